What follows belongs to an exercise in optimizing a design on an open flow for small area; a production flow would make more cautious choices. Function was checked by simulation only, so behaviour that the tests miss may differ from the original. The runs stand in the order in which they began. Some may have run side by side, so a run need not build on the results above it, and the first need not be the original design. Some runs may be left out. An edit can pass the tests and still lose a function that they never use. The clock port is modelled as an ideal driver; clocking choices that lean on that would not hold on a real chip.

**flow/run.sh**
```bash
#!/bin/bash
# synth_recipe.tcl (not shown) runs the flow's synth.tcl, then flattens the netlist and writes it again
# the make line also repeats each setting of config.mk as NAME=value (left out here)
make -C /OpenROAD-flow-scripts/flow DESIGN_CONFIG=/design/flow/config.mk WORK_HOME=/design/flow/orfs CLKGATE_MAP_FILE= SYNTH_SCRIPT=/design/flow/synth_recipe.tcl finish
```
**flow/config.mk**
```make
export PLATFORM = sky130hd
export DESIGN_NAME = morse
export DESIGN_NICKNAME = morse
export VERILOG_FILES = /design/flow/design.v
export SDC_FILE = /design/flow/constraint.sdc
export NUM_CORES = 4
export LEC_CHECK = 0
export CAP_MARGIN = 20
export CORE_MARGIN = 2
export CORE_UTILIZATION = 40
export SLEW_MARGIN = 20
```
**flow/constraint.sdc**
```tcl
create_clock -name core_clock -period 10.0 [get_ports {clk}]
set_input_delay 2.0000 -clock core_clock [delete_from_list [all_inputs] [get_ports {clk}]]
set_output_delay 2.0000 -clock core_clock [all_outputs]
set_load 0.01 [all_outputs]
```
**flow/design.v**
```verilog
`default_nettype none
module clock #(
    parameter integer COUNTER_WIDTH = 13,
    parameter [COUNTER_WIDTH-1:0] MAX_COUNT = 624
) (
    input wire i_clk,
    input wire i_rst,
    output reg o_clk,
    output wire o_rise
);
    reg [COUNTER_WIDTH-1:0] counter;
    assign o_rise = (counter == MAX_COUNT) && !o_clk;
    always @ (posedge i_clk, posedge i_rst) begin
        if (i_rst) begin
            counter <= 0;
            o_clk <= 0;
        end else if (counter == MAX_COUNT) begin
            counter <= 0;
            o_clk <= ~o_clk;
        end else begin
            counter <= counter + 1;
        end
    end
endmodule
`default_nettype none
module receiver(
    i_clk,
    i_rx,
    i_rst,
    o_data,
    ready
);
    input wire i_clk;
    input wire i_rx;
    input wire i_rst;
    output reg ready;
    output reg[7:0] o_data;
    reg continue_rx;
    reg prev;
    reg rx_steady_val;
    reg [1:0] steady;
    reg[7:0] s_data;
    reg[3:0] bit_counter;
    wire baud_clk;
    wire baud_tick;
    wire internal_clk;
    wire internal_tick;
    clock #(
        .MAX_COUNT(78),
        .COUNTER_WIDTH(7)
    ) internal_clk_gen (
        .i_clk(i_clk),
        .i_rst(i_rst),
        .o_clk(internal_clk),
        .o_rise(internal_tick)
    );
    clock baud_gen(
        .i_clk(i_clk),
        .i_rst(i_rst),
        .o_clk(baud_clk),
        .o_rise(baud_tick)
    );
    always @ (posedge i_clk, posedge i_rst) begin
        if (i_rst) begin
            prev <= 1;
            steady <= 0;
            rx_steady_val <= 1;
        end else if (internal_tick) begin
            if (steady == 2'b11) begin
                rx_steady_val <= prev;
                steady <= 0;
            end else if (prev == i_rx) begin
                steady <= steady + 1;
            end else begin
                steady <= 0;
                prev <= i_rx;
            end
        end
    end
    always @ (posedge i_clk, posedge i_rst) begin
        if (i_rst) begin
            continue_rx <= 0;
            bit_counter <= 0;
            s_data <= 0;
            o_data <= 0;
            ready <= 0;
        end else if (baud_tick) begin
            if (continue_rx) begin
                if (bit_counter < 8) begin
                    s_data <= {rx_steady_val, s_data[7:1]};
                    bit_counter <= bit_counter + 1;
                    ready <= 0;
                end else begin
                    continue_rx <= 0;
                    o_data <= s_data;
                    ready <= 1;
                end
            end else if (~rx_steady_val) begin
                continue_rx <= 1;
                bit_counter <= 0;
                s_data <= 0;
                ready <= 0;
            end
        end
    end
endmodule
`default_nettype none
module translator (
    input wire[7:0] in_ascii,
    output reg[19:0] out
);
    localparam reg [3:0] DASH = 4'b1110;
    localparam reg [1:0] DOT = 2'b10;
    always @ (in_ascii) begin
        casez (in_ascii)
            8'b00110000: out = { 5{DASH}};                           
            8'b00110001: out = { {1{DOT}}, {4{DASH}}, {2'b0} };      
            8'b00110010: out = { {2{DOT}}, {3{DASH}}, {4'b0} };      
            8'b00110011: out = { {3{DOT}}, {2{DASH}}, {6'b0} };      
            8'b00110100: out = { {4{DOT}}, {1{DASH}}, {8'b0} };      
            8'b00110101: out = { {5{DOT}}, {0{DASH}}, {10'b0} };     
            8'b00110110: out = { {1{DASH}}, {4{DOT}}, {8'b0} };      
            8'b00110111: out = { {2{DASH}}, {3{DOT}}, {6'b0} };      
            8'b00111000: out = { {3{DASH}}, {2{DOT}}, {4'b0} };      
            8'b00111001: out = { {4{DASH}}, {1{DOT}}, {2'b0} };      
            8'b01?00001: out = { DOT, DASH, 14'b0 };
            8'b01?00010: out = { DASH, {3{DOT}}, 10'b0 };
            8'b01?00011: out = { {2{DASH, DOT}}, 8'b0 };
            8'b01?00100: out = { DASH, {2{DOT}}, 12'b0};
            8'b01?00101: out = { DOT, 18'b0 };
            8'b01?00110: out = { {2{DOT}}, DASH, DOT, 10'b0 };
            8'b01?00111: out = { {2{DASH}}, DOT, 10'b0 };
            8'b01?01000: out = { {4{DOT}}, 12'b0 };
            8'b01?01001: out = { {2{DOT}}, 16'b0 };
            8'b01?01010: out = { DOT, {3{DASH}}, 6'b0 };
            8'b01?01011: out = { DASH, DOT, DASH, 10'b0 };
            8'b01?01100: out = { DOT, DASH, {2{DOT}}, 10'b0};
            8'b01?01101: out = { {2{DASH}}, 12'b0 };
            8'b01?01110: out = { DASH, DOT, 14'b0 };
            8'b01?01111: out = { {3{DASH}}, 8'b0 };
            8'b01?10000: out = { DOT, DASH, DASH, DOT, 8'b0 };
            8'b01?10001: out = { {2{DASH}}, DOT, DASH, 6'b0};
            8'b01?10010: out = { DOT, DASH, DOT, 12'b0 };
            8'b01?10011: out = { DOT, DOT, DOT, 14'b0 };
            8'b01?10100: out = { DASH, 16'b0 };
            8'b01?10101: out = { DOT, DOT, DASH, 12'b0 };
            8'b01?10110: out = { {3{DOT}}, DASH, 10'b0 };
            8'b01?10111: out = { DOT, DASH, DASH, 10'b0 };
            8'b01?11000: out = { DASH, DOT, DOT, DASH, 8'b0 };
            8'b01?11001: out = { DASH, DOT, {2{DASH}}, 6'b0 };
            8'b01?11010: out = { {2{DASH}}, {2{DOT}}, 8'b0 };
            default : out = 0;
        endcase
    end
endmodule
`default_nettype none
module buffer(
    input wire i_clk,
    input wire i_rst,
    input wire [19:0] i_w_data,
    input wire i_r_next,
    output wire [19:0] o_r_data,
    output reg buff_warn
);
    integer i;
    reg [3:0] r_addr;
    reg [3:0] w_addr;
    reg r_next_q;
    reg [19:0] memory [0:9];
    assign o_r_data = memory[r_addr];
    always @ (posedge i_clk) begin
        buff_warn <= 0;
        if (i_rst) begin
            w_addr <= 0;
            for (i=0; i<10; i=i+1) memory[i] <= 0;
        end else if (i_w_data != memory[w_addr]) begin
            if (w_addr == 9) begin
                if (r_addr == 0) begin
                    buff_warn <= 1;
                end else begin
                    memory[0] <= i_w_data;
                    w_addr <= 0;
                end
            end else begin
                if (r_addr == w_addr + 1) begin
                    buff_warn <= 1;
                end else begin
                    memory[w_addr + 1] <= i_w_data;
                    w_addr <= w_addr + 1;
                end
            end
        end
    end
    always @ (posedge i_clk) begin
        r_next_q <= i_r_next;
        if (i_rst) begin
            r_addr <= 0;
        end else if (i_r_next && !r_next_q && r_addr != w_addr) begin
            if (r_addr == 9) begin
                r_addr <= 0;
            end else begin
                r_addr <= r_addr + 1;
            end
        end
    end
endmodule
`default_nettype none
module blinker(
    input wire[19:0] morse_code,
    input wire i_clk,
    input wire i_rst,
    input wire i_read,
    output wire LED_B,
    output reg ready
);
    wire blinker_clk;
    wire blinker_tick;
    reg[19:0] blink_data;
    assign LED_B = blink_data[19];
    clock #(
        .MAX_COUNT(2999),
        .COUNTER_WIDTH(12)
    ) blinker_clk_gen(
        .i_clk(i_clk),
        .i_rst(i_rst),
        .o_clk(blinker_clk),
        .o_rise(blinker_tick)
    );
    always @ (posedge i_clk, posedge i_rst) begin
        if (i_rst) begin
            blink_data <= 0;
            ready <= 1;
        end else if (blinker_tick) begin
            if (~ready) begin
                ready <= 0;
                blink_data <= blink_data << 1;
                if (~(blink_data[18] || blink_data[17])) begin
                    ready <= 1;
                end
            end else if (i_read) begin
                blink_data <= morse_code;
                ready <= 0;
            end
        end
    end
endmodule
`default_nettype none
module morse (
    input wire clk,
    input wire RX,
    input wire[3:0] SW,  
    output wire LED_R,
    output wire LED_G,
    output wire LED_B
);
    wire LED_B_inv;
    wire LED_R_inv;
    wire uart_ready;
    wire blinker_ready;
    wire [7:0] rx_ascii;
    wire [19:0] morse_data;
    wire [19:0] morse_data_buff;
    assign LED_B = ~LED_B_inv;
    assign LED_R = ~LED_R_inv;
    assign LED_G = ~blinker_ready;
    receiver uart_rx(
        .i_clk(clk),
        .i_rx(RX),
        .i_rst(~SW[0]),
        .o_data(rx_ascii),
        .ready(uart_ready)
    );
    translator morse_trsltr (
        .in_ascii(rx_ascii),
        .out(morse_data)
    );
    buffer morse_buffer (
        .i_clk(clk),
        .i_rst(~SW[0]),
        .i_w_data(morse_data),
        .i_r_next(blinker_ready),
        .o_r_data(morse_data_buff),
        .buff_warn(LED_R_inv)
    );
    blinker morse_blinker (
        .morse_code(morse_data_buff),
        .i_clk(clk),
        .i_rst(~SW[0]),
        .i_read(blinker_ready),
        .LED_B(LED_B_inv),
        .ready(blinker_ready)
    );
endmodule
```
==> flow_metrics.tcl, run 1 <==
set metrics [dict create \
    io_buffers 5 \
    placed_cells 2015 \
    final_common_cell "edfxtp_1" \
    syn2layout_area_growth_pct 10.73 \
    final_util 0.4463 \
    ys_seq_area_frac 0.5480 \
    yosysUniqueCellTypes 76 \
    finalMaxSlewViolations 0 \
    whs_path_depth 1 \
    crit_buf_inv 3 \
    initial_utilization 0.4031 \
    critPathMaxStageDelay_ns 0.79 \
    drtIter0Drc 1340 \
    syn_avg_cell_area_sq_um 14.14 \
    die_area_sq_mm 0.05205 \
    grt_antenna_before_repair 0 \
    clock_path_buffers 3 \
    critPathKind "reg -> reg" \
    cts_sinks 386 \
    cp.arrival_ns 5.96 \
    fp.dieH_um 228.2 \
    postCtsSetupBuffers 0 \
    core_sq_mm 0.04986 \
    crit_fanout 62 \
    crit_chain "buf_4 -> mux4_2 -> a22oi_1 -> nand3_1 -> o31ai_1 -> nand4_2 -> o21ai_4 -> buf_4 -> buf_4 -> nor3_1" \
    synth_edf_count 288 \
    min_period_over_period 0.5703 \
    dr_total_vias 12900 \
    post_drt_wl_per_cell_um 26.13 \
    grt_max_degree 78 \
    ctsRootBufferMaster "clkbuf_16" \
    overflow 0 \
    outcome "no timing/DRC/antenna violations" \
    fin_cells 2092 \
    ys_async_sr_fraction 0.2073 \
    htreeDepth 2 \
    relSlewSlack 0.2777 \
    syn_inst 1421 \
    r2r_cells 10 \
    drt-pass1-iter-count 6 \
    max_freq_mhz 175.3 \
    min_to "uart_rx.baud_gen.o_clk" \
    cts_tree "yes" \
    final_layout_size_suffix_gt1_frac 0.2401 \
    die-width_um 228.2 \
    ios 9 \
    grt_util_all_layers 0.2115 \
    hold_viol_final 0 \
    wl_um 54660 \
    synth_nets 1436 \
    finClkSkew_ns 0.01972 \
    hold_start "uart_rx.baud_gen.o_clk" \
    worstSetupEndpointType "register" \
    worstPathRequired_ns 10.26 \
    crit_slowest_cell "dfxtp_4" \
    num_rows 82 \
    layout_common_cells "edfxtp_1 (288), mux4_2 (162), nor2_1 (93)" \
    diodes 0 \
    min_period_ns 5.703 \
    ctsHoldBuffers 0 \
    hp-class "reg -> reg" \
    grt_pass1_wl_um 82880 \
    setup_viol 0 \
    ys.flop_type "edfxtp_1" \
    dp_hpwl_um 33130 \
    clk_latency_ns 0.57 \
    ys_warn_count 7 \
    drcViolationCount 0 \
    drtAntennaViolNets 0 \
    start_kind "register" \
    fin_tns_setup_ns 0 \
    ys_ff_latch 386 \
    crit_family "buffers and inverters" \
    cpMostUsedCell "buf_4" \
    cts_buffers 42 \
    tightest_slew_ns 1.081 \
    clk_pin_slew_ns 0.07 \
    timing.rr.end "morse_buffer.memory[10][8]" \
    fin_nets 1402 \
    rrSetupSlack_ns 4.30 \
    first_global_vias 12900 \
    avgViaCountPerCell 6.164 \
    grt_setup_unrepaired "false" \
    drv_cap 0 \
    place_congestion 0.8197 \
    synthesis.area_sq_mm 0.02010 \
    post_cts_resized 0 \
]
[final cells by class]
cell class | instances | area [sq um]
fillers | 4433 | 27610
clock inverters | 23 | 271.5
inverters | 17 | 63.81
well taps | 672 | 840.8
multi-input cells | 882 | 8453
clock buffers | 54 | 1147
flip-flops and latches | 386 | 11030
repair buffers | 58 | 449.2
[synth_stat cells, types with 13 or more instances]
master,count,area [sq um]
nor4_1,88,550.5
mux2_2,14,157.7
a22oi_1,13,97.59
nand3_1,38,190.2
buf_6,15,168.9
nor3b_1,14,105.1
mux4_2,162,3649
nor3_1,88,440.4
buf_2,33,165.2
dfxtp_1,18,360.4
o21ai_0,21,105.1
a21oi_1,35,175.2
inv_1,17,63.81
nor2b_1,19,118.9
nand2b_1,14,87.58
dfrtp_1,77,1927
mux2i_1,34,340.3
clkbuf_1,63,236.5
edfxtp_1,288,8648
xnor2_1,31,271.5
xor2_1,21,183.9
nor2_1,93,349.1
nand2_1,50,187.7
[flip-flops by register name, indices dropped and copies added (netlist names), named ones only]
name / count
uart_rx.s_data: 8
morse_blinker.blinker_clk_gen.counter: 12
morse_buffer.buff_warn: 1
uart_rx.steady: 2
morse_buffer.r_next_q: 1
morse_buffer.r_addr: 4
uart_rx.internal_clk_gen.o_clk: 1
morse_buffer.w_addr: 4
morse_blinker.ready: 1
uart_rx.o_data: 8
morse_buffer.memory: 288
uart_rx.baud_gen.o_clk: 1
morse_blinker.blink_data: 19
uart_rx.internal_clk_gen.counter: 7
uart_rx.continue_rx: 1
morse_blinker.blinker_clk_gen.o_clk: 1
uart_rx.prev: 1
uart_rx.rx_steady_val: 1
uart_rx.baud_gen.counter: 13
uart_rx.bit_counter: 4
[stage by stage]
step | hold WS [ns] | setup WS (ns) | area [sq um]
2_1_floorplan | 0.4019 | 4.422 | 20100
6_report | 0.4568 | 4.297 | 22260
3_3_place_gp | 0.4466 | 4.298 | 20830
5_1_grt | 0.4886 | 3.981 | 22260
3_5_place_dp | 0.4501 | 4.300 | 20830
4_1_cts | 0.4603 | 4.260 | 22250
[cell families after synthesis]
family,count (synthesis),share of synthesized area
XOR/XNOR,53,0.02378
adder cells (fa/ha/maj),9,0.005603
AO/OA/AOI/OAI,141,0.04881
multiplexers,210,0.2063
buffers and inverters,153,0.03947
AND/OR/NAND/NOR,469,0.1280
flip-flops,386,0.5480
[worst register-to-register path, delay by kind of cell (launching register included)]
kind            cells  cell delay [ns]
compound gates      3             1.17
buf+inv             3             1.94
flops               1             0.79
mux                 1             0.66
simple gates        3             0.83
[per-layer routing]
metal | track usage | vias up | wire length [um]
met2 | 0.3390 | 588 | 25890
met3 | 0.04788 | 122 | 4349
met5 | 0 | - | 0
li1 | - | 5581 | -
met1 | 0.2836 | 6605 | 22420
met4 | 0.07598 | 0 | 1996
[how the worst max path moves through the flow]
| stage | from | endpoint | slack [ns] | depth (start not counted) |
|---|---|---|---|---|
| 3_5_place_dp | register | morse_buffer.memory[13][8] | 4.30 | 10 |
| 3_3_place_gp | register | morse_buffer.memory[9][11] | 4.30 | 9 |
| 5_1_grt | register | morse_buffer.memory[12][8] | 3.98 | 11 |
| 6_report | register | morse_buffer.memory[10][8] | 4.30 | 10 |
| 4_1_cts | register | morse_buffer.memory[10][8] | 4.26 | 10 |
| 2_1_floorplan | SW[0] | morse_buffer.memory[12][10] | 4.42 | 2 |
Power of run 1 is not shown: the default activity estimate is doubtful for this run.
==> inputs of run 2 (changes only) <==
==> flow/design.v (replaced) <==
`default_nettype none
module morse (
    input wire clk,
    input wire RX,
    input wire[3:0] SW,  
    output wire LED_R,
    output wire LED_G,
    output wire LED_B
);
    wire rst = ~SW[0];
    reg [6:0] fc;
    reg       ft;
    wire fwrap = fc[6] & fc[3] & fc[2] & fc[1];       
    wire ftick = fwrap & ~ft;
    always @(posedge clk) begin
        if (rst) begin
            fc <= 0;
            ft <= 0;
        end else if (fwrap) begin
            fc <= 0;
            ft <= ~ft;
        end else begin
            fc <= fc + 1'b1;
        end
    end
    reg [6:0] pc;
    reg [2:0] q5;
    reg [5:0] q48;
    wire pwrap = &pc[6:2];                            
    wire q5wrap = q5[2];                              
    wire q48wrap = q48[5] & (&q48[3:0]);              
    wire btick = pwrap & q5wrap & ~q48[0];
    wire ltick = pwrap & q48wrap;
    always @(posedge clk) begin
        if (rst) begin
            pc <= 0;
            q5 <= 0;
            q48 <= 6'd24;
        end else if (pwrap) begin
            pc <= 0;
            q5 <= q5wrap ? 3'd0 : q5 + 1'b1;
            q48 <= q48wrap ? 6'd0 : q48 + 1'b1;
        end else begin
            pc <= pc + 1'b1;
        end
    end
    reg prev;
    reg rxv;
    reg [1:0] steady;
    always @(posedge clk) begin
        if (rst) begin
            prev <= 1;
            steady <= 0;
            rxv <= 1;
        end else if (ftick) begin
            if (steady == 2'b11) begin
                rxv <= prev;
                steady <= 0;
            end else if (prev == RX) begin
                steady <= steady + 1'b1;
            end else begin
                steady <= 0;
                prev <= RX;
            end
        end
    end
    reg [8:0] sr;
    reg [5:0] cur;
    wire idle = ~|sr;
    always @(posedge clk) begin
        if (rst) begin
            sr <= 0;
            cur <= 0;
        end else if (btick) begin
            if (sr[0]) begin
                sr <= 0;
                cur <= tr(sr[8:1]);
            end else begin
                sr <= {rxv ^ idle, sr[8:1]};
            end
        end
    end
    reg [4:0] w_addr;
    reg [4:0] r_addr;
    reg [5:0] last;
    reg warn;
    reg tick_d;
    reg rdy;
    reg [5:0] mem0, mem1, mem2, mem3, mem4, mem5, mem6, mem7, mem8, mem9;
    wire [4:0] w_next = {w_addr[3:0], ~w_addr[4]};
    wire [4:0] r_next = {r_addr[3:0], ~r_addr[4]};
    wire [9:0] ws = jdec(w_next);
    wire [9:0] rs = jdec(r_addr);
    wire full = (w_next == r_addr);
    wire pend = (cur != last);
    wire we = pend & ~full;
    always @(posedge clk) begin
        warn <= pend & full;
        tick_d <= ltick;
        if (rst) begin
            w_addr <= 0;
            last <= 0;
            mem0 <= 0;
        end else if (we) begin
            w_addr <= w_next;
            last <= cur;
            if (ws[0]) mem0 <= cur;
        end
        if (rst)
            r_addr <= 0;
        else if (tick_d & rdy & (r_addr != w_addr))
            r_addr <= r_next;
    end
    always @(posedge clk) begin
        if (we) begin
            if (ws[1]) mem1 <= cur;
            if (ws[2]) mem2 <= cur;
            if (ws[3]) mem3 <= cur;
            if (ws[4]) mem4 <= cur;
            if (ws[5]) mem5 <= cur;
            if (ws[6]) mem6 <= cur;
            if (ws[7]) mem7 <= cur;
            if (ws[8]) mem8 <= cur;
            if (ws[9]) mem9 <= cur;
        end
    end
    wire [5:0] code =
        ({6{rs[0]}} & mem0) | ({6{rs[1]}} & mem1) | ({6{rs[2]}} & mem2) |
        ({6{rs[3]}} & mem3) | ({6{rs[4]}} & mem4) | ({6{rs[5]}} & mem5) |
        ({6{rs[6]}} & mem6) | ({6{rs[7]}} & mem7) | ({6{rs[8]}} & mem8) |
        ({6{rs[9]}} & mem9);
    reg [2:0] j;
    reg [1:0] ph;
    wire elem = code[j];
    wire islast = ((code >> 2) >> j) == 0;               
    wire empty = ~|code[5:1];
    wire [1:0] ph_n = (ph == 2'd0 && !elem) ? 2'd3 : ph + 1'b1;
    always @(posedge clk) begin
        if (rst) begin
            rdy <= 1;
        end else if (ltick) begin
            if (rdy) begin
                rdy <= 0;
                j <= 0;
                ph <= 0;
            end else if (ph_n == 2'd3 && islast) begin
                rdy <= 1;
            end else begin
                ph <= ph_n;
                if (ph == 2'd3) j <= j + 1'b1;
            end
        end
    end
    assign LED_B = ~(~rdy & ~empty & (ph != 2'd3));
    assign LED_G = ~rdy;
    assign LED_R = ~warn;
    function [9:0] jdec(input [4:0] x);
        begin
            jdec[0] = ~x[4] & ~x[0];
            jdec[1] =  x[0] & ~x[1];
            jdec[2] =  x[1] & ~x[2];
            jdec[3] =  x[2] & ~x[3];
            jdec[4] =  x[3] & ~x[4];
            jdec[5] =  x[4] &  x[0];
            jdec[6] = ~x[0] &  x[1];
            jdec[7] = ~x[1] &  x[2];
            jdec[8] = ~x[2] &  x[3];
            jdec[9] = ~x[3] &  x[4];
        end
    endfunction
    function [5:0] tr(input [7:0] a);
        begin
            tr[0] = TR0[a];
            tr[1] = TR1[a];
            tr[2] = TR2[a];
            tr[3] = TR3[a];
            tr[4] = TR4[a];
            tr[5] = TR5[a];
        end
    endfunction
    localparam [255:0] TR0 = 256'h000000000000000000000000000000000712e89c0712e89c03c1000000000000;
    localparam [255:0] TR1 = 256'h000000000000000000000000000000000497b4a20497b4a20383000000000000;
    localparam [255:0] TR2 = 256'h0000000000000000000000000000000002a1ee4a02a1ee4a0307000000000000;
    localparam [255:0] TR3 = 256'h0000000000000000000000000000000003ee8c9003ee8c90020f000000000000;
    localparam [255:0] TR4 = 256'h000000000000000000000000000000000743154c0743154c001f000000000000;
    localparam [255:0] TR5 = 256'h00000000000000000000000000000000000000000000000003ff000000000000;
endmodule
--- a/flow/config.mk
+++ b/flow/config.mk
@@ -5,7 +5,8 @@
 export SDC_FILE = /design/flow/constraint.sdc
 export NUM_CORES = 4
 export LEC_CHECK = 0
+export ABC_AREA = 1
 export CAP_MARGIN = 20
 export CORE_MARGIN = 2
-export CORE_UTILIZATION = 40
+export CORE_UTILIZATION = 75
 export SLEW_MARGIN = 20
==> run 2 against run 1 <==
  * Still clean on timing, DRC and antenna
  * Register-to-register slack improved by 2.4 ns
  * Routed wire length fell by 74%
  * Synthesized cell count fell by 54%
  * Final cell count shrank 63%
  * Fmax grew 15%
  * Area after synthesis fell by 71%
  * Setup slack better by 0.75 ns
  * Global-route usage rose by 15 points
  * Critical path depth down 1
  * Design area down 71%
  * Largest cell class unchanged
==> flow_metrics.tcl, run 2 <==
set metrics [dict create \
    outcome "no timing/DRC/antenna violations" \
    clock_path_buffers 2 \
    drtIter0Drc 722 \
    fin_cells 773 \
    ctsHoldBuffers 0 \
    dr_total_vias 4903 \
    post_drt_wl_per_cell_um 18.68 \
    core_sq_mm 0.007607 \
    worstSetupEndpointType "primary output" \
    final_layout_size_suffix_gt1_frac 0.07601 \
    synth_top_area_frac 0.3066 \
    place_congestion 0.9142 \
    tightest_slew_ns 1.143 \
    r2r_cells 8 \
    ys_async_sr_fraction 0 \
    wl_um 14440 \
    post_dp_cell_area_sq_mm 0.005874 \
    cts_buffers 17 \
    drt-pass1-iter-count 19 \
    diodes 0 \
    grt_setup_unrepaired "false" \
    synth.most_common_cell "nand2_1" \
    cp.arrival_ns 2.95 \
    grt_max_degree 23 \
    hold_start "fc[0]" \
    setup_viol 0 \
    critPathKind "reg -> out" \
    hp-class "reg -> reg" \
    overflow 0 \
    synth_common_cells "nand2_1 (116), nor2_1 (74), dfxtp_1 (68), inv_1 (65), nand3_1 (63)" \
    final_common_cell "nand2_1" \
    drv_cap 0 \
    ys_warn_count 1 \
    ff_latch_area_sq_mm 0.003133 \
    post_cts_resized 0 \
    largest_reg_flops 9 \
    drcViolationCount 0 \
    num_rows 32 \
    layout_common_cells "nand2_1 (116), nor2_1 (74), dfxtp_1 (68)" \
    die-width_um 91.78 \
    cts_sinks 127 \
    yosysUniqueCellTypes 50 \
    cts_tree "yes" \
    max_freq_mhz 201.8 \
    avgViaCountPerCell 6.343 \
    syn2layout_area_growth_pct 12.21 \
    die_area_sq_mm 0.008424 \
    min_to "fc[0]" \
    relSlewSlack 0.2324 \
    hold_viol_final 0 \
    ctsRootBufferMaster "clkbuf_8" \
    fin_area_sq_mm 0.006485 \
    timing.rr.end "mem8[4]" \
    yosysTopAreaCell "edfxtp_1" \
    ys_ff_latch 127 \
    ys.flop_type "dfxtp_1" \
    ys_seq_area_frac 0.5421 \
    clk_pin_slew_ns 0.06 \
    first_global_vias 4760 \
    min_period_ns 4.955 \
    grt_util_all_layers 0.3619 \
    grt_antenna_before_repair 0 \
    syn_avg_cell_area_sq_um 8.878 \
    whs_path_depth 1 \
    crit_fanout 13 \
    critPathLaunch "r_addr[1]" \
    clk_latency_ns 0.52 \
    placed_cells 741 \
    ios 9 \
    worstPathRequired_ns 8.00 \
    postCtsSetupBuffers 0 \
    dp_hpwl_um 8529 \
    io_buffers 5 \
    min_period_over_period 0.4955 \
    start_kind "register" \
    fin_tns_setup_ns 0 \
    largest_register "sr" \
    drtAntennaViolNets 0 \
    multi_input_area_sq_mm 0.002298 \
    initial_utilization 0.7597 \
    ys_top_cells_by_area "edfxtp_1 (31%), dfxtp_1 (24%), nand2_1 (7.5%), nand3_1 (5.5%), nor2_1 (4.8%)" \
    fp.dieH_um 91.78 \
    reg2reg_from "r_addr[3]" \
    finalMaxSlewViolations 0 \
    rrSetupSlack_ns 6.73 \
    holdWs_ns 0.4448 \
    syn_inst 651 \
    fin_nets 679 \
    grt_pass1_wl_um 23390 \
    synth_nets 672 \
    finClkSkew_ns 0.008252 \
    synthesis.area_sq_mm 0.005779 \
    synth_edf_count 59 \
    n_fill_cell 412 \
    largestRegisters "sr (9), fc (7), pc (7)" \
    htreeDepth 4 \
]
==> run 2: cell count changes after synthesis, moves of 50 or more <==
cell      delta
dfrtp_1     -77
nor3_1      -80
edfxtp_1   -229
nor4_1      -86
dfxtp_1     +50
mux4_2     -162
nand2_1     +66
clkbuf_1    -54
==> run 2: worst max path at each step <==
| stage | endpoint | cells past startpoint |
|---|---|---|
| 2_1_floorplan | LED_B | 7 |
| 3_3_place_gp | cur[0] | 5 |
| 3_5_place_dp | j[2] | 5 |
| 4_1_cts | LED_B | 9 |
| 5_1_grt | LED_B | 9 |
| 6_report | LED_B | 9 |
==> run 2: kinds of logic after synthesis <==
| logic type | after synthesis | share of synthesized area |
|---|---|---|
| AND/OR/NAND/NOR | 292 | 0.2282 |
| flip-flops | 127 | 0.5421 |
| AO/OA/AOI/OAI | 118 | 0.1189 |
| buffers and inverters | 87 | 0.06019 |
| adder cells (fa/ha/maj) | 15 | 0.03247 |
| XOR/XNOR | 12 | 0.01819 |
==> run 2: metrics by stage <==
step / setup WS [ns] / util
4_1_cts: 5.178 / 0.8525
6_report: 5.045 / 0.8525
3_3_place_gp: 5.595 / 0.7722
3_5_place_dp: 5.554 / 0.7722
2_1_floorplan: 6.834 / -
5_1_grt: 4.975 / 0.8525
==> run 2: critical path, cell delays in order, from the launching register on <==
cell	delay [ns]
dfxtp_1	0.69
inv_1	0.30
nand3_1	0.17
nand2_1	0.11
nor2_1	0.13
nand3b_1	0.17
nor2_1	0.16
nand4_1	0.11
nand2_1	0.08
clkdlybuf4s50_1	0.53
==> run 2: layout make-up <==
class                   instances  share of cell area
flip-flops and latches        127              0.4831
multi-input cells             437              0.3544
clock buffers                  18             0.06444
inverters                      70             0.04090
clock inverters                14             0.02971
well taps                     102             0.01968
repair buffers                  5            0.007718
==> run 2: metal layers <==
layer	vias up	global-route usage	wire, um
li1	2236	-	-
met1	2215	0.4162	5220
met2	346	0.6232	6916
met3	106	0.08299	1399
met4	0	0.2027	902
met5	-	0	0
Power of run 2 is not shown: the default activity estimate is doubtful for this run.
==> inputs of run 3 (changes only) <==
--- a/flow/config.mk
+++ b/flow/config.mk
@@ -5,8 +5,7 @@
 export SDC_FILE = /design/flow/constraint.sdc
 export NUM_CORES = 4
 export LEC_CHECK = 0
-export ABC_AREA = 1
 export CAP_MARGIN = 20
 export CORE_MARGIN = 2
-export CORE_UTILIZATION = 75
+export CORE_UTILIZATION = 40
 export SLEW_MARGIN = 20
==> run 3 against run 2 <==
  * Global-route usage decreased by 20 points
  * Routed wire length decreased by 15%
  * Fmax decreased by 3.7%
  * Sequential share of layout area is 0.68 points lower
  * Critical path type unchanged
  * Largest cell class unchanged
==> flow_metrics.tcl, run 3 <==
set metrics [dict create \
    start_kind "register" \
    drcViolationCount 0 \
    synth_edf_count 59 \
    avgViaCountPerCell 5.297 \
    relSlewSlack 0.3100 \
    synthesis.area_sq_mm 0.005906 \
    grt_max_degree 37 \
    drt-pass1-iter-count 4 \
    crit_buf_inv 2 \
    worstSetupEndpointType "primary output" \
    wl_um 12230 \
    cts_sinks 127 \
    drv_cap 0 \
    grt_util_all_layers 0.1624 \
    synth_common_cells "nor2_1 (86), dfxtp_1 (68), edfxtp_1 (59), nand2_1 (38), a21oi_1 (31)" \
    initial_utilization 0.4079 \
    die-width_um 125.5 \
    syn_avg_cell_area_sq_um 10.51 \
    holdWs_ns 0.4512 \
    reg2reg_from "r_addr[1]" \
    final_util 0.4543 \
    fin_tns_setup_ns 0 \
    largestRegisters "sr (9), fc (7), pc (7)" \
    cts_tree "yes" \
    ys_ff_latch 127 \
    ys_top_cells_by_area "edfxtp_1 (30%), dfxtp_1 (23%), nor2_1 (5.5%), mux2i_1 (3.4%), ha_1 (3.2%)" \
    syn2layout_area_growth_pct 11.38 \
    ys_async_sr_fraction 0 \
    ios 9 \
    crit_fanout 17 \
    place_congestion 0.8261 \
    htreeDepth 4 \
    hp-class "reg -> reg" \
    largest_register "sr" \
    grt_antenna_before_repair 0 \
    syn_inst 562 \
    crit_slowest_cell "dfxtp_1" \
    setup_viol 0 \
    grt_pass1_wl_um 20140 \
    core_sq_mm 0.01448 \
    critPathKind "reg -> out" \
    min_period_over_period 0.5148 \
    finClkSkew_ns 0.01135 \
    diodes 0 \
    drtIter0Drc 362 \
    crit_family "buffers and inverters" \
    io_buffers 5 \
    ys_seq_area_frac 0.5305 \
    dr_total_vias 3999 \
    ctsRootBufferMaster "clkbuf_16" \
    final_common_cell "nor2_1" \
    postCtsSetupBuffers 0 \
    die_area_sq_mm 0.01575 \
    whs_path_depth 1 \
    grt_setup_unrepaired "false" \
    synth_nets 583 \
    critPathLaunch "r_addr[1]" \
    synth.most_common_cell "nor2_1" \
    outcome "no timing/DRC/antenna violations" \
    yosysTopAreaCell "edfxtp_1" \
    fin_nets 579 \
    final_layout_size_suffix_gt1_frac 0.08932 \
    ctsHoldBuffers 0 \
    dp_hpwl_um 8089 \
    first_global_vias 3946 \
    largest_reg_flops 9 \
    finalMaxSlewViolations 0 \
    clk_pin_slew_ns 0.06 \
    fp.dieH_um 125.5 \
    worst-path-stages 6 \
    hold_viol_final 0 \
    critPathMaxStageDelay_ns 0.84 \
    ys_warn_count 1 \
    r2r_cells 7 \
    min_period_ns 5.148 \
    max_freq_mhz 194.3 \
    tightest_slew_ns 1.027 \
    clock_path_buffers 2 \
    crit_chain "inv_1 -> a22oi_1 -> o221a_2 -> nand4_1 -> o31ai_1 -> clkdlybuf4s50_1" \
    cp.arrival_ns 3.15 \
    overflow 0 \
    layout_common_cells "nor2_1 (86), dfxtp_1 (68), edfxtp_1 (59)" \
    post_drt_wl_per_cell_um 16.19 \
    synth_top_area_frac 0.3000 \
    drtAntennaViolNets 0 \
    worstPathRequired_ns 8.00 \
    post_cts_resized 0 \
    hold_start "pc[0]" \
    yosysUniqueCellTypes 70 \
    cts_buffers 17 \
    num_rows 44 \
    clk_latency_ns 0.42 \
    ys.flop_type "dfxtp_1" \
]
-- run 3: per-stage QoR --
step / setup slack, ns / area (sq um) / instances
4_1_cts: 4.842 / 6578 / 755
3_3_place_gp: 5.283 / 6021 / 723
2_1_floorplan: 6.491 / 5906 / 562
5_1_grt: 4.664 / 6578 / 755
6_report: 4.852 / 6578 / 755
3_5_place_dp: 5.294 / 6021 / 723
-- run 3: logic make-up (layout without fill, tap and decap cells) --
kind of cell	after synthesis	after routing	share of synthesized area
XOR/XNOR	32	32	0.04873
buffers and inverters	49	58	0.04195
flip-flops	127	127	0.5305
AND/OR/NAND/NOR	213	213	0.1780
multiplexers	20	20	0.03390
adder cells (fa/ha/maj)	15	15	0.03178
AO/OA/AOI/OAI	106	106	0.1352
-- run 3: final timing paths --
| check | end | slack (ns) |
|---|---|---|
| min reg2reg | pc[0] | 0.45 |
| min | pc[0] | 0.45 |
| max reg2reg | ph[1] | 7.13 |
| max | LED_B | 4.85 |
-- run 3: area by class of cell --
class	instances	area [sq um]
inverter	20	75.07
timing repair buffer	6	57.56
clock inverter	12	120.1
multi-input combinational	386	2525
fill	1320	7901
tap	184	230.2
sequential	127	3133
clock buffer	20	436.7
-- run 3: metal layers --
| metal | wire length [um] | global-route usage | part of all wire |
|---|---|---|---|
| met1 | 5813 | 0.2104 | 0.48 |
| met2 | 5769 | 0.2607 | 0.47 |
| met3 | 471 | 0.04707 | 0.039 |
| met4 | 172 | 0.05556 | 0.014 |
| met5 | 0 | 0 | 0 |
Power of run 3 is not shown: the default activity estimate is doubtful for this run.
==> inputs of run 4 (changes only) <==
--- a/flow/config.mk
+++ b/flow/config.mk
@@ -8,4 +8,7 @@
 export CAP_MARGIN = 20
 export CORE_MARGIN = 2
 export CORE_UTILIZATION = 40
+export CTS_BUF_LIST = sky130_fd_sc_hd__clkbuf_4
+export CTS_CLUSTER_DIAMETER = 100
+export CTS_CLUSTER_SIZE = 40
 export SLEW_MARGIN = 20
==> run 4 against run 3 <==
  * Clock skew rose by 0.010 ns
  * Via count grew 0.80%
  * Area after synthesis is the same
  * Critical endpoint unchanged
  * Non-clock buffer count is the same
  * Sequential share of layout area rose by 2.2 points
  * Design area fell by 4.4%
  * Critical path type unchanged
  * Flip-flop and latch count is the same
  * Setup slack got worse by 0.14 ns
  * Fmax down 2.6%
==> flow_metrics.tcl, run 4 <==
set metrics [dict create \
    grt_pass1_wl_um 19950 \
    wl_um 12080 \
    start_kind "register" \
    largest_register "sr" \
    dp_hpwl_um 8089 \
    fp.dieH_um 125.5 \
    syn_avg_cell_area_sq_um 10.51 \
    critPathKind "reg -> out" \
    hp-class "reg -> reg" \
    worstSetupEndpoint "LED_B" \
    final_layout_size_suffix_gt1_frac 0.09457 \
    relSlewSlack 0.3058 \
    drt-pass1-iter-count 5 \
    htreeDepth 4 \
    ys_top_cells_by_area "edfxtp_1 (30%), dfxtp_1 (23%), nor2_1 (5.5%), mux2i_1 (3.4%), ha_1 (3.2%)" \
    postCtsSetupBuffers 0 \
    met3_usage 0.03937 \
    tightest_slew_ns 1.033 \
    diodes 0 \
    io_buffers 5 \
    critPathLaunch "r_addr[4]" \
    dr_total_vias 4031 \
    place_congestion 0.8261 \
    synth_nets 583 \
    setup_viol 0 \
    layout_common_cells "nor2_1 (86), dfxtp_1 (68), edfxtp_1 (59)" \
    ys_seq_area_frac 0.5305 \
    top_usage_layer "met2" \
    grt_setup_unrepaired "false" \
    use_met1 0.2085 \
    cts_sinks 127 \
    first_global_vias 3936 \
    ys_ff_latch 127 \
    clk_pin_slew_ns 0.11 \
    drcViolationCount 0 \
    hold_viol_final 0 \
    post_cts_resized 0 \
    drv_cap 0 \
    ctsRootBufferMaster "clkbuf_4" \
    synth_common_cells "nor2_1 (86), dfxtp_1 (68), edfxtp_1 (59), nand2_1 (38), a21oi_1 (31)" \
    core_sq_mm 0.01448 \
    min_period_ns 5.284 \
    finClkSkew_ns 0.02162 \
    finalMaxSlewViolations 0 \
    syn2layout_area_growth_pct 6.525 \
    holdWs_ns 0.4589 \
    r2r_cells 7 \
    die-width_um 125.5 \
    max_freq_mhz 189.2 \
    post_drt_wl_per_cell_um 15.99 \
    yosysTopAreaCell "edfxtp_1" \
    largest_reg_flops 9 \
    num_rows 44 \
    cp.arrival_ns 3.28 \
    largestRegisters "sr (9), fc (7), pc (7)" \
    ys_warn_count 1 \
    ios 9 \
    cts_tree "yes" \
    grt_antenna_before_repair 0 \
    cts_buffers 17 \
    die_area_sq_mm 0.01575 \
    min_period_over_period 0.5284 \
    drtIter0Drc 300 \
    final_common_cell "nor2_1" \
    met2_usage 0.2595 \
    worstPathRequired_ns 8.00 \
    ys_async_sr_fraction 0 \
    grt_util_all_layers 0.1606 \
    reg2reg_from "r_addr[3]" \
    overflow 0 \
    rrSetupSlack_ns 7.08 \
    final_util 0.4345 \
    yosysUniqueCellTypes 70 \
    grt_max_degree 37 \
    crit_fanout 13 \
    outcome "no timing/DRC/antenna violations" \
    syn_inst 562 \
    drtAntennaViolNets 0 \
    clk_latency_ns 0.55 \
    ys.flop_type "dfxtp_1" \
    synthesis.area_sq_mm 0.005906 \
    timing.rr.end "j[2]" \
    fin_tns_setup_ns 0 \
    clock_path_buffers 2 \
    avgViaCountPerCell 5.339 \
    initial_utilization 0.4079 \
    synth_top_area_frac 0.3000 \
    ctsHoldBuffers 0 \
    synth_edf_count 59 \
    fin_nets 579 \
    synth.most_common_cell "nor2_1" \
    worstSetupEndpointType "primary output" \
]
-- run 4: cell counts after synthesis --
No cell type changed its count.
-- run 4: final cells by class --
| type | instances | area (sq um) |
|---|---|---|
| fillers | 1348 | 8188 |
| flip-flops and latches | 127 | 3133 |
| multi-input cells | 386 | 2525 |
| well taps | 184 | 230.2 |
| clock buffers | 20 | 150.1 |
| clock inverters | 12 | 120.1 |
| inverters | 20 | 75.07 |
| repair buffers | 6 | 57.56 |
-- run 4: cells by family after synthesis --
logic type      after synthesis  share of synthesized area
flops                       127                     0.5305
mux                          20                    0.03390
xor+xnor                     32                    0.04873
fa+ha+maj                    15                    0.03178
buf+inv                      49                    0.04195
compound gates              106                     0.1352
simple gates                213                     0.1780
-- run 4: layer usage --
layer	part of all wire	up-vias
li1	-	2005
met1	0.46	1931
met2	0.48	78
met3	0.043	17
met4	0.017	0
met5	0	-
-- run 4: stage by stage --
stage,instances,setup slack [ns],area [sq um]
2_1_floorplan,562,6.491,5906
3_3_place_gp,723,5.283,6021
3_5_place_dp,723,5.294,6021
4_1_cts,755,4.667,6291
5_1_grt,755,4.505,6291
6_report,755,4.716,6291
-- run 4: critical path, stage by stage (launching register included) --
cell	delay [ns]
dfxtp_1	0.71
inv_2	0.24
a221oi_1	0.50
o2111a_1	0.36
nand2_1	0.08
o31ai_1	0.25
clkdlybuf4s50_1	0.59
-- run 4: worst min path at each step --
stage,startpoint,end,slack (ns),depth (start not counted)
final,pc[0],pc[0],0.46,1
after CTS,pc[0],pc[0],0.46,1
after floorplan,pc[0],pc[0],0.42,1
after detailed placement,pc[0],pc[0],0.44,1
after global routing,pc[0],pc[0],0.49,1
after global placement,pc[0],pc[0],0.44,1
Power of run 4 is not shown: the default activity estimate is doubtful for this run.
==> inputs of run 5 (changes only) <==
--- a/flow/design.v
+++ b/flow/design.v
@@ -82,58 +82,43 @@
     end
     reg [4:0] w_addr;
     reg [4:0] r_addr;
+    reg [4:0] phase;
     reg [5:0] last;
     reg warn;
     reg tick_d;
     reg rdy;
-    reg [5:0] mem0, mem1, mem2, mem3, mem4, mem5, mem6, mem7, mem8, mem9;
+    reg [59:0] ring;
+    reg [5:0] bcode;
     wire [4:0] w_next = {w_addr[3:0], ~w_addr[4]};
     wire [4:0] r_next = {r_addr[3:0], ~r_addr[4]};
-    wire [9:0] ws = jdec(w_next);
-    wire [9:0] rs = jdec(r_addr);
     wire full = (w_next == r_addr);
     wire pend = (cur != last);
     wire we = pend & ~full;
+    wire [5:0] port = ring[59:54];
     always @(posedge clk) begin
         warn <= pend & full;
         tick_d <= ltick;
         if (rst) begin
             w_addr <= 0;
             last <= 0;
-            mem0 <= 0;
         end else if (we) begin
             w_addr <= w_next;
             last <= cur;
-            if (ws[0]) mem0 <= cur;
         end
         if (rst)
             r_addr <= 0;
         else if (tick_d & rdy & (r_addr != w_addr))
             r_addr <= r_next;
+        if (rst)
+            phase <= 0;
+        else
+            phase <= {phase[3:0], ~phase[4]};
+        ring <= {ring[53:0], (phase == w_addr) ? last : port};
     end
-    always @(posedge clk) begin
-        if (we) begin
-            if (ws[1]) mem1 <= cur;
-            if (ws[2]) mem2 <= cur;
-            if (ws[3]) mem3 <= cur;
-            if (ws[4]) mem4 <= cur;
-            if (ws[5]) mem5 <= cur;
-            if (ws[6]) mem6 <= cur;
-            if (ws[7]) mem7 <= cur;
-            if (ws[8]) mem8 <= cur;
-            if (ws[9]) mem9 <= cur;
-        end
-    end
-    wire [5:0] code =
-        ({6{rs[0]}} & mem0) | ({6{rs[1]}} & mem1) | ({6{rs[2]}} & mem2) |
-        ({6{rs[3]}} & mem3) | ({6{rs[4]}} & mem4) | ({6{rs[5]}} & mem5) |
-        ({6{rs[6]}} & mem6) | ({6{rs[7]}} & mem7) | ({6{rs[8]}} & mem8) |
-        ({6{rs[9]}} & mem9);
-    reg [2:0] j;
     reg [1:0] ph;
-    wire elem = code[j];
-    wire islast = ((code >> 2) >> j) == 0;               
-    wire empty = ~|code[5:1];
+    wire elem = bcode[0];
+    wire islast = ~|bcode[5:2];
+    wire empty = ~|bcode[5:1];
     wire [1:0] ph_n = (ph == 2'd0 && !elem) ? 2'd3 : ph + 1'b1;
     always @(posedge clk) begin
         if (rst) begin
@@ -141,33 +126,20 @@
         end else if (ltick) begin
             if (rdy) begin
                 rdy <= 0;
-                j <= 0;
                 ph <= 0;
             end else if (ph_n == 2'd3 && islast) begin
                 rdy <= 1;
             end else begin
                 ph <= ph_n;
-                if (ph == 2'd3) j <= j + 1'b1;
+                if (ph == 2'd3) bcode <= bcode >> 1;
             end
         end
+        if (rdy && phase == r_addr)
+            bcode <= port;
     end
     assign LED_B = ~(~rdy & ~empty & (ph != 2'd3));
     assign LED_G = ~rdy;
     assign LED_R = ~warn;
-    function [9:0] jdec(input [4:0] x);
-        begin
-            jdec[0] = ~x[4] & ~x[0];
-            jdec[1] =  x[0] & ~x[1];
-            jdec[2] =  x[1] & ~x[2];
-            jdec[3] =  x[2] & ~x[3];
-            jdec[4] =  x[3] & ~x[4];
-            jdec[5] =  x[4] &  x[0];
-            jdec[6] = ~x[0] &  x[1];
-            jdec[7] = ~x[1] &  x[2];
-            jdec[8] = ~x[2] &  x[3];
-            jdec[9] = ~x[3] &  x[4];
-        end
-    endfunction
     function [5:0] tr(input [7:0] a);
         begin
             tr[0] = TR0[a];
==> run 5 against run 4 <==
  * Critical endpoint unchanged
  * Synthesized cell count down 14%
  * Via count down 21%
  * Non-clock buffer count unchanged
  * Still clean on timing, DRC and antenna
  * Die area down 14%
  * Design area down 13%
  * Fmax up 29%
  * Hold slack worse by 0.13 ns
  * Routed wire length down 33%
  * First-iteration DRC count down 38%
  * Setup slack better by 1.2 ns
  * Sequential share of layout area up 1.0 points
  * Area after synthesis down 14%
==> flow_metrics.tcl, run 5 <==
set metrics [dict create \
    synth_top_area_frac 0.5028 \
    syn_inst 486 \
    tightest_slew_ns 0.7996 \
    worstPathRequired_ns 8.00 \
    ys_async_sr_fraction 0 \
    start_kind "register" \
    fin_nets 507 \
    n_fill_cell 1227 \
    ys.flop_type "dfxtp_1" \
    outcome "no timing/DRC/antenna violations" \
    hold_start "ring[35]" \
    die_area_sq_mm 0.01356 \
    min_period_over_period 0.4107 \
    layout_common_cells "dfxtp_1 (127), nand2_1 (54), nor2_1 (39)" \
    setup_viol 0 \
    clock_path_buffers 2 \
    grt_setup_unrepaired "false" \
    htreeDepth 4 \
    final_common_cell "dfxtp_1" \
    yosysUniqueCellTypes 53 \
    critPathLaunch "bcode[5]" \
    fin_tns_setup_ns 0 \
    dp_worst_setup_slack_ns 6.121 \
    postCtsSetupBuffers 0 \
    crit_slowest_cell "clkdlybuf4s50_1" \
    hold_viol_final 0 \
    finalWorstSetupSlack_ns 5.893 \
    drt-pass1-iter-count 5 \
    ctsHoldBuffers 0 \
    clk_latency_ns 0.52 \
    cp.arrival_ns 2.11 \
    largestRegisters "ring (60), sr (9)" \
    initial_utilization 0.4056 \
    finalMaxSlewViolations 0 \
    drtIter0Drc 187 \
    yosysTopAreaCell "dfxtp_1" \
    core_sq_mm 0.01247 \
    grt_util_all_layers 0.1290 \
    synth_common_cells "dfxtp_1 (127), nand2_1 (54), nor2_1 (40), a21oi_1 (21), o21ai_0 (21)" \
    die-width_um 116.4 \
    overflow 0 \
    cts_buffers 17 \
    fp.dieH_um 116.4 \
    hp-class "reg -> reg" \
    finClkSkew_ns 0.01074 \
    multi_input_area_sq_mm 0.002052 \
    first_global_vias 3015 \
    post_drt_wl_per_cell_um 11.99 \
    synth_edf_count 8 \
    dr_total_vias 3193 \
    cts_sinks 135 \
    syn2layout_area_growth_pct 8.265 \
    grt_pass1_wl_um 13410 \
    syn_avg_cell_area_sq_um 10.40 \
    clk_pin_slew_ns 0.11 \
    ys_top_cells_by_area "dfxtp_1 (50%), edfxtp_1 (4.8%), nand2_1 (4.0%), ha_1 (3.5%), xnor2_1 (3.5%)" \
    synth.most_common_cell "dfxtp_1" \
    relSlewSlack 0.4662 \
    min_period_ns 4.107 \
    ys_seq_area_frac 0.5504 \
    io_buffers 5 \
    holdWs_ns 0.3337 \
    critPathKind "reg -> out" \
    place_congestion 0.8005 \
    largest_reg_flops 60 \
    post_cts_resized 0 \
    final_util 0.4391 \
    synth_nets 506 \
    grt_max_degree 44 \
    critPathMaxStageDelay_ns 0.53 \
    reg2reg_from "pc[2]" \
    dp_hpwl_um 5519 \
    max_freq_mhz 243.5 \
    wl_um 8054 \
    crit_chain "nor4_1 -> a211o_1 -> clkdlybuf4s50_1" \
    ios 9 \
    crit_fanout 2 \
    ys_warn_count 1 \
    ff_latch_area_sq_mm 0.002783 \
    ys_ff_latch 135 \
    drv_cap 0 \
    largest_register "ring" \
    final_layout_size_suffix_gt1_frac 0.1120 \
    worstSetupEndpointType "primary output" \
    avgViaCountPerCell 4.751 \
    synthesis.area_sq_mm 0.005056 \
    ctsRootBufferMaster "clkbuf_4" \
    drtAntennaViolNets 0 \
    drcViolationCount 0 \
    cts_tree "yes" \
    diodes 0 \
    grt_antenna_before_repair 0 \
    num_rows 41 \
]
run 5: cell types whose count changed in the layout (fill, tap and decap cells not counted), sizes merged, moves of 12 or more:
cell,change
dfxtp,+59
edfxtp,-51
nor2,-46
nand2,+17
nand2b,-14
mux2,+12
run 5: final cells by class:
class / count / area share
flip-flops and latches: 135 / 0.5083
multi-input cells: 311 / 0.3749
well taps: 172 / 0.03931
clock buffers: 21 / 0.02880
clock inverters: 11 / 0.02720
inverters: 16 / 0.01097
repair buffers: 6 / 0.01051
run 5: final timing paths:
check	endpoint	slack, ns	cells after the start
setup reg to reg	bcode[4]	7.73	5
hold / removal	ring[41]	0.33	0
setup / recovery	LED_B	5.89	3
hold reg to reg	ring[41]	0.33	0
run 5: kinds of logic (layout without fill, tap and decap cells):
kind of cell	Yosys count	count (layout)	synth area share
mux	27	27	0.05939
compound gates	71	71	0.08859
fa+ha+maj	14	14	0.03465
buf+inv	40	54	0.04430
flops	135	135	0.5504
xor+xnor	39	39	0.06756
simple gates	160	160	0.1552
run 5: per-stage QoR:
stage               instances  instance area (sq um)
finish                    672                   5474
floorplan                 486                   5056
CTS                       672                   5472
global placement          640                   5165
detailed placement        640                   5165
global route              672                   5474
run 5: routing by layer:
layer  vias to the layer above  wire (um)  track usage
li1                       1646          -            -
met1                      1502       4009       0.1540
met2                        35       3670       0.2035
met3                        10        253      0.05760
met4                         0        121      0.05238
met5                         -          0            0
run 5: critical path: cells and delay by family (launching register included):
family | cells | cell delay (ns)
AOI/OAI and AO/OA | 1 | 0.20
and+or+nand+nor | 1 | 0.45
buffers and inverters | 1 | 0.53
DFF | 1 | 0.41
Power of run 5 is not shown: the default activity estimate is doubtful for this run.
==> inputs of run 6 (changes only) <==
==> flow/flow/run.sh (new file) <==
#!/bin/bash
# The standard layout, with one change: synthesis maps the logic with an
# area-only ABC script (flow/abc_area.script, used through ABC_AREA 1) in
# place of ORFS's, which also buffers and sizes for speed. Everything else,
# register mapping included, is ORFS's own.
set -euo pipefail
here=$(pwd)
mkdir -p scripts
for f in "$FLOW_HOME"/scripts/*; do
  ln -sf "$f" scripts/
done
rm -f scripts/abc_area.script
cp flow/abc_area.script scripts/abc_area.script
export SCRIPTS_DIR="$here/scripts"
bash standard.sh > "$here/standard.log" 2>&1
==> flow/flow/abc_area.script (new file) <==
strash
&get -n
&st
&dch
&nf -R 1000
&put
==> flow/standard.sh (new file) <==
#!/bin/bash
# synth_recipe.tcl (not shown) runs the flow's synth.tcl, then flattens the netlist and writes it again
# the make line also repeats each setting of config.mk as NAME=value (left out here)
make -C /OpenROAD-flow-scripts/flow DESIGN_CONFIG=/design/flow/config.mk WORK_HOME=/design/flow/orfs CLKGATE_MAP_FILE= SYNTH_SCRIPT=/design/flow/synth_recipe.tcl "${@:-finish}"
--- a/flow/config.mk
+++ b/flow/config.mk
@@ -5,10 +5,11 @@
 export SDC_FILE = /design/flow/constraint.sdc
 export NUM_CORES = 4
 export LEC_CHECK = 0
+export ABC_AREA = 1
 export CAP_MARGIN = 20
 export CORE_MARGIN = 2
 export CORE_UTILIZATION = 40
-export CTS_BUF_LIST = sky130_fd_sc_hd__clkbuf_4
+export CTS_BUF_LIST = sky130_fd_sc_hd__clkbuf_8
 export CTS_CLUSTER_DIAMETER = 100
 export CTS_CLUSTER_SIZE = 40
 export SLEW_MARGIN = 20
removed: flow/run.sh
==> run 6 against run 5 <==
  * Critical path depth unchanged
  * Routed wire length fell by 3.9%
  * Die area is 6.4% lower
  * Setup slack improved by 0.047 ns
  * Synthesized cell count down 5.8%
  * Via count down 0.60%
  * Still clean on timing, DRC and antenna
==> flow_metrics.tcl, run 6 <==
set metrics [dict create \
    fin_area_sq_mm 0.005369 \
    postCtsSetupBuffers 0 \
    fp.dieH_um 112.6 \
    ctsHoldBuffers 0 \
    cts_tree "yes" \
    drt-pass1-iter-count 4 \
    largestRegisters "ring (60), sr (9)" \
    fin_nets 503 \
    drcViolationCount 0 \
    post_cts_resized 0 \
    synth_compound_area_frac 0.1217 \
    dp_hpwl_um 5264 \
    reg2reg_from "pc[3]" \
    grt_util_all_layers 0.1324 \
    rrSetupSlack_ns 7.72 \
    yosysUniqueCellTypes 39 \
    min_period_ns 4.060 \
    ys_top_cells_by_area "dfxtp_1 (54%), edfxtp_1 (5.1%), a21oi_1 (3.7%), ha_1 (3.7%), o21ai_0 (3.7%)" \
    synth-xor-area-share 0.06310 \
    muxShareOfSynthArea 0.02625 \
    critPathKind "reg -> out" \
    grt_max_degree 47 \
    ctsRootBufferMaster "clkbuf_8" \
    wl_um 7737 \
    diodes 0 \
    grt_setup_unrepaired "false" \
    clk_pin_slew_ns 0.08 \
    hold_viol_final 0 \
    synth.most_common_cell "dfxtp_1" \
    drv_cap 0 \
    synth_edf_count 8 \
    ys_ff_latch 135 \
    clock_path_buffers 2 \
    fin_tns_setup_ns 0 \
    core_sq_mm 0.01147 \
    dr_total_vias 3174 \
    worstSetupEndpointType "primary output" \
    r2r_cells 5 \
    hp-class "reg -> reg" \
    syn2layout_area_growth_pct 13.76 \
    yosys.area_share.adder 0.03712 \
    tightest_slew_ns 0.7607 \
    drtAntennaViolNets 0 \
    clk_latency_ns 0.42 \
    crit_fanout 2 \
    htreeDepth 4 \
    outcome "no timing/DRC/antenna violations" \
    post_drt_wl_per_cell_um 12.11 \
    grt_antenna_before_repair 0 \
    ys_warn_count 1 \
    cts_buffers 17 \
    setup_viol 0 \
    min_period_over_period 0.4060 \
    worstPathRequired_ns 8.00 \
    place_congestion 0.8140 \
    synth_top_family_by_area "simple AND/OR/NAND/NOR gates" \
    finalMaxSlewViolations 0 \
    synth-simple-area-share 0.1416 \
    timing.rr.end "bcode[5]" \
    finClkSkew_ns 0.01481 \
    io_buffers 5 \
    ios 9 \
    layout_common_cells "dfxtp_1 (127), nor2_1 (46), o21ai_0 (35), a21oi_1 (35), clkinv_1 (26)" \
    worstSetupEndpoint "LED_B" \
    num_rows 39 \
    die-width_um 112.6 \
    critPathLaunch "bcode[5]" \
    cts_sinks 135 \
    die_area_sq_mm 0.01268 \
    syn_avg_cell_area_sq_um 10.30 \
    largest_register "ring" \
    grt_pass1_wl_um 13530 \
    final_layout_size_suffix_gt1_frac 0.07056 \
    syn_inst 458 \
    drtIter0Drc 180 \
    largest_reg_flops 60 \
    yosysTopAreaCell "dfxtp_1" \
    synth_common_cells "dfxtp_1 (127), nor2_1 (46), a21oi_1 (35), o21ai_0 (35), clkinv_1 (26)" \
    synth_top_area_frac 0.5387 \
    overflow 0 \
    n_fill_cell 1059 \
    first_global_vias 2953 \
    ys_async_sr_fraction 0 \
    cp.arrival_ns 2.06 \
    ys_seq_area_frac 0.5896 \
    start_kind "register" \
    post_dp_cell_area_sq_mm 0.004964 \
    max_freq_mhz 246.3 \
    avgViaCountPerCell 4.967 \
    relSlewSlack 0.4873 \
    ys.flop_type "dfxtp_1" \
    initial_utilization 0.4116 \
    final_common_cell "dfxtp_1" \
    synthesis.area_sq_mm 0.004720 \
    synth_nets 478 \
]
run 6: area by class of cell:
type                    instances  area [sq um]  area share
repair buffers                  6         57.56     0.01072
multi-input cells             297          1849      0.3444
well taps                     143         178.9     0.03333
inverters                      26         97.59     0.01818
flip-flops and latches        135          2783      0.5183
clock buffers                  19         261.5     0.04871
clock inverters                13         141.4     0.02633
run 6: metrics by stage:
step / hold WS [ns] / util / cells / worst slack [ns]
floorplan: 0.3096 / - / 458 / 6.747
global placement: 0.3105 / 0.4322 / 607 / 5.537
detailed placement: 0.3121 / 0.4328 / 607 / 5.900
CTS: 0.3290 / 0.4680 / 639 / 5.894
global route: 0.3337 / 0.4682 / 639 / 5.810
finish: 0.3263 / 0.4682 / 639 / 5.940
run 6: metal layers:
layer  GRT usage  part of all wire  vias to the layer above
met5           0                 0                        -
met1      0.1771              0.50                     1468
li1            -                 -                     1657
met3     0.04698             0.033                        5
met4     0.04959            0.0079                        0
met2      0.1976              0.45                       44
run 6: worst min path at each step:
stage                        start       end  slack, ns  cells after the start
after floorplan            ring[4]  ring[10]       0.31                      0
after global placement    ring[40]  ring[46]       0.31                      0
after detailed placement  ring[46]  ring[52]       0.31                      0
after CTS                 ring[23]  ring[29]       0.33                      0
after global routing      ring[34]  ring[40]       0.33                      0
final                     ring[53]  ring[59]       0.33                      0
run 6: kinds of logic after synthesis:
logic type               count (synthesis)
multiplexers                            11
AND/OR/NAND/NOR                        139
AO/OA/AOI/OAI                           99
flip-flops                             135
XOR/XNOR                                34
adder cells (fa/ha/maj)                 14
buffers and inverters                   26
run 6: critical path, cell delays in order (launching register included):
cell             delay (ns)
edfxtp_1               0.38
or4_1                  0.55
o21ai_0                0.17
clkdlybuf4s50_1        0.56
Power of run 6 is not shown: the default activity estimate is doubtful for this run.
==> inputs of run 7 (changes only) <==
--- a/flow/flow/run.sh
+++ b/flow/flow/run.sh
@@ -12,4 +12,5 @@
 rm -f scripts/abc_area.script
 cp flow/abc_area.script scripts/abc_area.script
 export SCRIPTS_DIR="$here/scripts"
+export CTS_ARGS="-sink_clustering_enable -repair_clock_nets -buf_list sky130_fd_sc_hd__clkbuf_4 -sink_clustering_size 12 -sink_clustering_max_diameter 50 -dont_use_dummy_load"
 bash standard.sh > "$here/standard.log" 2>&1
--- a/flow/config.mk
+++ b/flow/config.mk
@@ -9,7 +9,7 @@
 export CAP_MARGIN = 20
 export CORE_MARGIN = 2
 export CORE_UTILIZATION = 40
-export CTS_BUF_LIST = sky130_fd_sc_hd__clkbuf_8
-export CTS_CLUSTER_DIAMETER = 100
-export CTS_CLUSTER_SIZE = 40
+export CTS_BUF_LIST = sky130_fd_sc_hd__clkbuf_4
+export CTS_CLUSTER_DIAMETER = 60
+export CTS_CLUSTER_SIZE = 20
 export SLEW_MARGIN = 20
==> run 7 against run 6 <==
  * Sequential share of layout area is 2.8 points higher
  * Global-route usage is 0.078 points lower
  * Utilization is 2.4 points lower
  * Still clean
  * Critical path type unchanged
  * Synthesized cell count stayed put
  * Critical endpoint unchanged
==> flow_metrics.tcl, run 7 <==
set metrics [dict create \
    drv_cap 0 \
    finClkSkew_ns 0.03911 \
    num_rows 39 \
    overflow 0 \
    ys_warn_count 1 \
    cp.arrival_ns 2.12 \
    crit_slowest_cell "clkdlybuf4s50_1" \
    synth_top_area_frac 0.5387 \
    cts_sinks 135 \
    initial_utilization 0.4116 \
    min_period_over_period 0.4115 \
    n_fill_cell 1085 \
    io_buffers 5 \
    grt_setup_unrepaired "false" \
    max_freq_mhz 243.0 \
    wl_um 7678 \
    ys.flop_type "dfxtp_1" \
    ctsRootBufferMaster "clkbuf_4" \
    grt_antenna_before_repair 0 \
    whs_path_depth 0 \
    synth_compound_area_frac 0.1217 \
    muxShareOfSynthArea 0.02625 \
    synth_top_family_by_area "simple AND/OR/NAND/NOR gates" \
    ys_ff_latch 135 \
    timing.rr.end "bcode[5]" \
    grt_pass1_wl_um 13410 \
    worst-path-stages 3 \
    fin_tns_setup_ns 0 \
    rrSetupSlack_ns 7.71 \
    drtIter0Drc 169 \
    worstSetupEndpointType "primary output" \
    ys_seq_area_frac 0.5896 \
    multi_input_area_sq_mm 0.001849 \
    die-width_um 112.6 \
    syn2layout_area_growth_pct 7.927 \
    reg2reg_from "pc[3]" \
    crit_buf_inv 1 \
    postCtsSetupBuffers 0 \
    synth_common_cells "dfxtp_1 (127), nor2_1 (46), a21oi_1 (35), o21ai_0 (35), clkinv_1 (26)" \
    synth.most_common_cell "dfxtp_1" \
    ios 9 \
    post_cts_resized 0 \
    clk_latency_ns 0.48 \
    diodes 0 \
    yosysUniqueCellTypes 39 \
    finalMaxSlewViolations 0 \
    fp.dieH_um 112.6 \
    synth-simple-area-share 0.1416 \
    dp_hpwl_um 5264 \
    min_period_ns 4.115 \
    synth-xor-area-share 0.06310 \
    relSlewSlack 0.4850 \
    yosys.area_share.adder 0.03712 \
    ctsHoldBuffers 0 \
    final_common_cell "dfxtp_1" \
    ys_async_sr_fraction 0 \
    yosysTopAreaCell "dfxtp_1" \
    synth_edf_count 8 \
    crit_chain "or4_1 -> o21ai_0 -> clkdlybuf4s50_1" \
    synth_nets 478 \
    synthesis.area_sq_mm 0.004720 \
    hp-class "reg -> reg" \
    ff_latch_area_sq_mm 0.002783 \
    core_sq_mm 0.01147 \
    r2r_cells 5 \
    avgViaCountPerCell 5.022 \
    syn_avg_cell_area_sq_um 10.30 \
    worstPathRequired_ns 8.00 \
    largest_reg_flops 60 \
    critPathMaxStageDelay_ns 0.56 \
    post_drt_wl_per_cell_um 12.30 \
    largest_register "ring" \
    drt-pass1-iter-count 4 \
    cts_buffers 17 \
    htreeDepth 4 \
    setup_viol 0 \
    critPathLaunch "bcode[5]" \
    drtAntennaViolNets 0 \
    crit_fanout 2 \
    place_congestion 0.8140 \
    grt_util_all_layers 0.1316 \
    fin_nets 503 \
    first_global_vias 2943 \
    die_area_sq_mm 0.01268 \
    clk_pin_slew_ns 0.08 \
    start_kind "register" \
    tightest_slew_ns 0.7641 \
    ys_top_cells_by_area "dfxtp_1 (54%), edfxtp_1 (5.1%), a21oi_1 (3.7%), ha_1 (3.7%), o21ai_0 (3.7%)" \
    final_layout_size_suffix_gt1_frac 0.04158 \
    drcViolationCount 0 \
    clock_path_buffers 2 \
    critPathKind "reg -> out" \
    syn_inst 458 \
    worstSetupEndpoint "LED_B" \
    grt_max_degree 47 \
    crit_family "buffers and inverters" \
    post_dp_cell_area_sq_mm 0.004964 \
    cts_tree "yes" \
    layout_common_cells "dfxtp_1 (127), nor2_1 (46), o21ai_0 (35), a21oi_1 (35), clkinv_1 (26)" \
    dr_total_vias 3134 \
    outcome "no timing/DRC/antenna violations" \
    fin_area_sq_mm 0.005094 \
    largestRegisters "ring (60), sr (9)" \
    hold_viol_final 0 \
]
## run 7: cell count changes in the layout (fill, tap and decap cells not counted), sizes merged
cell and change:
bufinv -2, clkbuf -2, clkinv -4, clkinvlp -2, inv -5
## run 7: kinds of logic after synthesis
| family | Yosys count |
|---|---|
| and+or+nand+nor | 139 |
| xor gates and xnor gates | 34 |
| buffers and inverters | 26 |
| AOI/OAI and AO/OA | 99 |
| DFF | 135 |
| adders and majority gates | 14 |
| muxes | 11 |
## run 7: worst min-delay path by stage
stage / from / end
detailed placement: ring[46] / ring[52]
floorplan: ring[4] / ring[10]
CTS: ring[23] / ring[29]
global route: ring[23] / ring[29]
global placement: ring[40] / ring[46]
finish: ring[23] / ring[29]
## run 7: per-stage QoR
step | util | cells | setup slack [ns] | hold WS [ns]
global route | 0.4442 | 624 | 5.720 | 0.3266
finish | 0.4442 | 624 | 5.885 | 0.3150
detailed placement | 0.4328 | 607 | 5.900 | 0.3121
global placement | 0.4322 | 607 | 5.537 | 0.3105
CTS | 0.4440 | 624 | 5.810 | 0.3155
floorplan | - | 458 | 6.747 | 0.3096
## run 7: layout make-up
cell class,count,share of cell area
Timing Repair Buffer,6,0.01130
Tap cell,143,0.03513
Multi-Input combinational cell,297,0.3631
Clock buffer,17,0.02506
Inverter,26,0.01916
Sequential cell,135,0.5463
## run 7: routing by layer
metal | share of wire | global-route usage | wire (um)
met3 | 0.030 | 0.04698 | 234
met4 | 0.0057 | 0.05203 | 44
met5 | 0 | 0 | 0
met1 | 0.51 | 0.1761 | 3935
met2 | 0.45 | 0.1948 | 3463
Power of run 7 is not shown: the default activity estimate is doubtful for this run.
==> inputs of run 8 (changes only) <==
--- a/flow/flow/run.sh
+++ b/flow/flow/run.sh
@@ -12,5 +12,5 @@
 rm -f scripts/abc_area.script
 cp flow/abc_area.script scripts/abc_area.script
 export SCRIPTS_DIR="$here/scripts"
-export CTS_ARGS="-sink_clustering_enable -repair_clock_nets -buf_list sky130_fd_sc_hd__clkbuf_4 -sink_clustering_size 12 -sink_clustering_max_diameter 50 -dont_use_dummy_load"
+export CTS_ARGS="-sink_clustering_enable -repair_clock_nets -buf_list {sky130_fd_sc_hd__clkbuf_4 sky130_fd_sc_hd__clkbuf_8} -root_buf sky130_fd_sc_hd__clkbuf_8 -sink_clustering_size 20 -sink_clustering_max_diameter 60 -dont_use_dummy_load"
 bash standard.sh > "$here/standard.log" 2>&1
==> run 8 against run 7 <==
  * Global-route usage hardly changed
  * Sequential share of layout area is 1.1 points lower
  * Synthesized cell count stayed put
  * Final cell count stayed put
  * Fmax is 1.6% higher
  * Setup slack better by 0.065 ns
  * Utilization is 0.93 points higher
  * Count of clock-buffer cells in the layout stayed put
  * Routed wire length is 0.61% higher
  * Die area stayed put
  * Clock skew is 0.013 ns lower
  * Highest routed layer unchanged
==> flow_metrics.tcl, run 8 <==
set metrics [dict create \
    avgViaCountPerCell 5.040 \
    setup_viol 0 \
    rrSetupSlack_ns 7.69 \
    cts_buffers 17 \
    fin_nets 503 \
    syn_avg_cell_area_sq_um 10.30 \
    start_kind "register" \
    post_drt_wl_per_cell_um 12.38 \
    ctsRootBufferMaster "clkbuf_8" \
    drv_cap 0 \
    htreeDepth 4 \
    die_area_sq_mm 0.01268 \
    worstSetupEndpointType "primary output" \
    worstPathRequired_ns 8.00 \
    clk_pin_slew_ns 0.06 \
    grt_util_all_layers 0.1318 \
    syn_inst 458 \
    fin_tns_setup_ns 0 \
    initial_utilization 0.4116 \
    dp_worst_setup_slack_ns 5.900 \
    min_to "ring[29]" \
    ctsHoldBuffers 0 \
    ios 9 \
    min_period_ns 4.050 \
    final_layout_size_suffix_gt1_frac 0.04158 \
    crit_fanout 2 \
    place_congestion 0.8140 \
    grt_antenna_before_repair 0 \
    synth_nets 478 \
    layout_common_cells "dfxtp_1 (127), nor2_1 (46), o21ai_0 (35), a21oi_1 (35), clkinv_1 (26)" \
    clock_path_buffers 2 \
    ys_async_sr_fraction 0 \
    crit_family "buffers and inverters" \
    ys.flop_type "dfxtp_1" \
    crit_chain "or4_1 -> o21ai_0 -> clkdlybuf4s50_1" \
    hold_viol_final 0 \
    cp.arrival_ns 2.05 \
    drtAntennaViolNets 0 \
    largest_reg_flops 60 \
    yosysUniqueCellTypes 39 \
    final_common_cell "dfxtp_1" \
    yosysTopAreaCell "dfxtp_1" \
    io_buffers 5 \
    post_cts_resized 0 \
    num_rows 39 \
    postCtsSetupBuffers 0 \
    crit_slowest_cell "clkdlybuf4s50_1" \
    ys_warn_count 1 \
    cts_sinks 135 \
    whs_path_depth 0 \
    outcome "no timing/DRC/antenna violations" \
    min_period_over_period 0.4050 \
    dr_total_vias 3145 \
    grt_pass1_wl_um 13460 \
    final_util 0.4535 \
    critPathMaxStageDelay_ns 0.56 \
    ys_top_cells_by_area "dfxtp_1 (54%), edfxtp_1 (5.1%), a21oi_1 (3.7%), ha_1 (3.7%), o21ai_0 (3.7%)" \
    timing.rr.end "bcode[5]" \
    synth.most_common_cell "dfxtp_1" \
    synthesis.area_sq_mm 0.004720 \
    dp_hpwl_um 5264 \
    diodes 0 \
    largestRegisters "ring (60), sr (9)" \
    hold_start "ring[23]" \
    synth_top_area_frac 0.5387 \
    grt_setup_unrepaired "false" \
    max_freq_mhz 246.9 \
    drcViolationCount 0 \
    overflow 0 \
    fp.dieH_um 112.6 \
    cts_tree "yes" \
    tightest_slew_ns 0.7576 \
    reg2reg_from "pc[3]" \
    die-width_um 112.6 \
    ys_seq_area_frac 0.5896 \
    hp-class "reg -> reg" \
    finClkSkew_ns 0.02562 \
    finalWorstSetupSlack_ns 5.950 \
    grt_max_degree 47 \
    finalMaxSlewViolations 0 \
    largest_register "ring" \
    fin_cells 624 \
    placed_cells 607 \
    clk_latency_ns 0.41 \
    ys_ff_latch 135 \
    drt-pass1-iter-count 5 \
    drtIter0Drc 142 \
    first_global_vias 2952 \
    relSlewSlack 0.4894 \
    wl_um 7725 \
    critPathKind "reg -> out" \
    synth_edf_count 8 \
    synth_common_cells "dfxtp_1 (127), nor2_1 (46), a21oi_1 (35), o21ai_0 (35), clkinv_1 (26)" \
    syn2layout_area_growth_pct 10.18 \
    crit_buf_inv 1 \
    core_sq_mm 0.01147 \
    r2r_cells 5 \
]
run 8: cell count changes in the layout (fill, tap and decap cells not counted):
cell	previous run	this run
clkbuf_8	0	17
clkbuf_4	17	0
run 8: worst max path at each step:
stage / end / cells past startpoint / slack, ns / from
2_1_floorplan: bcode[0] / 2 / 6.75 / SW[0]
3_3_place_gp: bcode[1] / 4 / 5.54 / SW[0]
3_5_place_dp: bcode[0] / 4 / 5.90 / SW[0]
4_1_cts: LED_B / 3 / 5.91 / bcode[5]
5_1_grt: LED_B / 3 / 5.83 / bcode[5]
6_report: LED_B / 3 / 5.95 / bcode[5]
run 8: per-stage QoR:
| stage | hold WS (ns) | cell area (sq um) |
|---|---|---|
| 6_report | 0.3150 | 5200 |
| 5_1_grt | 0.3236 | 5200 |
| 4_1_cts | 0.3153 | 5197 |
| 3_5_place_dp | 0.3121 | 4964 |
| 3_3_place_gp | 0.3105 | 4956 |
| 2_1_floorplan | 0.3096 | 4720 |
run 8: kinds of logic after synthesis:
| family | Yosys count | synth area share |
|---|---|---|
| AO/OA/AOI/OAI | 99 | 0.1217 |
| XOR/XNOR | 34 | 0.06310 |
| adder cells (fa/ha/maj) | 14 | 0.03712 |
| buffers and inverters | 26 | 0.02068 |
| flip-flops | 135 | 0.5896 |
| multiplexers | 11 | 0.02625 |
| AND/OR/NAND/NOR | 139 | 0.1416 |
run 8: metal layers:
metal	vias to the layer above	track usage	routed length, um
met5	-	0	0
met4	0	0.04959	105
met3	13	0.04698	310
met2	40	0.1968	3405
met1	1460	0.1758	3903
li1	1632	-	-
run 8: layout make-up:
cell class / count / area, sq um
clock buffer: 17 / 234.0
timing repair buffer: 6 / 57.56
inverter: 26 / 97.59
sequential: 135 / 2783
multi-input combinational: 297 / 1849
fill: 1072 / 6267
tap: 143 / 178.9
run 8: worst register-to-register path, stage by stage, from the launching register on:
cell and delay [ns]:
dfxtp_1 0.37, nand2_1 0.08, nor2_1 0.17, and2_0 0.36, nand4_1 0.27, o41ai_2 0.67
Power of run 8 is not shown: the default activity estimate is doubtful for this run.
==> inputs of run 9 (changes only) <==
--- a/flow/flow/run.sh
+++ b/flow/flow/run.sh
@@ -12,5 +12,5 @@
 rm -f scripts/abc_area.script
 cp flow/abc_area.script scripts/abc_area.script
 export SCRIPTS_DIR="$here/scripts"
-export CTS_ARGS="-sink_clustering_enable -repair_clock_nets -buf_list {sky130_fd_sc_hd__clkbuf_4 sky130_fd_sc_hd__clkbuf_8} -root_buf sky130_fd_sc_hd__clkbuf_8 -sink_clustering_size 20 -sink_clustering_max_diameter 60 -dont_use_dummy_load"
+export CTS_ARGS="-repair_clock_nets -buf_list sky130_fd_sc_hd__clkbuf_4 -dont_use_dummy_load"
 bash standard.sh > "$here/standard.log" 2>&1
==> run 9 against run 8 <==
  * Still clean on timing, DRC and antenna
  * First-iteration DRC count is 19% higher
  * Die area stayed put
  * Routed wire length shrank 0.61%
  * Non-clock buffer count stayed put
  * Fmax fell by 1.6%
  * Final cell count did not move
==> flow_metrics.tcl, run 9 <==
set metrics [dict create \
    fin_area_sq_mm 0.005094 \
    grt_setup_unrepaired "false" \
    place_congestion 0.8140 \
    setup_viol 0 \
    crit_slowest_cell "clkdlybuf4s50_1" \
    core_sq_mm 0.01147 \
    ys.flop_type "dfxtp_1" \
    post_dp_cell_area_sq_mm 0.004964 \
    met2_length_um 3463 \
    drt-pass1-iter-count 4 \
    yosysTopAreaCell "dfxtp_1" \
    dr_total_vias 3134 \
    cts_buffers 17 \
    outcome "no timing/DRC/antenna violations" \
    post_drt_wl_per_cell_um 12.30 \
    drtAntennaViolNets 0 \
    ctsRootBufferMaster "clkbuf_4" \
    synth.most_common_cell "dfxtp_1" \
    initial_utilization 0.4116 \
    worstSetupEndpointType "primary output" \
    dp_hpwl_um 5264 \
    grt_util_all_layers 0.1316 \
    wl_um 7678 \
    synth_top_area_frac 0.5387 \
    grt_max_degree 47 \
    grt_pass1_wl_um 13410 \
    diodes 0 \
    yosysUniqueCellTypes 39 \
    min_period_over_period 0.4115 \
    finClkSkew_ns 0.03911 \
    largest_register "ring" \
    overflow 0 \
    finalWorstSetupSlack_ns 5.885 \
    dp_worst_setup_slack_ns 5.900 \
    drcViolationCount 0 \
    ys_warn_count 1 \
    num_rows 39 \
    crit_buf_inv 1 \
    synthesis.area_sq_mm 0.004720 \
    ios 9 \
    syn_avg_cell_area_sq_um 10.30 \
    highest_layer "met4" \
    relSlewSlack 0.4850 \
    grt_antenna_before_repair 0 \
    die-width_um 112.6 \
    critPathKind "reg -> out" \
    final_layout_size_suffix_gt1_frac 0.04158 \
    final_common_cell "dfxtp_1" \
    syn_inst 458 \
    fin_tns_setup_ns 0 \
    cts_tree "yes" \
    rrSetupSlack_ns 7.71 \
    syn2layout_area_growth_pct 7.927 \
    met3_wirelength_um 234 \
    ys_top_cells_by_area "dfxtp_1 (54%), edfxtp_1 (5.1%), a21oi_1 (3.7%), ha_1 (3.7%), o21ai_0 (3.7%)" \
    synth_edf_count 8 \
    ys_ff_latch 135 \
    die_area_sq_mm 0.01268 \
    wl_met1_um 3935 \
    ys_seq_area_frac 0.5896 \
    worstPathRequired_ns 8.00 \
    io_buffers 5 \
    postCtsSetupBuffers 0 \
    cp.arrival_ns 2.12 \
    tightest_slew_ns 0.7641 \
    cts_sinks 135 \
    crit_chain "or4_1 -> o21ai_0 -> clkdlybuf4s50_1" \
    min_period_ns 4.115 \
    critPathMaxStageDelay_ns 0.56 \
    first_global_vias 2943 \
    crit_family "buffers and inverters" \
    crit_fanout 2 \
    clk_pin_slew_ns 0.08 \
    ctsHoldBuffers 0 \
    drv_cap 0 \
    synth_nets 478 \
    fp.dieH_um 112.6 \
    layout_common_cells "dfxtp_1 (127), nor2_1 (46), o21ai_0 (35), a21oi_1 (35), clkinv_1 (26)" \
    largestRegisters "ring (60), sr (9)" \
    synth_common_cells "dfxtp_1 (127), nor2_1 (46), a21oi_1 (35), o21ai_0 (35), clkinv_1 (26)" \
    clock_path_buffers 2 \
    avgViaCountPerCell 5.022 \
    drtIter0Drc 169 \
    ys_async_sr_fraction 0 \
    start_kind "register" \
    hold_viol_final 0 \
    htreeDepth 4 \
    clk_latency_ns 0.48 \
    max_freq_mhz 243.0 \
    largest_reg_flops 60 \
    hp-class "reg -> reg" \
    fin_nets 503 \
    finalMaxSlewViolations 0 \
    post_cts_resized 0 \
]
run 9: final cells by class:
type / instances / area (sq um)
Multi-Input combinational cell: 297 / 1849
Sequential cell: 135 / 2783
Clock buffer: 17 / 127.6
Fill cell: 1085 / 6374
Inverter: 26 / 97.59
Timing Repair Buffer: 6 / 57.56
Tap cell: 143 / 178.9
run 9: cell families after synthesis:
group | share of synthesized area
DFF | 0.5896
buffers and inverters | 0.02068
muxes | 0.02625
and+or+nand+nor | 0.1416
xor gates and xnor gates | 0.06310
adders and majority gates | 0.03712
AOI/OAI and AO/OA | 0.1217
run 9: final timing paths:
check | startpoint | end | cells after the start
min | ring[23] | ring[29] | 0
min reg2reg | ring[23] | ring[29] | 0
max | bcode[5] | LED_B | 3
max reg2reg | pc[3] | bcode[5] | 5
run 9: metrics by stage:
step	cells	hold slack (ns)	util
final	624	0.3150	0.4442
after global routing	624	0.3266	0.4442
after CTS	624	0.3155	0.4440
after detailed placement	607	0.3121	0.4328
after global placement	607	0.3105	0.4322
after floorplan	458	0.3096	-
run 9: per-layer routing:
metal	GRT usage	vias up
li1	-	1644
met1	0.1761	1450
met2	0.1948	38
met3	0.04698	2
met4	0.05203	0
met5	0	-
Power of run 9 is not shown: the default activity estimate is doubtful for this run.
==> inputs of run 10 (changes only) <==
--- a/flow/flow/run.sh
+++ b/flow/flow/run.sh
@@ -12,5 +12,5 @@
 rm -f scripts/abc_area.script
 cp flow/abc_area.script scripts/abc_area.script
 export SCRIPTS_DIR="$here/scripts"
-export CTS_ARGS="-repair_clock_nets -buf_list sky130_fd_sc_hd__clkbuf_4 -dont_use_dummy_load"
+export CTS_ARGS="-sink_clustering_enable -repair_clock_nets -buf_list {sky130_fd_sc_hd__clkbuf_4 sky130_fd_sc_hd__clkbuf_8} -sink_clustering_size 30 -sink_clustering_max_diameter 120 -sink_clustering_levels 1 -dont_use_dummy_load"
 bash standard.sh > "$here/standard.log" 2>&1
==> run 10 against run 9 <==
  * Via count grew 0.35%
  * Clock skew shrank 0.013 ns
  * Non-clock buffer count is the same
  * Flip-flop and latch count is the same
  * Die area is the same
  * Sequential share of layout area shrank 1.1 points
  * Routed wire length grew 0.61%
  * Setup slack gained 0.065 ns
  * Critical endpoint unchanged
==> flow_metrics.tcl, run 10 <==
set metrics [dict create \
    overflow 0 \
    cp.arrival_ns 2.05 \
    yosysTopAreaCell "dfxtp_1" \
    clk_latency_ns 0.41 \
    finClkSkew_ns 0.02562 \
    synth_top_area_frac 0.5387 \
    critPathKind "reg -> out" \
    cts_tree "yes" \
    tightest_slew_ns 0.7576 \
    holdWs_ns 0.3150 \
    num_rows 39 \
    drt-pass1-iter-count 5 \
    io_buffers 5 \
    syn_inst 458 \
    grt_util_all_layers 0.1318 \
    ys_warn_count 1 \
    ys.flop_type "dfxtp_1" \
    grt_setup_unrepaired "false" \
    ctsRootBufferMaster "clkbuf_8" \
    cts_sinks 135 \
    dr_total_vias 3145 \
    finalWorstSetupSlack_ns 5.950 \
    ys_seq_area_frac 0.5896 \
    synth_nets 478 \
    largestRegisters "ring (60), sr (9)" \
    placed_cells 607 \
    grt_antenna_before_repair 0 \
    largest_register "ring" \
    min_period_ns 4.050 \
    core_sq_mm 0.01147 \
    clock_path_buffers 2 \
    synthesis.area_sq_mm 0.004720 \
    post_drt_wl_per_cell_um 12.38 \
    drcViolationCount 0 \
    max_freq_mhz 246.9 \
    drtIter0Drc 142 \
    fp.dieH_um 112.6 \
    first_global_vias 2952 \
    outcome "no timing/DRC/antenna violations" \
    dp_hpwl_um 5264 \
    min_period_over_period 0.4050 \
    initial_utilization 0.4116 \
    wl_um 7725 \
    diodes 0 \
    clk_pin_slew_ns 0.06 \
    final_layout_size_suffix_gt1_frac 0.04158 \
    crit_fanout 2 \
    synth_common_cells "dfxtp_1 (127), nor2_1 (46), a21oi_1 (35), o21ai_0 (35), clkinv_1 (26)" \
    die-width_um 112.6 \
    n_fill_cell 1072 \
    yosysUniqueCellTypes 39 \
    fin_cells 624 \
    final_common_cell "dfxtp_1" \
    hp-class "reg -> reg" \
    synth.most_common_cell "dfxtp_1" \
    avgViaCountPerCell 5.040 \
    htreeDepth 4 \
    ys_async_sr_fraction 0 \
    hold_viol_final 0 \
    layout_common_cells "dfxtp_1 (127), nor2_1 (46), o21ai_0 (35), a21oi_1 (35), clkinv_1 (26)" \
    drtAntennaViolNets 0 \
    relSlewSlack 0.4894 \
    fin_tns_setup_ns 0 \
    postCtsSetupBuffers 0 \
    start_kind "register" \
    fin_nets 503 \
    post_cts_resized 0 \
    worstPathRequired_ns 8.00 \
    ys_ff_latch 135 \
    drv_cap 0 \
    ctsHoldBuffers 0 \
    worstSetupEndpointType "primary output" \
    syn_avg_cell_area_sq_um 10.30 \
    ys_top_cells_by_area "dfxtp_1 (54%), edfxtp_1 (5.1%), a21oi_1 (3.7%), ha_1 (3.7%), o21ai_0 (3.7%)" \
    synth_edf_count 8 \
    syn2layout_area_growth_pct 10.18 \
    largest_reg_flops 60 \
    finalMaxSlewViolations 0 \
    grt_pass1_wl_um 13460 \
    setup_viol 0 \
    cts_buffers 17 \
    dp_worst_setup_slack_ns 5.900 \
    ios 9 \
    grt_max_degree 47 \
    die_area_sq_mm 0.01268 \
    place_congestion 0.8140 \
]
[run 10: cell counts after synthesis]
Identical to the previous run, type by type.
[run 10: layer usage]
metal,wire [um],track usage
met1,3903,0.1758
met2,3405,0.1968
met3,310,0.04698
met4,105,0.04959
met5,0,0
[run 10: area by class of cell]
type / instances / area, sq um / area share
flip-flops and latches: 135 / 2783 / 0.5351
repair buffers: 6 / 57.56 / 0.01107
clock buffers: 17 / 234.0 / 0.04500
well taps: 143 / 178.9 / 0.03441
inverters: 26 / 97.59 / 0.01877
multi-input cells: 297 / 1849 / 0.3556
[run 10: logic make-up after synthesis]
kind of cell / synth area share
multiplexers: 0.02625
AO/OA/AOI/OAI: 0.1217
buffers and inverters: 0.02068
adder cells (fa/ha/maj): 0.03712
XOR/XNOR: 0.06310
flip-flops: 0.5896
AND/OR/NAND/NOR: 0.1416
[run 10: path summary, 6_finish.rpt]
path	startpoint	endpoint	slack [ns]	depth (start not counted)
max	bcode[5]	LED_B	5.95	3
min	ring[23]	ring[29]	0.31	0
min reg2reg	ring[23]	ring[29]	0.31	0
max reg2reg	pc[3]	bcode[5]	7.69	5
[run 10: stage by stage]
stage | instance area, sq um | utilization
floorplan | 4720 | -
global placement | 4956 | 0.4322
detailed placement | 4964 | 0.4328
CTS | 5197 | 0.4532
global route | 5200 | 0.4535
finish | 5200 | 0.4535
[run 10: critical path, stage by stage, from the launching register on]
cell and delay (ns):
edfxtp_1 0.37, or4_1 0.55, o21ai_0 0.17, clkdlybuf4s50_1 0.56
Power of run 10 is not shown: the default activity estimate is doubtful for this run.
==> inputs of run 11 (changes only) <==
--- a/flow/design.v
+++ b/flow/design.v
@@ -23,25 +23,33 @@
             fc <= fc + 1'b1;
         end
     end
-    reg [6:0] pc;
-    reg [2:0] q5;
-    reg [5:0] q48;
-    wire pwrap = &pc[6:2];                            
-    wire q5wrap = q5[2];                              
-    wire q48wrap = q48[5] & (&q48[3:0]);              
-    wire btick = pwrap & q5wrap & ~q48[0];
-    wire ltick = pwrap & q48wrap;
+    reg [4:0] phase;
+    reg [4:0] A;
+    reg [2:0] B5;
+    reg [4:0] B24;
+    wire ph9 = phase[4] & ~phase[3];                  
+    wire ph4 = ~phase[4] & phase[3];                  
+    wire Awrap = A[4] & A[3];                         
+    wire A12 = ~A[4] & A[3] & A[2] & ~A[1] & ~A[0];   
+    wire B5wrap = B5[2];                              
+    wire B24wrap = B24[4] & B24[2] & B24[1] & B24[0];  
+    wire btick = ph4 & A12 & B5wrap;
+    wire ltick = ph9 & Awrap & B24wrap;
     always @(posedge clk) begin
         if (rst) begin
-            pc <= 0;
-            q5 <= 0;
-            q48 <= 6'd24;
-        end else if (pwrap) begin
-            pc <= 0;
-            q5 <= q5wrap ? 3'd0 : q5 + 1'b1;
-            q48 <= q48wrap ? 6'd0 : q48 + 1'b1;
+            phase <= 0;
+            A <= 0;
+            B5 <= 3'd2;
+            B24 <= 5'd12;
         end else begin
-            pc <= pc + 1'b1;
+            phase <= {phase[3:0], ~phase[4]};
+            if (ph9) begin
+                A <= Awrap ? 5'd0 : A + 1'b1;
+                if (Awrap) begin
+                    B5 <= B5wrap ? 3'd0 : B5 + 1'b1;
+                    B24 <= B24wrap ? 5'd0 : B24 + 1'b1;
+                end
+            end
         end
     end
     reg prev;
@@ -74,7 +82,7 @@
         end else if (btick) begin
             if (sr[0]) begin
                 sr <= 0;
-                cur <= tr(sr[8:1]);
+                cur <= qc(sr[8:1]);
             end else begin
                 sr <= {rxv ^ idle, sr[8:1]};
             end
@@ -82,7 +90,6 @@
     end
     reg [4:0] w_addr;
     reg [4:0] r_addr;
-    reg [4:0] phase;
     reg [5:0] last;
     reg warn;
     reg tick_d;
@@ -109,10 +116,6 @@
             r_addr <= 0;
         else if (tick_d & rdy & (r_addr != w_addr))
             r_addr <= r_next;
-        if (rst)
-            phase <= 0;
-        else
-            phase <= {phase[3:0], ~phase[4]};
         ring <= {ring[53:0], (phase == w_addr) ? last : port};
     end
     reg [1:0] ph;
@@ -135,25 +138,33 @@
             end
         end
         if (rdy && phase == r_addr)
-            bcode <= port;
+            bcode <= tr2(port);
     end
     assign LED_B = ~(~rdy & ~empty & (ph != 2'd3));
     assign LED_G = ~rdy;
     assign LED_R = ~warn;
-    function [5:0] tr(input [7:0] a);
+    function [5:0] qc(input [7:0] a);
+        reg letter, digit;
         begin
-            tr[0] = TR0[a];
-            tr[1] = TR1[a];
-            tr[2] = TR2[a];
-            tr[3] = TR3[a];
-            tr[4] = TR4[a];
-            tr[5] = TR5[a];
+            letter = (a[7:6] == 2'b01) && (a[4:0] != 5'd0) && (a[4:0] <= 5'd26);
+            digit = (a[7:4] == 4'b0011) && (a[3:0] <= 4'd9);
+            qc = {digit, (letter | digit) ? a[4:0] : 5'd0};
         end
     endfunction
-    localparam [255:0] TR0 = 256'h000000000000000000000000000000000712e89c0712e89c03c1000000000000;
-    localparam [255:0] TR1 = 256'h000000000000000000000000000000000497b4a20497b4a20383000000000000;
-    localparam [255:0] TR2 = 256'h0000000000000000000000000000000002a1ee4a02a1ee4a0307000000000000;
-    localparam [255:0] TR3 = 256'h0000000000000000000000000000000003ee8c9003ee8c90020f000000000000;
-    localparam [255:0] TR4 = 256'h000000000000000000000000000000000743154c0743154c001f000000000000;
-    localparam [255:0] TR5 = 256'h00000000000000000000000000000000000000000000000003ff000000000000;
+    function [5:0] tr2(input [5:0] q);
+        begin
+            tr2[0] = TB0[q];
+            tr2[1] = TB1[q];
+            tr2[2] = TB2[q];
+            tr2[3] = TB3[q];
+            tr2[4] = TB4[q];
+            tr2[5] = TB5[q];
+        end
+    endfunction
+    localparam [63:0] TB0 = 64'h03c100000712e89c;
+    localparam [63:0] TB1 = 64'h038300000497b4a2;
+    localparam [63:0] TB2 = 64'h0307000002a1ee4a;
+    localparam [63:0] TB3 = 64'h020f000003ee8c90;
+    localparam [63:0] TB4 = 64'h001f00000743154c;
+    localparam [63:0] TB5 = 64'h03ff000000000000;
 endmodule
==> flow/flow/run.sh (replaced) <==
#!/bin/bash
# The standard layout (standard.sh, ORFS's own scripts), with two changes:
# - synthesis maps the logic with an area-only ABC script
#   (flow/abc_area.script, picked up through ABC_AREA 1) in place of ORFS's,
#   which also buffers and sizes for speed; register mapping is unchanged;
# - clock tree synthesis inserts no dummy loads (CTS_ARGS).
# ORFS's logs stay under orfs/logs; standard.sh's output goes to standard.log.
set -euo pipefail
here=$(pwd)
mkdir -p scripts
for f in "$FLOW_HOME"/scripts/*; do
  ln -sf "$f" scripts/
done
rm -f scripts/abc_area.script
cp flow/abc_area.script scripts/abc_area.script
export SCRIPTS_DIR="$here/scripts"
export CTS_ARGS="-sink_clustering_enable -repair_clock_nets -buf_list sky130_fd_sc_hd__clkbuf_4 -sink_clustering_size 12 -sink_clustering_max_diameter 50 -dont_use_dummy_load"
bash standard.sh > "$here/standard.log" 2>&1
==> run 11 against run 10 <==
  * Final cell count fell by 0.32%
  * Hold slack got worse by 0.0041 ns
  * Flip-flop and latch count fell by 3
  * Fmax fell by 3.0%
  * Register-to-register slack got worse by 0.66 ns
  * Area after synthesis fell by 1.9%
  * Utilization fell by 1.4 points
  * Critical path type unchanged
==> flow_metrics.tcl, run 11 <==
set metrics [dict create \
    outcome "no timing/DRC/antenna violations" \
    layout_common_cells "dfxtp_1 (124), nand2_1 (41), a21oi_1 (40)" \
    min_period_ns 4.176 \
    ys.flop_type "dfxtp_1" \
    min_period_over_period 0.4176 \
    synth_top_area_frac 0.5359 \
    syn_avg_cell_area_sq_um 10.16 \
    whs_path_depth 0 \
    critPathKind "reg -> out" \
    drv_cap 0 \
    ys_seq_area_frac 0.5878 \
    syn2layout_area_growth_pct 7.915 \
    overflow 0 \
    finalMaxSlewViolations 0 \
    max_freq_mhz 239.5 \
    clock_path_buffers 2 \
    ctsHoldBuffers 0 \
    postCtsSetupBuffers 0 \
    avgViaCountPerCell 5.166 \
    grt_antenna_before_repair 0 \
    grt_pass1_wl_um 13370 \
    grt_util_all_layers 0.1330 \
    post_drt_wl_per_cell_um 12.21 \
    post_cts_resized 0 \
    wl_um 7595 \
    initial_utilization 0.4074 \
    diodes 0 \
    critPathLaunch "bcode[4]" \
    cts_tree "yes" \
    cts_buffers 17 \
    drcViolationCount 0 \
    fin_nets 499 \
    place_congestion 0.8237 \
    drt-pass1-iter-count 4 \
    cp.arrival_ns 2.18 \
    drtAntennaViolNets 0 \
    largest_reg_flops 60 \
    synth_edf_count 8 \
    crit_fanout 2 \
    largest_register "ring" \
    ys_async_sr_fraction 0 \
    first_global_vias 3062 \
    hold_viol_final 0 \
    dr_total_vias 3213 \
    drtIter0Drc 212 \
    num_rows 39 \
    start_kind "register" \
    cts_sinks 132 \
    clk_pin_slew_ns 0.11 \
    final_common_cell "dfxtp_1" \
    synth_common_cells "dfxtp_1 (124), nand2_1 (41), a21oi_1 (40), nor2_1 (36), o21ai_0 (31)" \
    die-width_um 111.6 \
    hold_start "ring[23]" \
    htreeDepth 4 \
    synth.most_common_cell "dfxtp_1" \
    finClkSkew_ns 0.03157 \
    ios 9 \
    final_layout_size_suffix_gt1_frac 0.03967 \
    ys_warn_count 1 \
    relSlewSlack 0.3891 \
    grt_setup_unrepaired "false" \
    dp_hpwl_um 5135 \
    ys_ff_latch 132 \
    worstSetupEndpointType "primary output" \
    setup_viol 0 \
    r2r_cells 6 \
    synth_nets 474 \
    fin_tns_setup_ns 0 \
    io_buffers 5 \
    tightest_slew_ns 0.9085 \
    fp.dieH_um 111.6 \
    ctsRootBufferMaster "clkbuf_4" \
    worstPathRequired_ns 8.00 \
    yosysTopAreaCell "dfxtp_1" \
    core_sq_mm 0.01137 \
    synthesis.area_sq_mm 0.004632 \
    grt_max_degree 58 \
    yosysUniqueCellTypes 44 \
    reg2reg_from "phase[4]" \
    hp-class "reg -> reg" \
    syn_inst 456 \
    clk_latency_ns 0.51 \
    ys_top_cells_by_area "dfxtp_1 (54%), edfxtp_1 (5.2%), a21oi_1 (4.3%), xor2_1 (3.4%), o21ai_0 (3.3%)" \
    largestRegisters "ring (60), sr (9), fc (7)" \
    die_area_sq_mm 0.01246 \
]
-- run 11: cell types whose count changed after synthesis, moves of 5 or more --
cell	previous run	this run
mux2_1	11	4
nor3_1	13	7
nor2_1	46	36
nand2_1	24	41
a21oi_1	35	40
-- run 11: worst max-delay path, stage by stage, from the launching register on --
cell and delay [ns]:
edfxtp_1 0.41, or4_1 0.55, o21ai_0 0.16, clkdlybuf4s50_1 0.55
-- run 11: stage by stage --
step	setup slack [ns]	instances	hold WS [ns]	util	area [sq um]
after floorplan	6.824	456	0.3096	-	4632
after global placement	5.862	605	0.3098	0.4282	4868
after detailed placement	5.827	605	0.3121	0.4282	4868
after CTS	5.753	622	0.3146	0.4394	4996
after global routing	5.683	622	0.3188	0.4396	4999
final	5.824	622	0.3109	0.4396	4999
-- run 11: worst paths after layout --
check | end | slack [ns]
setup / recovery | LED_B | 5.82
hold / removal | ring[29] | 0.31
setup reg to reg | bcode[1] | 7.03
hold reg to reg | ring[29] | 0.31
-- run 11: logic make-up after synthesis --
family | count (synthesis) | share of synthesized area
mux | 5 | 0.01188
flops | 132 | 0.5878
simple gates | 140 | 0.1467
compound gates | 109 | 0.1407
xor+xnor | 31 | 0.05862
fa+ha+maj | 12 | 0.03241
buf+inv | 27 | 0.02188
-- run 11: layout make-up --
cell class              count  area [sq um]
fillers                  1106          6371
repair buffers              6         57.56
multi-input cells         297          1810
inverters                  27         101.3
well taps                 143         178.9
clock buffers              17         127.6
flip-flops and latches    132          2723
-- run 11: layer usage --
| layer | part of all wire | GRT usage | vias to the layer above |
|---|---|---|---|
| li1 | - | - | 1648 |
| met1 | 0.49 | 0.1617 | 1503 |
| met2 | 0.45 | 0.2041 | 44 |
| met3 | 0.035 | 0.04845 | 18 |
| met4 | 0.023 | 0.07654 | 0 |
| met5 | 0 | 0 | - |
Power of run 11 is not shown: the default activity estimate is doubtful for this run.
==> inputs of run 12 (changes only) <==
--- a/flow/design.v
+++ b/flow/design.v
@@ -10,18 +10,17 @@
     wire rst = ~SW[0];
     reg [6:0] fc;
     reg       ft;
-    wire fwrap = fc[6] & fc[3] & fc[2] & fc[1];       
+    wire fwrap = (fc == 7'b1001001);
     wire ftick = fwrap & ~ft;
     always @(posedge clk) begin
-        if (rst) begin
+        if (rst | fwrap)
             fc <= 0;
+        else
+            fc <= {fc[5:0], ~(fc[6] ^ fc[5])};
+        if (rst)
             ft <= 0;
-        end else if (fwrap) begin
-            fc <= 0;
+        else if (fwrap)
             ft <= ~ft;
-        end else begin
-            fc <= fc + 1'b1;
-        end
     end
     reg [4:0] phase;
     reg [4:0] A;
--- a/flow/flow/run.sh
+++ b/flow/flow/run.sh
@@ -3,7 +3,8 @@
 # - synthesis maps the logic with an area-only ABC script
 #   (flow/abc_area.script, picked up through ABC_AREA 1) in place of ORFS's,
 #   which also buffers and sizes for speed; register mapping is unchanged;
-# - clock tree synthesis inserts no dummy loads (CTS_ARGS).
+# - clock tree synthesis inserts no dummy loads (CTS_ARGS);
+# - the port buffers are buf_1 (BUFFER_PORTS_ARGS).
 # ORFS's logs stay under orfs/logs; standard.sh's output goes to standard.log.
 set -euo pipefail
 here=$(pwd)
@@ -15,4 +16,5 @@
 cp flow/abc_area.script scripts/abc_area.script
 export SCRIPTS_DIR="$here/scripts"
 export CTS_ARGS="-sink_clustering_enable -repair_clock_nets -buf_list sky130_fd_sc_hd__clkbuf_4 -sink_clustering_size 12 -sink_clustering_max_diameter 50 -dont_use_dummy_load"
+export BUFFER_PORTS_ARGS="-buffer_cell sky130_fd_sc_hd__buf_1"
 bash standard.sh > "$here/standard.log" 2>&1
==> run 12 against run 11 <==
  * Via count shrank 3.8%
  * Utilization up 0.56 points
  * Largest cell class unchanged
  * Highest routed layer unchanged
  * Critical path depth stayed put
  * Design area fell by 2.2%
  * Fmax up 11%
==> flow_metrics.tcl, run 12 <==
set metrics [dict create \
    outcome "no timing/DRC/antenna violations" \
    max_freq_mhz 264.7 \
    synth_top_family_by_area "simple AND/OR/NAND/NOR gates" \
    muxShareOfSynthArea 0.01209 \
    critPathKind "reg -> out" \
    fp.dieH_um 110.7 \
    final_layout_size_suffix_gt1_frac 0.04228 \
    min_period_over_period 0.3778 \
    synth-xor-area-share 0.05577 \
    fin_tns_setup_ns 0 \
    ios 9 \
    ys_async_sr_fraction 0 \
    yosys.area_share.adder 0.03022 \
    start_kind "register" \
    cp.arrival_ns 1.78 \
    grt_antenna_before_repair 1 \
    ys_ff_latch 132 \
    clk_pin_slew_ns 0.12 \
    crit_family "simple AND/OR/NAND/NOR gates" \
    relSlewSlack 0.4533 \
    ys_seq_area_frac 0.5978 \
    ctsRootBufferMaster "clkbuf_4" \
    synth.most_common_cell "dfxtp_1" \
    finClkSkew_ns 0.03849 \
    crit_chain "or4_1 -> o21ai_0 -> buf_1" \
    htreeDepth 4 \
    critPathMaxStageDelay_ns 0.55 \
    fin_area_sq_mm 0.004890 \
    drtIter0Drc 164 \
    dp_hpwl_um 4899 \
    cts_buffers 17 \
    ff_latch_area_sq_mm 0.002723 \
    multi_input_area_sq_mm 0.001718 \
    synth_edf_count 8 \
    die-width_um 110.7 \
    ys_warn_count 1 \
    timing.rr.end "bcode[5]" \
    synth_top_area_frac 0.5451 \
    synthesis.area_sq_mm 0.004554 \
    io_buffers 5 \
    setup_viol 0 \
    min_period_ns 3.778 \
    drv_cap 0 \
    n_fill_cell 1026 \
    worstPathRequired_ns 8.00 \
    ys.flop_type "dfxtp_1" \
    ctsHoldBuffers 0 \
    yosysTopAreaCell "dfxtp_1" \
    final_common_cell "dfxtp_1" \
    num_rows 38 \
    cts_sinks 132 \
    initial_utilization 0.4147 \
    fin_cells 614 \
    post_dp_cell_area_sq_mm 0.004757 \
    met3_usage 0.04429 \
    first_global_vias 2961 \
    syn_inst 450 \
    synth-simple-area-share 0.1404 \
    largest_reg_flops 60 \
    drt-pass1-iter-count 4 \
    met2_usage 0.1988 \
    synth_common_cells "dfxtp_1 (124), nand2_1 (42), a21oi_1 (39), o21ai_0 (35)" \
    postCtsSetupBuffers 0 \
    finalMaxSlewViolations 0 \
    post_drt_wl_per_cell_um 12.15 \
    worst-path-stages 3 \
    largest_register "ring" \
    place_congestion 0.8212 \
    grt_setup_unrepaired "false" \
    hold_viol_final 0 \
    wl_um 7462 \
    grt_max_degree 57 \
    worstSetupEndpoint "LED_B" \
    ys_top_cells_by_area "dfxtp_1 (55%), edfxtp_1 (5.3%), a21oi_1 (4.3%), o21ai_0 (3.8%), xor2_1 (3.8%)" \
    tightest_slew_ns 0.8115 \
    crit_buf_inv 1 \
    synth_compound_area_frac 0.1382 \
    reg2reg_from "phase[4]" \
    critPathLaunch "bcode[5]" \
    avgViaCountPerCell 5.033 \
    r2r_cells 6 \
    overflow 0 \
    fin_nets 492 \
    holdWs_ns 0.2994 \
    cts_tree "yes" \
    rrSetupSlack_ns 7.17 \
    whs_path_depth 0 \
    synth_nets 467 \
    drtAntennaViolNets 0 \
    die_area_sq_mm 0.01226 \
    dr_total_vias 3090 \
    drcViolationCount 0 \
    worstSetupEndpointType "primary output" \
    yosysUniqueCellTypes 42 \
    clk_latency_ns 0.53 \
    layout_common_cells "dfxtp_1 (124), nand2_1 (42), a21oi_1 (39)" \
    core_sq_mm 0.01098 \
    crit_slowest_cell "or4_1" \
    largestRegisters "ring (60), sr (9), fc (7)" \
    top_usage_layer "met2" \
    placed_cells 596 \
    grt_pass1_wl_um 13140 \
    grt_util_all_layers 0.1317 \
    hp-class "reg -> reg" \
    clock_path_buffers 2 \
    syn_avg_cell_area_sq_um 10.12 \
    use_met1 0.1666 \
    crit_fanout 2 \
    syn2layout_area_growth_pct 7.363 \
    post_cts_resized 0 \
]
## run 12: cell types whose count changed after synthesis, sizes merged, moves of 3 or more
| cell | delta |
|---|---|
| xnor2 | -4 |
| and2 | +4 |
| nor2 | -5 |
| nor2b | -3 |
| clkinv | +4 |
| a32o | -5 |
| o22ai | +6 |
| o21ai | +4 |
## run 12: cell type report
cell class,count,area share
inverter,31,0.02380
sequential,132,0.5568
timing repair buffer,6,0.005629
multi-input combinational,287,0.3513
clock buffer,17,0.02610
tap,140,0.03582
antenna,1,0.0005118
## run 12: worst min-delay path by stage
stage	start	end	slack (ns)
3_3_place_gp	ring[36]	ring[42]	0.31
4_1_cts	ring[35]	ring[41]	0.30
3_5_place_dp	ring[6]	ring[12]	0.31
5_1_grt	ring[47]	ring[53]	0.30
6_report	ring[35]	ring[41]	0.30
2_1_floorplan	ring[4]	ring[10]	0.31
## run 12: stage by stage
| stage | util | setup WS (ns) |
|---|---|---|
| floorplan | - | 6.825 |
| global placement | 0.4331 | 6.305 |
| detailed placement | 0.4331 | 6.264 |
| CTS | 0.4447 | 6.174 |
| global route | 0.4452 | 6.024 |
| finish | 0.4452 | 6.222 |
## run 12: logic make-up (layout without fill, tap and decap cells)
logic type	Yosys count	in the layout
AO/OA/AOI/OAI	109	109
flip-flops	132	132
AND/OR/NAND/NOR	133	133
buffers and inverters	31	54
XOR/XNOR	29	29
adder cells (fa/ha/maj)	11	11
multiplexers	5	5
other	0	1
## run 12: metal layers
layer,vias to the layer above,part of all wire
met4,0,0.020
met3,14,0.036
met5,-,0
li1,1608,-
met2,42,0.45
met1,1426,0.50
Power of run 12 is not shown: the default activity estimate is doubtful for this run.
==> inputs of run 13 (changes only) <==
--- a/flow/flow/run.sh
+++ b/flow/flow/run.sh
@@ -1,5 +1,5 @@
 #!/bin/bash
-# The standard layout (standard.sh, ORFS's own scripts), with two changes:
+# The standard layout (standard.sh, ORFS's own scripts), with these changes:
 # - synthesis maps the logic with an area-only ABC script
 #   (flow/abc_area.script, picked up through ABC_AREA 1) in place of ORFS's,
 #   which also buffers and sizes for speed; register mapping is unchanged;
==> run 13 against run 12 <==
  * Largest cell class unchanged
  * Critical path depth unchanged
  * Via count stayed put
  * Hold slack stayed put
==> flow_metrics.tcl, run 13 <==
set metrics [dict create \
    grt_max_degree 57 \
    whs_path_depth 0 \
    largestRegisters "ring (60), sr (9), fc (7)" \
    crit_chain "or4_1 -> o21ai_0 -> buf_1" \
    cts_sinks 132 \
    core_sq_mm 0.01098 \
    relSlewSlack 0.4533 \
    grt_util_all_layers 0.1317 \
    drv_cap 0 \
    clk_pin_slew_ns 0.12 \
    ys_warn_count 1 \
    drt-pass1-iter-count 4 \
    drtAntennaViolNets 0 \
    fin_area_sq_mm 0.004890 \
    synth_common_cells "dfxtp_1 (124), nand2_1 (42), a21oi_1 (39), o21ai_0 (35)" \
    syn_avg_cell_area_sq_um 10.12 \
    drcViolationCount 0 \
    ys_seq_area_frac 0.5978 \
    setup_viol 0 \
    cts_buffers 17 \
    die-width_um 110.7 \
    synth.most_common_cell "dfxtp_1" \
    critPathMaxStageDelay_ns 0.55 \
    avgViaCountPerCell 5.033 \
    io_buffers 5 \
    htreeDepth 4 \
    initial_utilization 0.4147 \
    largest_register "ring" \
    finalMaxSlewViolations 0 \
    synthesis.area_sq_mm 0.004554 \
    crit_family "simple AND/OR/NAND/NOR gates" \
    dp_hpwl_um 4899 \
    largest_reg_flops 60 \
    ctsHoldBuffers 0 \
    postCtsSetupBuffers 0 \
    grt_antenna_before_repair 1 \
    worstSetupEndpointType "primary output" \
    place_congestion 0.8212 \
    wl_um 7462 \
    grt_pass1_wl_um 13140 \
    synth_edf_count 8 \
    cts_tree "yes" \
    overflow 0 \
    critPathKind "reg -> out" \
    min_period_over_period 0.3778 \
    crit_buf_inv 1 \
    crit_slowest_cell "or4_1" \
    ys_ff_latch 132 \
    outcome "no timing/DRC/antenna violations" \
    hp-class "reg -> reg" \
    start_kind "register" \
    drtIter0Drc 164 \
    post_drt_wl_per_cell_um 12.15 \
    fin_tns_setup_ns 0 \
    ios 9 \
    rrSetupSlack_ns 7.17 \
    fin_nets 492 \
    synth_top_area_frac 0.5451 \
    timing.rr.end "bcode[5]" \
    clock_path_buffers 2 \
    grt_setup_unrepaired "false" \
    max_freq_mhz 264.7 \
    layout_common_cells "dfxtp_1 (124), nand2_1 (42), a21oi_1 (39)" \
    syn2layout_area_growth_pct 7.363 \
    final_common_cell "dfxtp_1" \
    tightest_slew_ns 0.8115 \
    min_period_ns 3.778 \
    r2r_cells 6 \
    num_rows 38 \
    worst-path-stages 3 \
    synth_nets 467 \
    syn_inst 450 \
    clk_latency_ns 0.53 \
    final_layout_size_suffix_gt1_frac 0.04228 \
    hold_viol_final 0 \
    hold_start "ring[35]" \
    ctsRootBufferMaster "clkbuf_4" \
    finClkSkew_ns 0.03849 \
    post_dp_cell_area_sq_mm 0.004757 \
    post_cts_resized 0 \
    crit_fanout 2 \
    min_to "ring[41]" \
    yosysTopAreaCell "dfxtp_1" \
    die_area_sq_mm 0.01226 \
    n_fill_cell 1026 \
    dr_total_vias 3090 \
    fp.dieH_um 110.7 \
    ys_async_sr_fraction 0 \
    ys.flop_type "dfxtp_1" \
    first_global_vias 2961 \
    ys_top_cells_by_area "dfxtp_1 (55%), edfxtp_1 (5.3%), a21oi_1 (4.3%), o21ai_0 (3.8%), xor2_1 (3.8%)" \
    yosysUniqueCellTypes 42 \
    worstPathRequired_ns 8.00 \
    cp.arrival_ns 1.78 \
    reg2reg_from "phase[4]" \
]
==> run 13: worst reg2reg max path, delay by kind of cell, from the launching register on <==
kind	cells	cell delay [ns]
and+or+nand+nor	4	1.27
DFF	1	0.46
buffers and inverters	1	0.07
AOI/OAI and AO/OA	1	0.69
==> run 13: cell families after synthesis <==
group / Yosys count / synth area share
xor+xnor: 29 / 0.05577
buf+inv: 31 / 0.02555
simple gates: 133 / 0.1404
flops: 132 / 0.5978
fa+ha+maj: 11 / 0.03022
compound gates: 109 / 0.1382
mux: 5 / 0.01209
==> run 13: per-layer routing <==
metal / share of wire / GRT usage / wire length (um) / up-vias
met5: 0 / 0 / 0 / -
met1: 0.50 / 0.1666 / 3701 / 1426
met3: 0.036 / 0.04429 / 268 / 14
li1: - / - / - / 1608
met2: 0.45 / 0.1988 / 3343 / 42
met4: 0.020 / 0.07083 / 149 / 0
==> run 13: cell type report <==
cell class / count / area, sq um / area share
multi-input combinational: 287 / 1718 / 0.3513
antenna: 1 / 2.502 / 0.0005118
clock buffer: 17 / 127.6 / 0.02610
timing repair buffer: 6 / 27.53 / 0.005629
sequential: 132 / 2723 / 0.5568
tap: 140 / 175.2 / 0.03582
inverter: 31 / 116.4 / 0.02380
==> run 13: how the worst max path moves through the flow <==
stage,startpoint,endpoint
after floorplan,bcode[5],LED_B
final,bcode[5],LED_B
after CTS,bcode[5],LED_B
after global placement,SW[0],bcode[3]
after global routing,bcode[5],LED_B
after detailed placement,SW[0],bcode[5]
==> run 13: through the flow <==
step / hold WS, ns / util / std cells / setup slack, ns
floorplan: 0.3096 / - / 450 / 6.825
global placement: 0.3103 / 0.4331 / 596 / 6.305
detailed placement: 0.3121 / 0.4331 / 596 / 6.264
CTS: 0.2997 / 0.4447 / 613 / 6.174
global route: 0.2985 / 0.4452 / 614 / 6.024
finish: 0.2994 / 0.4452 / 614 / 6.222
Power of run 13 is not shown: the default activity estimate is doubtful for this run.
==> inputs of run 14 (changes only) <==
--- a/flow/flow/run.sh
+++ b/flow/flow/run.sh
@@ -15,6 +15,7 @@
 rm -f scripts/abc_area.script
 cp flow/abc_area.script scripts/abc_area.script
 export SCRIPTS_DIR="$here/scripts"
-export CTS_ARGS="-sink_clustering_enable -repair_clock_nets -buf_list sky130_fd_sc_hd__clkbuf_4 -sink_clustering_size 12 -sink_clustering_max_diameter 50 -dont_use_dummy_load"
+export CTS_ARGS="-sink_clustering_enable -repair_clock_nets -buf_list sky130_fd_sc_hd__clkbuf_4 -sink_clustering_size 30 -sink_clustering_max_diameter 100 -dont_use_dummy_load"
 export BUFFER_PORTS_ARGS="-buffer_cell sky130_fd_sc_hd__buf_1"
+export PRE_CTS_TCL="$here/flow/pre_cts.tcl"
 bash standard.sh > "$here/standard.log" 2>&1
==> flow/flow/pre_cts.tcl (new file) <==
set_max_fanout 40 [current_design]
==> run 14 against run 13 <==
  * Non-clock buffer count up 2
  * Final cell count up 0.33%
  * Register-to-register slack better by 0.02 ns
  * Largest cell class unchanged
==> flow_metrics.tcl, run 14 <==
set metrics [dict create \
    grt_antenna_before_repair 1 \
    cts_tree "yes" \
    synthesis.area_sq_mm 0.004554 \
    largestRegisters "ring (60), sr (9), fc (7)" \
    first_global_vias 2961 \
    finalWorstSetupSlack_ns 5.969 \
    synth_nets 467 \
    n_fill_cell 1024 \
    worstPathRequired_ns 10.14 \
    hp-class "reg -> reg" \
    crit_fanout 24 \
    tightest_slew_ns 0.8069 \
    finClkSkew_ns 0.03651 \
    post_cts_resized 0 \
    rrSetupSlack_ns 7.19 \
    grt_setup_unrepaired "false" \
    dp_hpwl_um 4899 \
    fp.dieH_um 110.7 \
    die_area_sq_mm 0.01226 \
    cts_sinks 132 \
    fin_nets 494 \
    ys_top_cells_by_area "dfxtp_1 (55%), edfxtp_1 (5.3%), a21oi_1 (4.3%), o21ai_0 (3.8%), xor2_1 (3.8%)" \
    cts_buffers 17 \
    syn_avg_cell_area_sq_um 10.12 \
    overflow 0 \
    largest_reg_flops 60 \
    ys.flop_type "dfxtp_1" \
    largest_register "ring" \
    ys_ff_latch 132 \
    finalMaxSlewViolations 0 \
    yosysTopAreaCell "dfxtp_1" \
    cp.arrival_ns 4.17 \
    relSlewSlack 0.4564 \
    synth_common_cells "dfxtp_1 (124), nand2_1 (42), a21oi_1 (39), o21ai_0 (35)" \
    synth_edf_count 8 \
    min_period_over_period 0.4031 \
    syn_inst 450 \
    reg2reg_from "phase[4]" \
    initial_utilization 0.4147 \
    critPathKind "in -> reg" \
    core_sq_mm 0.01098 \
    outcome "no timing/DRC/antenna violations" \
    drt-pass1-iter-count 5 \
    worstSetupEndpointType "register" \
    dp_worst_setup_slack_ns 6.264 \
    grt_util_all_layers 0.1317 \
    fin_tns_setup_ns 0 \
    min_to "ring[41]" \
    dr_total_vias 3098 \
    drv_cap 0 \
    grt_max_degree 57 \
    final_common_cell "dfxtp_1" \
    whs_path_depth 0 \
    num_rows 38 \
    hold_viol_final 0 \
    die-width_um 110.7 \
    fin_area_sq_mm 0.004911 \
    avgViaCountPerCell 5.029 \
    hold_start "ring[35]" \
    ctsHoldBuffers 0 \
    synth.most_common_cell "dfxtp_1" \
    setup_viol 0 \
    final_layout_size_suffix_gt1_frac 0.04421 \
    grt_pass1_wl_um 13140 \
    ys_seq_area_frac 0.5978 \
    place_congestion 0.8212 \
    max_freq_mhz 248.1 \
    syn2layout_area_growth_pct 7.830 \
    post_drt_wl_per_cell_um 12.23 \
    layout_common_cells "dfxtp_1 (124), nand2_1 (42), a21oi_1 (39)" \
    drtIter0Drc 169 \
    io_buffers 5 \
    yosysUniqueCellTypes 42 \
    clk_latency_ns 0.52 \
    post_dp_cell_area_sq_mm 0.004757 \
    timing.rr.end "bcode[5]" \
    drtAntennaViolNets 0 \
    postCtsSetupBuffers 0 \
    holdWs_ns 0.2997 \
    min_period_ns 4.031 \
    ys_warn_count 1 \
    clk_pin_slew_ns 0.12 \
    ys_async_sr_fraction 0 \
    wl_um 7535 \
    start_kind "input pin" \
    ios 9 \
    drcViolationCount 0 \
    r2r_cells 6 \
    synth_top_area_frac 0.5451 \
]
-- run 14: cell counts after synthesis --
Identical to the previous run, type by type.
-- run 14: critical path: stages --
cell and delay [ns]:
clkbuf_2 0.07, buf_4 0.20, clkdlybuf4s50_1 0.85, buf_6 0.28, nand4_1 0.11, o21ai_0 0.65
-- run 14: area by class of cell --
type / count / area (sq um) / share of cell area
sequential: 132 / 2723 / 0.5544
multi-input combinational: 287 / 1718 / 0.3498
tap: 140 / 175.2 / 0.03567
clock buffer: 17 / 127.6 / 0.02599
inverter: 31 / 116.4 / 0.02369
timing repair buffer: 8 / 48.80 / 0.009936
antenna: 1 / 2.502 / 0.0005096
-- run 14: metrics by stage --
stage / instances / util
3_3_place_gp: 596 / 0.4331
3_5_place_dp: 596 / 0.4331
6_report: 616 / 0.4471
2_1_floorplan: 450 / -
5_1_grt: 616 / 0.4471
4_1_cts: 613 / 0.4447
-- run 14: routing by layer --
layer,global-route usage,wire (um),up-vias
met5,0,0,-
met4,0.07083,108,0
met3,0.04429,256,9
met2,0.1988,3438,40
met1,0.1666,3732,1437
li1,-,-,1612
-- run 14: worst max path at each step --
stage / from / to / cells past startpoint
2_1_floorplan: bcode[5] / LED_B / 2
3_3_place_gp: SW[0] / bcode[3] / 4
3_5_place_dp: SW[0] / bcode[5] / 4
4_1_cts: bcode[5] / LED_B / 3
5_1_grt: SW[0] / bcode[5] / 6
6_report: SW[0] / bcode[5] / 6
-- run 14: cell families (layout without fill, tap and decap cells) --
kind of cell / after synthesis / after routing / synth area share
buffers and inverters: 31 / 56 / 0.02555
AND/OR/NAND/NOR: 133 / 133 / 0.1404
XOR/XNOR: 29 / 29 / 0.05577
other: 0 / 1 / 0
adder cells (fa/ha/maj): 11 / 11 / 0.03022
AO/OA/AOI/OAI: 109 / 109 / 0.1382
flip-flops: 132 / 132 / 0.5978
multiplexers: 5 / 5 / 0.01209
Power of run 14 is not shown: the default activity estimate is doubtful for this run.
==> inputs of run 15 (changes only) <==
==> flow/run.sh (new file) <==
#!/bin/bash
# synth_recipe.tcl (not shown) runs the flow's synth.tcl, then flattens the netlist and writes it again
# the make line also repeats each setting of config.mk as NAME=value (left out here)
make -C /OpenROAD-flow-scripts/flow DESIGN_CONFIG=/design/flow/config.mk WORK_HOME=/design/flow/orfs CLKGATE_MAP_FILE= SYNTH_SCRIPT=/design/flow/synth_recipe.tcl finish
==> flow/config.mk (replaced) <==
export PLATFORM = sky130hd
export DESIGN_NAME = morse
export DESIGN_NICKNAME = morse
export VERILOG_FILES = /design/flow/design.v
export SDC_FILE = /design/flow/constraint.sdc
export NUM_CORES = 4
export LEC_CHECK = 0
export CAP_MARGIN = 20
export CORE_MARGIN = 2
export CORE_UTILIZATION = 40
export CTS_BUF_LIST = sky130_fd_sc_hd__clkbuf_8
export CTS_CLUSTER_DIAMETER = 100
export CTS_CLUSTER_SIZE = 40
export SLEW_MARGIN = 20
removed: flow/flow/run.sh
removed: flow/flow/abc_area.script
removed: flow/flow/pre_cts.tcl
removed: flow/standard.sh
==> run 15 against run 14 <==
  * Count of clock-buffer cells in the layout grew 1
  * Hold slack better by 0.024 ns
  * Design area up 11%
  * Utilization rose by 0.74 points
  * Highest routed layer unchanged
==> flow_metrics.tcl, run 15 <==
set metrics [dict create \
    outcome "no timing/DRC/antenna violations" \
    num_rows 40 \
    hold_start "ring[36]" \
    final_common_cell "dfxtp_1" \
    io_buffers 5 \
    die-width_um 114.4 \
    hold_viol_final 0 \
    worstSetupEndpointType "primary output" \
    overflow 0 \
    drtAntennaViolNets 0 \
    reg2reg_from "phase[4]" \
    fin_tns_setup_ns 0 \
    critPathKind "reg -> out" \
    grt_setup_unrepaired "false" \
    largestRegisters "ring (60), sr (9), fc (7)" \
    fp.dieH_um 114.4 \
    cts_tree "yes" \
    syn_avg_cell_area_sq_um 10.05 \
    place_congestion 0.8473 \
    htreeDepth 4 \
    holdWs_ns 0.3242 \
    avgViaCountPerCell 4.913 \
    drv_cap 0 \
    crit_fanout 2 \
    post_drt_wl_per_cell_um 12.38 \
    ys_top_cells_by_area "dfxtp_1 (51%), edfxtp_1 (4.9%), nor2_1 (3.6%), nand2_1 (3.5%), mux2i_1 (3.3%)" \
    cts_buffers 17 \
    ys.flop_type "dfxtp_1" \
    grt_antenna_before_repair 0 \
    synth_nets 502 \
    yosysTopAreaCell "dfxtp_1" \
    hp-class "reg -> reg" \
    fin_nets 502 \
    n_fill_cell 1128 \
    ctsHoldBuffers 0 \
    finalMaxSlewViolations 0 \
    rrSetupSlack_ns 7.42 \
    synth.most_common_cell "dfxtp_1" \
    ys_ff_latch 132 \
    dr_total_vias 3169 \
    grt_pass1_wl_um 13880 \
    ys_seq_area_frac 0.5585 \
    diodes 0 \
    dp_hpwl_um 5131 \
    wl_um 7983 \
    tightest_slew_ns 0.7811 \
    synth_edf_count 8 \
    drtIter0Drc 207 \
    syn2layout_area_growth_pct 11.52 \
    synth_top_area_frac 0.5092 \
    layout_common_cells "dfxtp_1 (124), nor2_1 (46), nand2_1 (45)" \
    finClkSkew_ns 0.009659 \
    post_dp_cell_area_sq_mm 0.005025 \
    ys_async_sr_fraction 0 \
    die_area_sq_mm 0.01309 \
    largest_register "ring" \
    post_cts_resized 0 \
    fin_area_sq_mm 0.005436 \
    cts_sinks 132 \
    yosysUniqueCellTypes 51 \
    postCtsSetupBuffers 0 \
    worstPathRequired_ns 8.00 \
    clk_pin_slew_ns 0.08 \
    cp.arrival_ns 1.93 \
    ys_warn_count 1 \
    core_sq_mm 0.01196 \
    final_layout_size_suffix_gt1_frac 0.08835 \
    synth_common_cells "dfxtp_1 (124), nor2_1 (47), nand2_1 (45), a21oi_1 (29), clkbuf_1 (23)" \
    min_period_over_period 0.3930 \
    largest_reg_flops 60 \
    drt-pass1-iter-count 4 \
    ctsRootBufferMaster "clkbuf_8" \
    clock_path_buffers 2 \
    syn_inst 485 \
    max_freq_mhz 254.4 \
    clk_latency_ns 0.44 \
    start_kind "register" \
    grt_max_degree 48 \
    critPathLaunch "bcode[5]" \
    synthesis.area_sq_mm 0.004875 \
    drcViolationCount 0 \
    setup_viol 0 \
    grt_util_all_layers 0.1369 \
    ios 9 \
    first_global_vias 3007 \
    min_period_ns 3.930 \
    relSlewSlack 0.4785 \
    initial_utilization 0.4075 \
]
[run 15: changes by cell type after synthesis, moves of 9 or more]
cell      change
o22ai_1      -14
a21oi_1      -10
and2_1       +11
mux2i_1      +15
o21ai_0      -16
clkbuf_1     +23
and2_0       -11
clkinv_1     -31
nor3b_1       +9
inv_1        +12
nor2_1       +16
[run 15: path summary, 6_finish.rpt]
path,to,depth (start not counted)
worst min-delay path,ring[42],0
worst min register to register,ring[42],0
worst max register to register,bcode[5],5
worst max-delay path,LED_B,3
[run 15: metal layers]
layer	vias up	routed length [um]	track usage	part of all wire
met5	-	0	0	0
li1	1670	-	-	-
met4	0	183	0.07480	0.023
met1	1457	3972	0.1670	0.50
met2	28	3579	0.2095	0.45
met3	14	247	0.05082	0.031
[run 15: logic make-up after synthesis]
| family | Yosys count | share of synthesized area |
|---|---|---|
| flops | 132 | 0.5585 |
| buf+inv | 38 | 0.02952 |
| simple gates | 166 | 0.1684 |
| compound gates | 81 | 0.1052 |
| mux | 23 | 0.04902 |
| fa+ha+maj | 11 | 0.02823 |
| xor+xnor | 34 | 0.06109 |
[run 15: layout make-up]
class | count | area [sq um] | share of cell area
Tap cell | 147 | 183.9 | 0.03383
Timing Repair Buffer | 7 | 65.06 | 0.01197
Clock inverter | 14 | 161.4 | 0.02969
Multi-Input combinational cell | 315 | 2011 | 0.3699
Clock buffer | 18 | 247.7 | 0.04557
Inverter | 12 | 45.04 | 0.008285
Sequential cell | 132 | 2723 | 0.5008
[run 15: critical path, cell delays in order, from the launching register on]
cell and delay [ns]:
edfxtp_1 0.39, nor4_1 0.37, a211o_1 0.19, clkdlybuf4s50_1 0.53
[run 15: metrics by stage]
step,util,std cells,setup WS [ns]
6_report,0.4545,645,6.070
5_1_grt,0.4545,645,5.918
4_1_cts,0.4543,645,6.004
3_5_place_dp,0.4201,613,6.053
3_3_place_gp,0.4201,613,6.134
2_1_floorplan,-,485,6.655
Power of run 15 is not shown: the default activity estimate is doubtful for this run.

[static timing again, ports no longer ideal]
How much do the figures lean on ideal ports? The routed layouts below were timed once more, with nothing changed but the port constraints.
Step 1, drivers: a clkbuf_16 drives clk and a buf_2 each remaining input, both assumed.
Step 2, shift: input delay + t, output delay - t, t = (earliest + latest rising clock arrival at the registers) / 2. This alone moves slack from input paths to output paths.
a / b / c = no drivers / after step 1 / after step 2; a / b = the first two.
run	shift t [ns]	slack for setup (ns)	worst register clock-pin slew, ns	worst data-port slew with drivers (ns)	cell pins on the clock port's net
run 1	0.619	4.297 / 4.297 / 4.297	0.07 / 0.07	0.04	1
run 2	0.547	5.045 / 5.013 / 5.438	0.06 / 0.06	0.03	1
run 3	0.451	4.852 / 4.814 / 5.265	0.06 / 0.06	0.03	1
run 4	0.569	4.716 / 4.682 / 5.251	0.12 / 0.12	0.03	1
run 5	0.549	5.893 / 5.857 / 6.134	0.11 / 0.11	0.03	1
run 6	0.442	5.940 / 5.907 / 5.905	0.08 / 0.08	0.03	1
run 7	0.496	5.885 / 5.853 / 5.902	0.12 / 0.12	0.03	1
run 8	0.438	5.950 / 5.916 / 5.904	0.08 / 0.08	0.03	1
run 9	0.496	5.885 / 5.853 / 5.902	0.12 / 0.12	0.03	1
run 10	0.438	5.950 / 5.916 / 5.904	0.08 / 0.08	0.03	1
run 11	0.530	5.824 / 5.793 / 5.794	0.11 / 0.11	0.03	1
run 12	0.538	6.222 / 6.189 / 6.294	0.12 / 0.12	0.03	1
run 13	0.538	6.222 / 6.189 / 6.294	0.12 / 0.12	0.03	1
run 14	0.534	5.969 / 5.980 / 5.445	0.12 / 0.12	0.03	1
run 15	0.468	6.070 / 6.038 / 6.093	0.08 / 0.08	0.03	1
After both steps setup and hold are still met in every run listed. For run 14, which loses most, drivers alone change the setup slack by +0.011 ns; drivers and shift together by -0.524 ns.
